Context: an optimization exercise on an open-source flow, tuned for small area. The choices shown serve that exercise and are no tape-out recipe. Order is by start time. A run may have started before the one above it ended, and the first run may already hold edits. Some runs may be left out. An edit can pass the tests and still lose a function that they never use. No functional check of the RTL was part of any run shown here.

### constraint.sdc
create_clock -name core_clock -period 10.0 [get_ports {clk_50m}]
set_input_delay 2.0000 -clock core_clock [delete_from_list [all_inputs] [get_ports {clk_50m}]]
set_output_delay 2.0000 -clock core_clock [all_outputs]
set_load 0.01 [all_outputs]
### design.v
module sqrt
	#( 	     
			parameter  d_width = 32,
			parameter  q_width = d_width/2,
			parameter  r_width = q_width + 1	)
	(
	input	wire clk,
	input	wire rst_n,
	input	wire i_vaild,
	input	wire [d_width-1:0]	data_i,  
	output	reg	o_vaild,
	output	reg	[q_width-1:0]	data_o,  
	output	reg	[r_width-1:0]	data_r   
    );
	reg 	[d_width-1:0] D     [q_width:1];  
	reg 	[q_width-1:0] Q_z	[q_width:1];  
	reg	 	[q_width-1:0] Q_q	[q_width:1];  
	reg 	valid_flag		    [q_width:1];  
	always@(posedge	clk or negedge	rst_n)
		begin
			if(!rst_n)
				begin
					D[q_width] <= 0;
					Q_z[q_width] <= 0;
					Q_q[q_width] <= 0;
					valid_flag[q_width] <= 0;
				end
			else if(i_vaild)
				begin
					D[q_width] <= data_i;   
					Q_z[q_width] <= {1'b1,{(q_width-1){1'b0}}};  
					Q_q[q_width] <= 0;  
					valid_flag[q_width] <= 1;
				end
			else
				begin
					D[q_width] <= 0;
					Q_z[q_width] <= 0;
					Q_q[q_width] <= 0;
					valid_flag[q_width] <= 0;
				end
		end
		generate
			genvar i;
				for(i=q_width-1;i>=1;i=i-1)
					begin:U
						always@(posedge clk or negedge	rst_n)
							begin
								if(!rst_n)
									begin
										D[i] <= 0;
										Q_z[i] <= 0;
										Q_q[i] <= 0;
										valid_flag[i] <= 0;
									end
								else	if(valid_flag[i+1])
									begin
										if(Q_z[i+1]*Q_z[i+1] > D[i+1])
											begin
												Q_z[i] <= {Q_q[i+1][q_width-1:i],1'b1,{{i-1}{1'b0}}};
												Q_q[i] <= Q_q[i+1];
											end
										else
											begin
												Q_z[i] <= {Q_z[i+1][q_width-1:i],1'b1,{{i-1}{1'b0}}};
												Q_q[i] <= Q_z[i+1];
											end
										D[i] <= D[i+1];
										valid_flag[i] <= 1;
									end
								else
									begin
										valid_flag[i] <= 0;
										D[i] <= 0;
										Q_q[i] <= 0;
										Q_z[i] <= 0;
									end
							end
					end
		endgenerate
		always@(posedge	clk or negedge	rst_n) 
			begin
				if(!rst_n)
					begin
						data_o <= 0;
						data_r <= 0;
						o_vaild <= 0;
					end
				else	if(valid_flag[1])
					begin
						if(Q_z[1]*Q_z[1] > D[1])
							begin
								data_o <= Q_q[1];
								data_r <= D[1] - Q_q[1]*Q_q[1];
								o_vaild <= 1;
							end
						else
							begin
								data_o <= {Q_q[1][q_width-1:1],Q_z[1][0]};
								data_r <= D[1] - {Q_q[1][q_width-1:1],Q_z[1][0]}*{Q_q[1][q_width-1:1],Q_z[1][0]};
								o_vaild <= 1;
							end
					end
				else
					begin
						data_o <= 0;
						data_r <= 0;
						o_vaild <= 0;
					end
			end
endmodule
module data_modulus(
    input             clk_50m,
    input             rst_n,
    input   [15:0]    source_real,
    input   [15:0]    source_imag,
    input             source_sop,
    input             source_eop,
    input             source_valid,
    output  [15:0]    amp,  
    output            data_sop,
    output            data_eop,
    output            data_valid
);
reg  [31:0] amp_reg; 
reg  [15:0] data_real; 
reg  [15:0] data_imag;
always @ (posedge clk_50m or negedge rst_n) begin 
    if(!rst_n) begin 
        amp_reg <= 32'd0; 
        data_real   <= 16'd0; 
        data_imag   <= 16'd0; 
    end 
    else begin 
        if(source_real[15]==1'b0)                
            data_real <= source_real; 
        else 
            data_real <= ~source_real + 1'b1; 
        if(source_imag[15]==1'b0)                
           data_imag <= source_imag; 
        else 
            data_imag <= ~source_imag + 1'b1;             
        amp_reg <= (data_real*data_real) + (data_imag*data_imag); 
    end 
end
reg [18:0] source_valid_d;
reg [18:0] source_eop_d;
reg [18:0] source_sop_d;
assign data_eop = source_eop_d[18];
assign data_sop = source_sop_d[18];
assign data_valid = source_valid_d[18];
always @ (posedge clk_50m or negedge rst_n) begin
    if(!rst_n) begin
        source_eop_d <= 19'd0;
        source_valid_d <= 19'd0;
        source_sop_d <= 19'd0;
    end
    else begin
        source_valid_d <= {source_valid_d[17:0],source_valid};
        source_eop_d <= {source_eop_d[17:0],source_eop};
        source_sop_d <= {source_sop_d[17:0],source_sop};
    end
end
sqrt sqrt_inst 
(
    .clk(clk_50m),
    .rst_n(rst_n),
    .i_vaild(1'b1),
    .data_i(amp_reg),
    .data_o(amp)
 );
endmodule 
### config.mk
export PLATFORM = sky130hd
export DESIGN_NAME = data_modulus
export DESIGN_NICKNAME = data_modulus
export VERILOG_FILES = /design/flow/design.v
export SDC_FILE = /design/flow/constraint.sdc
export NUM_CORES = 4
export LEC_CHECK = 0
export CAP_MARGIN = 20
export CORE_MARGIN = 2
export CORE_UTILIZATION = 40
export SLEW_MARGIN = 20
### run.sh
#!/bin/bash
# synth_recipe.tcl (not shown) runs the flow's synth.tcl, then flattens the netlist and writes it again
# the make line also repeats each setting of config.mk as NAME=value (left out here)
make -C /OpenROAD-flow-scripts/flow DESIGN_CONFIG=/design/flow/config.mk WORK_HOME=/design/flow/orfs CLKGATE_MAP_FILE= SYNTH_SCRIPT=/design/flow/synth_recipe.tcl finish
==> results of run 1 <==
per-layer routing:
layer,up-vias,wire [µm]
met5,-,0
met4,0,4820
met3,245,6200
met2,831,95100
met1,28300,81700
li1,26700,-
cell type report:
| cell class | instances | share of cell area (%) |
|---|---|---|
| Multi-Input combinational cell | 5693 | 63.2 |
| Sequential cell | 785 | 20.9 |
| Inverter | 1966 | 7.86 |
| Tap cell | 2854 | 3.80 |
| Clock buffer | 118 | 2.69 |
| Timing Repair Buffer | 76 | 0.821 |
| Clock inverter | 50 | 0.708 |
| Antenna cell | 2 | 0.00533 |
metrics by stage:
stage | cells | instance area [µm²] | hold slack, ps
floorplan | 8656 | 87100 | 331
global placement | 11400 | 90700 | 333
detailed placement | 11400 | 90700 | 335
CTS | 11500 | 93800 | 341
global route | 11500 | 93900 | 342
finish | 11500 | 93900 | 342
worst max-delay path, delay by kind of cell (launching register included):
| family | cells | cell delay, ps |
|---|---|---|
| adders and majority gates | 8 | 3320 |
| and+or+nand+nor | 7 | 1560 |
| AOI/OAI and AO/OA | 7 | 1280 |
| DFF | 1 | 820 |
| buffers and inverters | 4 | 560 |
| xor gates and xnor gates | 2 | 330 |
path summary, 6_finish.rpt:
| path | slack (ps) | depth (start not counted) | endpoint | startpoint |
|---|---|---|---|---|
| worst max-delay path | 2010 | 28 | sqrt_inst.data_o[0] | sqrt_inst.Q_z[1][0] |
| worst min-delay path | 340 | 0 | source_valid_d[14] | source_valid_d[13] |
| worst max register to register | 2010 | 28 | sqrt_inst.data_o[0] | sqrt_inst.Q_z[1][0] |
| worst min register to register | 340 | 0 | source_valid_d[14] | source_valid_d[13] |
| max in group asynchronous | 6580 | 3 | source_eop_d[17] | rst_n |
| min in group asynchronous | 1270 | 1 | amp_reg[19] | rst_n |
logic make-up (layout without fill, tap and decap cells):
kind of cell | count (synthesis) | after routing | synth area share [%]
AOI/OAI and AO/OA | 722 | 722 | 5.39
xor gates and xnor gates | 323 | 323 | 3.25
adders and majority gates | 2478 | 2478 | 45.8
buffers and inverters | 2178 | 2210 | 9.39
DFF | 785 | 785 | 22.5
muxes | 14 | 14 | 0.181
other | 2 | 4 | 0.00862
and+or+nand+nor | 2154 | 2154 | 13.5
Yosys cell counts, types with 4 or more instances:
master	instances
ha_1	1293
a221o_1	4
and4_1	5
inv_1	1966
dfrtp_1	785
or4_1	11
and2_1	990
a211oi_1	17
nor2b_1	101
nor4_1	52
fa_1	1184
o221ai_1	4
a31o_2	7
nand3_1	60
o21a_1	29
nor3_1	56
xor2_1	70
o22ai_1	4
clkbuf_1	206
nand2_1	495
mux2_2	14
a21o_1	153
nor2_1	189
xnor2_1	253
o21bai_1	16
o31ai_1	12
o21ai_0	133
a221oi_1	9
a21oi_1	212
a31oi_1	20
or3_1	13
nor4b_1	14
or2_2	22
nand3b_1	5
o211ai_1	12
and3_1	26
o21ai_1	5
a211o_1	6
o2111ai_1	11
a21boi_0	18
o41ai_1	7
nand4_1	65
nand2b_1	31
==> reports/qor.txt, run 1 <==
layer with the highest usage - met2
HP Class - reg2reg
Synth top area share - 27.2%
post-route setup TNS - 0 ps
max_cap viols - 0
post-synth top area cell - fa_1
final net count - 11,100
setup slack at placement - 1940 ps
asr flop ratio synth - 100%
setup ws final - 2010 ps
met2 usage - 31.3%
CTS buffer count - 92
Final Util - 43.3%
Vias/cell - 4.86
max-slew violation count - 0
TritonCTS clock tree - yes
met3 usage - 2.05%
core area - 217,000 µm²
IO buf count - 55
max reg flops - 512
Post-Syn Area - 87,100 µm²
CTS Sinks - 785
Detail Placement HPWL - 156,000 µm
Max Fclk - 0.125 GHz
final worst path period share - 79.9%
Setup crit end kind - flip-flop
Synth area leaders - fa_1 27%, dfrtp_1 23%, ha_1 19%
max_slew headroom - 34.2%
critical-path maximum fanout - 17
initial antenna violation count - 2
H-Tree Depth - 3
CP peak stage delay - 820 ps
Longest Clk Path Bufs - 3
crit start category - flip-flop
DRC violations left - 0
Worst EP required - 10,580 ps
Mapped Avg Cell Area - 10.1 µm²
Die H - 471 µm
most common cell after layout, fill and taps aside - inv_1
setup violators final - 0
row count - 171
Wirelength per Cell - 16.3 µm
Mapped Cells - 8,656
final hold vios - 0
Clock Latency Late Sink - 730 ps
1st-iter DRT viols - 2,521
synthesis-stage register bit count - 785
outcome - finished clean
GR Overflow Total - 0
Worst Skew - 59.6 ps
Synthesized Nets - 11,200
vias in the first global route - 61,900
min Tclk post-route - 7990 ps
hold-fix buffers at CTS - 0
main flop type after synthesis - dfrtp_1
post-synthesis sequential area ratio - 22.5%
first-pass GRT wire length - 319,000 µm
Arr. time, crit path - 8570 ps
I/O pins - 56
Reg area - 19,600 µm²
antenna viol nets, final - 0
worst slew pin tran - 987 ps
Die Wd - 471 µm
Synth Warn # - 6
number of flops mapped to enable cells by yosys - 0
Critical Setup Path Class - reg2reg
Die ar. - 222,000 µm²
Root Buffer - clkbuf_16
largest net degree at the start of global routing - 168
Area growth, synth to finish - 7.73%
fillers - 20,700
met1 usage - 22.8%
initial core utilization - 40.2%
Post-CTS Setup Inserts - 0
layout cell share with drive strength beyond 1 - 2.74%
gp weighted congestion - 0.857
slowest CP cell - dfrtp_1
DRT Wirelength - 188,000 µm
Multi-input gate area - 59,300 µm²
most frequent cells in the layout - 1,966 x inv_1, 1,293 x ha_1, 1,184 x fa_1
DRT Pass-1 Iters - 5
vias post-DR - 56,100
Post-CTS Resized - 0
Worst-path clk slew - 60 ps
global-route usage over all layers - 17.6%
RSZ-0062 raised after global routing - false
Synth cell types - 88
Power of run 1 is not shown: the default activity estimate is doubtful for this run.
==> inputs of run 2 (changes only) <==
==> design.v (replaced) <==
module mag_core (
    input clk,
    input [15:0] re,
    input [15:0] im,
    output [15:0] amp
);
wire re_0 = re[0];
wire re_1 = re[1];
wire re_2 = re[2];
wire re_3 = re[3];
wire re_4 = re[4];
wire re_5 = re[5];
wire re_6 = re[6];
wire re_7 = re[7];
wire re_8 = re[8];
wire re_9 = re[9];
wire re_10 = re[10];
wire re_11 = re[11];
wire re_12 = re[12];
wire re_13 = re[13];
wire re_14 = re[14];
wire re_15 = re[15];
wire im_0 = im[0];
wire im_1 = im[1];
wire im_2 = im[2];
wire im_3 = im[3];
wire im_4 = im[4];
wire im_5 = im[5];
wire im_6 = im[6];
wire im_7 = im[7];
wire im_8 = im[8];
wire im_9 = im[9];
wire im_10 = im[10];
wire im_11 = im[11];
wire im_12 = im[12];
wire im_13 = im[13];
wire im_14 = im[14];
wire im_15 = im[15];
wire n1 = re_0 & re_1;
wire n2 = re_0 & re_2;
wire n3 = re_0 & re_3;
wire n4 = re_0 & re_4;
wire n5 = re_0 & re_5;
wire n6 = re_0 & re_6;
wire n7 = re_0 & re_7;
wire n8 = re_0 & re_8;
wire n9 = re_0 & re_9;
wire n10 = re_0 & re_10;
wire n11 = re_0 & re_11;
wire n12 = re_0 & re_12;
wire n13 = re_0 & re_13;
wire n14 = re_0 & re_14;
wire n15 = re_1 & re_2;
wire n16 = re_1 & re_3;
wire n17 = re_1 & re_4;
wire n18 = re_1 & re_5;
wire n19 = re_1 & re_6;
wire n20 = re_1 & re_7;
wire n21 = re_1 & re_8;
wire n22 = re_1 & re_9;
wire n23 = re_1 & re_10;
wire n24 = re_1 & re_11;
wire n25 = re_1 & re_12;
wire n26 = re_1 & re_13;
wire n27 = re_1 & re_14;
wire n28 = re_2 & re_3;
wire n29 = re_2 & re_4;
wire n30 = re_2 & re_5;
wire n31 = re_2 & re_6;
wire n32 = re_2 & re_7;
wire n33 = re_2 & re_8;
wire n34 = re_2 & re_9;
wire n35 = re_2 & re_10;
wire n36 = re_2 & re_11;
wire n37 = re_2 & re_12;
wire n38 = re_2 & re_13;
wire n39 = re_2 & re_14;
wire n40 = re_3 & re_4;
wire n41 = re_3 & re_5;
wire n42 = re_3 & re_6;
wire n43 = re_3 & re_7;
wire n44 = re_3 & re_8;
wire n45 = re_3 & re_9;
wire n46 = re_3 & re_10;
wire n47 = re_3 & re_11;
wire n48 = re_3 & re_12;
wire n49 = re_3 & re_13;
wire n50 = re_3 & re_14;
wire n51 = re_4 & re_5;
wire n52 = re_4 & re_6;
wire n53 = re_4 & re_7;
wire n54 = re_4 & re_8;
wire n55 = re_4 & re_9;
wire n56 = re_4 & re_10;
wire n57 = re_4 & re_11;
wire n58 = re_4 & re_12;
wire n59 = re_4 & re_13;
wire n60 = re_4 & re_14;
wire n61 = re_5 & re_6;
wire n62 = re_5 & re_7;
wire n63 = re_5 & re_8;
wire n64 = re_5 & re_9;
wire n65 = re_5 & re_10;
wire n66 = re_5 & re_11;
wire n67 = re_5 & re_12;
wire n68 = re_5 & re_13;
wire n69 = re_5 & re_14;
wire n70 = re_6 & re_7;
wire n71 = re_6 & re_8;
wire n72 = re_6 & re_9;
wire n73 = re_6 & re_10;
wire n74 = re_6 & re_11;
wire n75 = re_6 & re_12;
wire n76 = re_6 & re_13;
wire n77 = re_6 & re_14;
wire n78 = re_7 & re_8;
wire n79 = re_7 & re_9;
wire n80 = re_7 & re_10;
wire n81 = re_7 & re_11;
wire n82 = re_7 & re_12;
wire n83 = re_7 & re_13;
wire n84 = re_7 & re_14;
wire n85 = re_8 & re_9;
wire n86 = re_8 & re_10;
wire n87 = re_8 & re_11;
wire n88 = re_8 & re_12;
wire n89 = re_8 & re_13;
wire n90 = re_8 & re_14;
wire n91 = re_9 & re_10;
wire n92 = re_9 & re_11;
wire n93 = re_9 & re_12;
wire n94 = re_9 & re_13;
wire n95 = re_9 & re_14;
wire n96 = re_10 & re_11;
wire n97 = re_10 & re_12;
wire n98 = re_10 & re_13;
wire n99 = re_10 & re_14;
wire n100 = re_11 & re_12;
wire n101 = re_11 & re_13;
wire n102 = re_11 & re_14;
wire n103 = re_12 & re_13;
wire n104 = re_12 & re_14;
wire n105 = re_13 & re_14;
wire n106 = ~(re_15 & re_0);
wire n107 = ~(re_15 & re_1);
wire n108 = ~(re_15 & re_2);
wire n109 = ~(re_15 & re_3);
wire n110 = ~(re_15 & re_4);
wire n111 = ~(re_15 & re_5);
wire n112 = ~(re_15 & re_6);
wire n113 = ~(re_15 & re_7);
wire n114 = ~(re_15 & re_8);
wire n115 = ~(re_15 & re_9);
wire n116 = ~(re_15 & re_10);
wire n117 = ~(re_15 & re_11);
wire n118 = ~(re_15 & re_12);
wire n119 = ~(re_15 & re_13);
wire n120 = ~(re_15 & re_14);
wire n121 = im_0 & im_1;
wire n122 = im_0 & im_2;
wire n123 = im_0 & im_3;
wire n124 = im_0 & im_4;
wire n125 = im_0 & im_5;
wire n126 = im_0 & im_6;
wire n127 = im_0 & im_7;
wire n128 = im_0 & im_8;
wire n129 = im_0 & im_9;
wire n130 = im_0 & im_10;
wire n131 = im_0 & im_11;
wire n132 = im_0 & im_12;
wire n133 = im_0 & im_13;
wire n134 = im_0 & im_14;
wire n135 = im_1 & im_2;
wire n136 = im_1 & im_3;
wire n137 = im_1 & im_4;
wire n138 = im_1 & im_5;
wire n139 = im_1 & im_6;
wire n140 = im_1 & im_7;
wire n141 = im_1 & im_8;
wire n142 = im_1 & im_9;
wire n143 = im_1 & im_10;
wire n144 = im_1 & im_11;
wire n145 = im_1 & im_12;
wire n146 = im_1 & im_13;
wire n147 = im_1 & im_14;
wire n148 = im_2 & im_3;
wire n149 = im_2 & im_4;
wire n150 = im_2 & im_5;
wire n151 = im_2 & im_6;
wire n152 = im_2 & im_7;
wire n153 = im_2 & im_8;
wire n154 = im_2 & im_9;
wire n155 = im_2 & im_10;
wire n156 = im_2 & im_11;
wire n157 = im_2 & im_12;
wire n158 = im_2 & im_13;
wire n159 = im_2 & im_14;
wire n160 = im_3 & im_4;
wire n161 = im_3 & im_5;
wire n162 = im_3 & im_6;
wire n163 = im_3 & im_7;
wire n164 = im_3 & im_8;
wire n165 = im_3 & im_9;
wire n166 = im_3 & im_10;
wire n167 = im_3 & im_11;
wire n168 = im_3 & im_12;
wire n169 = im_3 & im_13;
wire n170 = im_3 & im_14;
wire n171 = im_4 & im_5;
wire n172 = im_4 & im_6;
wire n173 = im_4 & im_7;
wire n174 = im_4 & im_8;
wire n175 = im_4 & im_9;
wire n176 = im_4 & im_10;
wire n177 = im_4 & im_11;
wire n178 = im_4 & im_12;
wire n179 = im_4 & im_13;
wire n180 = im_4 & im_14;
wire n181 = im_5 & im_6;
wire n182 = im_5 & im_7;
wire n183 = im_5 & im_8;
wire n184 = im_5 & im_9;
wire n185 = im_5 & im_10;
wire n186 = im_5 & im_11;
wire n187 = im_5 & im_12;
wire n188 = im_5 & im_13;
wire n189 = im_5 & im_14;
wire n190 = im_6 & im_7;
wire n191 = im_6 & im_8;
wire n192 = im_6 & im_9;
wire n193 = im_6 & im_10;
wire n194 = im_6 & im_11;
wire n195 = im_6 & im_12;
wire n196 = im_6 & im_13;
wire n197 = im_6 & im_14;
wire n198 = im_7 & im_8;
wire n199 = im_7 & im_9;
wire n200 = im_7 & im_10;
wire n201 = im_7 & im_11;
wire n202 = im_7 & im_12;
wire n203 = im_7 & im_13;
wire n204 = im_7 & im_14;
wire n205 = im_8 & im_9;
wire n206 = im_8 & im_10;
wire n207 = im_8 & im_11;
wire n208 = im_8 & im_12;
wire n209 = im_8 & im_13;
wire n210 = im_8 & im_14;
wire n211 = im_9 & im_10;
wire n212 = im_9 & im_11;
wire n213 = im_9 & im_12;
wire n214 = im_9 & im_13;
wire n215 = im_9 & im_14;
wire n216 = im_10 & im_11;
wire n217 = im_10 & im_12;
wire n218 = im_10 & im_13;
wire n219 = im_10 & im_14;
wire n220 = im_11 & im_12;
wire n221 = im_11 & im_13;
wire n222 = im_11 & im_14;
wire n223 = im_12 & im_13;
wire n224 = im_12 & im_14;
wire n225 = im_13 & im_14;
wire n226 = ~(im_15 & im_0);
wire n227 = ~(im_15 & im_1);
wire n228 = ~(im_15 & im_2);
wire n229 = ~(im_15 & im_3);
wire n230 = ~(im_15 & im_4);
wire n231 = ~(im_15 & im_5);
wire n232 = ~(im_15 & im_6);
wire n233 = ~(im_15 & im_7);
wire n234 = ~(im_15 & im_8);
wire n235 = ~(im_15 & im_9);
wire n236 = ~(im_15 & im_10);
wire n237 = ~(im_15 & im_11);
wire n238 = ~(im_15 & im_12);
wire n239 = ~(im_15 & im_13);
wire n240 = ~(im_15 & im_14);
wire s241 = re_1 ^ im_1 ^ n1;
wire c242 = (re_1 & im_1) | (re_1 & n1) | (im_1 & n1);
wire s243 = n2 ^ n122 ^ c242;
wire c244 = (n2 & n122) | (n2 & c242) | (n122 & c242);
wire s245 = re_2 ^ im_2 ^ n3;
wire c246 = (re_2 & im_2) | (re_2 & n3) | (im_2 & n3);
wire s247 = n15 ^ n123 ^ n135;
wire c248 = (n15 & n123) | (n15 & n135) | (n123 & n135);
wire s249 = s245 ^ s247 ^ c244;
wire c250 = (s245 & s247) | (s245 & c244) | (s247 & c244);
wire s251 = n4 ^ n16 ^ n124;
wire c252 = (n4 & n16) | (n4 & n124) | (n16 & n124);
wire s253 = n136 ^ c246 ^ c248;
wire c254 = (n136 & c246) | (n136 & c248) | (c246 & c248);
wire s255 = s251 ^ s253 ^ c250;
wire c256 = (s251 & s253) | (s251 & c250) | (s253 & c250);
wire s257 = re_3 ^ im_3 ^ n5;
wire c258 = (re_3 & im_3) | (re_3 & n5) | (im_3 & n5);
wire s259 = n17 ^ n28 ^ n125;
wire c260 = (n17 & n28) | (n17 & n125) | (n28 & n125);
wire s261 = n137 ^ n148 ^ c252;
wire c262 = (n137 & n148) | (n137 & c252) | (n148 & c252);
wire s263 = s257 ^ s259 ^ c254;
wire c264 = (s257 & s259) | (s257 & c254) | (s259 & c254);
wire s265 = s261 ^ s263 ^ c256;
wire c266 = (s261 & s263) | (s261 & c256) | (s263 & c256);
wire s267 = n6 ^ n18 ^ n29;
wire c268 = (n6 & n18) | (n6 & n29) | (n18 & n29);
wire s269 = n126 ^ n138 ^ n149;
wire c270 = (n126 & n138) | (n126 & n149) | (n138 & n149);
wire s271 = c258 ^ c260 ^ s267;
wire c272 = (c258 & c260) | (c258 & s267) | (c260 & s267);
wire s273 = s269 ^ c262 ^ s271;
wire c274 = (s269 & c262) | (s269 & s271) | (c262 & s271);
wire s275 = c264 ^ s273 ^ c266;
wire c276 = (c264 & s273) | (c264 & c266) | (s273 & c266);
wire s277 = re_4 ^ im_4 ^ n7;
wire c278 = (re_4 & im_4) | (re_4 & n7) | (im_4 & n7);
wire s279 = n19 ^ n30 ^ n40;
wire c280 = (n19 & n30) | (n19 & n40) | (n30 & n40);
wire s281 = n127 ^ n139 ^ n150;
wire c282 = (n127 & n139) | (n127 & n150) | (n139 & n150);
wire s283 = n160 ^ c268 ^ c270;
wire c284 = (n160 & c268) | (n160 & c270) | (c268 & c270);
wire s285 = s277 ^ s279 ^ s281;
wire c286 = (s277 & s279) | (s277 & s281) | (s279 & s281);
wire s287 = c272 ^ s283 ^ s285;
wire c288 = (c272 & s283) | (c272 & s285) | (s283 & s285);
wire s289 = c274 ^ s287 ^ c276;
wire c290 = (c274 & s287) | (c274 & c276) | (s287 & c276);
wire s291 = n8 ^ n20 ^ n31;
wire c292 = (n8 & n20) | (n8 & n31) | (n20 & n31);
wire s293 = n41 ^ n128 ^ n140;
wire c294 = (n41 & n128) | (n41 & n140) | (n128 & n140);
wire s295 = n151 ^ n161 ^ c278;
wire c296 = (n151 & n161) | (n151 & c278) | (n161 & c278);
wire s297 = c280 ^ c282 ^ s291;
wire c298 = (c280 & c282) | (c280 & s291) | (c282 & s291);
wire s299 = s293 ^ c284 ^ c286;
wire c300 = (s293 & c284) | (s293 & c286) | (c284 & c286);
wire s301 = s295 ^ s297 ^ c288;
wire c302 = (s295 & s297) | (s295 & c288) | (s297 & c288);
wire s303 = s299 ^ s301 ^ c290;
wire c304 = (s299 & s301) | (s299 & c290) | (s301 & c290);
wire s305 = re_5 ^ im_5 ^ n9;
wire c306 = (re_5 & im_5) | (re_5 & n9) | (im_5 & n9);
wire s307 = n21 ^ n32 ^ n42;
wire c308 = (n21 & n32) | (n21 & n42) | (n32 & n42);
wire s309 = n51 ^ n129 ^ n141;
wire c310 = (n51 & n129) | (n51 & n141) | (n129 & n141);
wire s311 = n152 ^ n162 ^ n171;
wire c312 = (n152 & n162) | (n152 & n171) | (n162 & n171);
wire s313 = c292 ^ c294 ^ s305;
wire c314 = (c292 & c294) | (c292 & s305) | (c294 & s305);
wire s315 = s307 ^ s309 ^ s311;
wire c316 = (s307 & s309) | (s307 & s311) | (s309 & s311);
wire s317 = c296 ^ c298 ^ s313;
wire c318 = (c296 & c298) | (c296 & s313) | (c298 & s313);
wire s319 = s315 ^ c300 ^ s317;
wire c320 = (s315 & c300) | (s315 & s317) | (c300 & s317);
wire s321 = c302 ^ s319 ^ c304;
wire c322 = (c302 & s319) | (c302 & c304) | (s319 & c304);
wire s323 = n10 ^ n22 ^ n33;
wire c324 = (n10 & n22) | (n10 & n33) | (n22 & n33);
wire s325 = n43 ^ n52 ^ n130;
wire c326 = (n43 & n52) | (n43 & n130) | (n52 & n130);
wire s327 = n142 ^ n153 ^ n163;
wire c328 = (n142 & n153) | (n142 & n163) | (n153 & n163);
wire s329 = n172 ^ c306 ^ c308;
wire c330 = (n172 & c306) | (n172 & c308) | (c306 & c308);
wire s331 = c310 ^ c312 ^ s323;
wire c332 = (c310 & c312) | (c310 & s323) | (c312 & s323);
wire s333 = s325 ^ s327 ^ c314;
wire c334 = (s325 & s327) | (s325 & c314) | (s327 & c314);
wire s335 = c316 ^ s329 ^ s331;
wire c336 = (c316 & s329) | (c316 & s331) | (s329 & s331);
wire s337 = c318 ^ s333 ^ s335;
wire c338 = (c318 & s333) | (c318 & s335) | (s333 & s335);
wire s339 = c320 ^ s337 ^ c322;
wire c340 = (c320 & s337) | (c320 & c322) | (s337 & c322);
wire s341 = re_6 ^ im_6 ^ n11;
wire c342 = (re_6 & im_6) | (re_6 & n11) | (im_6 & n11);
wire s343 = n23 ^ n34 ^ n44;
wire c344 = (n23 & n34) | (n23 & n44) | (n34 & n44);
wire s345 = n53 ^ n61 ^ n131;
wire c346 = (n53 & n61) | (n53 & n131) | (n61 & n131);
wire s347 = n143 ^ n154 ^ n164;
wire c348 = (n143 & n154) | (n143 & n164) | (n154 & n164);
wire s349 = n173 ^ n181 ^ c324;
wire c350 = (n173 & n181) | (n173 & c324) | (n181 & c324);
wire s351 = c326 ^ c328 ^ s341;
wire c352 = (c326 & c328) | (c326 & s341) | (c328 & s341);
wire s353 = s343 ^ s345 ^ s347;
wire c354 = (s343 & s345) | (s343 & s347) | (s345 & s347);
wire s355 = c330 ^ c332 ^ s349;
wire c356 = (c330 & c332) | (c330 & s349) | (c332 & s349);
wire s357 = s351 ^ s353 ^ c334;
wire c358 = (s351 & s353) | (s351 & c334) | (s353 & c334);
wire s359 = c336 ^ s355 ^ s357;
wire c360 = (c336 & s355) | (c336 & s357) | (s355 & s357);
wire s361 = c338 ^ s359 ^ c340;
wire c362 = (c338 & s359) | (c338 & c340) | (s359 & c340);
wire s363 = n12 ^ n24 ^ n35;
wire c364 = (n12 & n24) | (n12 & n35) | (n24 & n35);
wire s365 = n45 ^ n54 ^ n62;
wire c366 = (n45 & n54) | (n45 & n62) | (n54 & n62);
wire s367 = n132 ^ n144 ^ n155;
wire c368 = (n132 & n144) | (n132 & n155) | (n144 & n155);
wire s369 = n165 ^ n174 ^ n182;
wire c370 = (n165 & n174) | (n165 & n182) | (n174 & n182);
wire s371 = c342 ^ c344 ^ c346;
wire c372 = (c342 & c344) | (c342 & c346) | (c344 & c346);
wire s373 = c348 ^ s363 ^ s365;
wire c374 = (c348 & s363) | (c348 & s365) | (s363 & s365);
wire s375 = s367 ^ s369 ^ c350;
wire c376 = (s367 & s369) | (s367 & c350) | (s369 & c350);
wire s377 = c352 ^ c354 ^ s371;
wire c378 = (c352 & c354) | (c352 & s371) | (c354 & s371);
wire s379 = s373 ^ c356 ^ s375;
wire c380 = (s373 & c356) | (s373 & s375) | (c356 & s375);
wire s381 = s377 ^ c358 ^ s379;
wire c382 = (s377 & c358) | (s377 & s379) | (c358 & s379);
wire s383 = c360 ^ s381 ^ c362;
wire c384 = (c360 & s381) | (c360 & c362) | (s381 & c362);
wire s385 = re_7 ^ im_7 ^ n13;
wire c386 = (re_7 & im_7) | (re_7 & n13) | (im_7 & n13);
wire s387 = n25 ^ n36 ^ n46;
wire c388 = (n25 & n36) | (n25 & n46) | (n36 & n46);
wire s389 = n55 ^ n63 ^ n70;
wire c390 = (n55 & n63) | (n55 & n70) | (n63 & n70);
wire s391 = n133 ^ n145 ^ n156;
wire c392 = (n133 & n145) | (n133 & n156) | (n145 & n156);
wire s393 = n166 ^ n175 ^ n183;
wire c394 = (n166 & n175) | (n166 & n183) | (n175 & n183);
wire s395 = n190 ^ c364 ^ c366;
wire c396 = (n190 & c364) | (n190 & c366) | (c364 & c366);
wire s397 = c368 ^ c370 ^ s385;
wire c398 = (c368 & c370) | (c368 & s385) | (c370 & s385);
wire s399 = s387 ^ s389 ^ s391;
wire c400 = (s387 & s389) | (s387 & s391) | (s389 & s391);
wire s401 = s393 ^ c372 ^ c374;
wire c402 = (s393 & c372) | (s393 & c374) | (c372 & c374);
wire s403 = s395 ^ s397 ^ s399;
wire c404 = (s395 & s397) | (s395 & s399) | (s397 & s399);
wire s405 = c376 ^ c378 ^ s401;
wire c406 = (c376 & c378) | (c376 & s401) | (c378 & s401);
wire s407 = s403 ^ c380 ^ s405;
wire c408 = (s403 & c380) | (s403 & s405) | (c380 & s405);
wire s409 = c382 ^ s407 ^ c384;
wire c410 = (c382 & s407) | (c382 & c384) | (s407 & c384);
wire s411 = n14 ^ n26 ^ n37;
wire c412 = (n14 & n26) | (n14 & n37) | (n26 & n37);
wire s413 = n47 ^ n56 ^ n64;
wire c414 = (n47 & n56) | (n47 & n64) | (n56 & n64);
wire s415 = n71 ^ n134 ^ n146;
wire c416 = (n71 & n134) | (n71 & n146) | (n134 & n146);
wire s417 = n157 ^ n167 ^ n176;
wire c418 = (n157 & n167) | (n157 & n176) | (n167 & n176);
wire s419 = n184 ^ n191 ^ c386;
wire c420 = (n184 & n191) | (n184 & c386) | (n191 & c386);
wire s421 = c388 ^ c390 ^ c392;
wire c422 = (c388 & c390) | (c388 & c392) | (c390 & c392);
wire s423 = c394 ^ s411 ^ s413;
wire c424 = (c394 & s411) | (c394 & s413) | (s411 & s413);
wire s425 = s415 ^ s417 ^ c396;
wire c426 = (s415 & s417) | (s415 & c396) | (s417 & c396);
wire s427 = c398 ^ c400 ^ s419;
wire c428 = (c398 & c400) | (c398 & s419) | (c400 & s419);
wire s429 = s421 ^ s423 ^ c402;
wire c430 = (s421 & s423) | (s421 & c402) | (s423 & c402);
wire s431 = s425 ^ c404 ^ s427;
wire c432 = (s425 & c404) | (s425 & s427) | (c404 & s427);
wire s433 = c406 ^ s429 ^ s431;
wire c434 = (c406 & s429) | (c406 & s431) | (s429 & s431);
wire s435 = c408 ^ s433 ^ c410;
wire c436 = (c408 & s433) | (c408 & c410) | (s433 & c410);
wire s437 = re_8 ^ im_8 ^ n106;
wire c438 = (re_8 & im_8) | (re_8 & n106) | (im_8 & n106);
wire s439 = n226 ^ n27 ^ n38;
wire c440 = (n226 & n27) | (n226 & n38) | (n27 & n38);
wire s441 = n48 ^ n57 ^ n65;
wire c442 = (n48 & n57) | (n48 & n65) | (n57 & n65);
wire s443 = n72 ^ n78 ^ n147;
wire c444 = (n72 & n78) | (n72 & n147) | (n78 & n147);
wire s445 = n158 ^ n168 ^ n177;
wire c446 = (n158 & n168) | (n158 & n177) | (n168 & n177);
wire s447 = n185 ^ n192 ^ n198;
wire c448 = (n185 & n192) | (n185 & n198) | (n192 & n198);
wire s449 = c412 ^ c414 ^ c416;
wire c450 = (c412 & c414) | (c412 & c416) | (c414 & c416);
wire s451 = c418 ^ s437 ^ s439;
wire c452 = (c418 & s437) | (c418 & s439) | (s437 & s439);
wire s453 = s441 ^ s443 ^ s445;
wire c454 = (s441 & s443) | (s441 & s445) | (s443 & s445);
wire s455 = s447 ^ c420 ^ c422;
wire c456 = (s447 & c420) | (s447 & c422) | (c420 & c422);
wire s457 = c424 ^ s449 ^ s451;
wire c458 = (c424 & s449) | (c424 & s451) | (s449 & s451);
wire s459 = s453 ^ c426 ^ c428;
wire c460 = (s453 & c426) | (s453 & c428) | (c426 & c428);
wire s461 = s455 ^ s457 ^ c430;
wire c462 = (s455 & s457) | (s455 & c430) | (s457 & c430);
wire s463 = c432 ^ s459 ^ s461;
wire c464 = (c432 & s459) | (c432 & s461) | (s459 & s461);
wire s465 = c434 ^ s463 ^ c436;
wire c466 = (c434 & s463) | (c434 & c436) | (s463 & c436);
wire n467 = ~(n107 ^ n227);
wire n468 = n107 | n227;
wire s469 = n39 ^ n49 ^ n58;
wire c470 = (n39 & n49) | (n39 & n58) | (n49 & n58);
wire s471 = n66 ^ n73 ^ n79;
wire c472 = (n66 & n73) | (n66 & n79) | (n73 & n79);
wire s473 = n159 ^ n169 ^ n178;
wire c474 = (n159 & n169) | (n159 & n178) | (n169 & n178);
wire s475 = n186 ^ n193 ^ n199;
wire c476 = (n186 & n193) | (n186 & n199) | (n193 & n199);
wire s477 = n467 ^ c438 ^ c440;
wire c478 = (n467 & c438) | (n467 & c440) | (c438 & c440);
wire s479 = c442 ^ c444 ^ c446;
wire c480 = (c442 & c444) | (c442 & c446) | (c444 & c446);
wire s481 = c448 ^ s469 ^ s471;
wire c482 = (c448 & s469) | (c448 & s471) | (s469 & s471);
wire s483 = s473 ^ s475 ^ c450;
wire c484 = (s473 & s475) | (s473 & c450) | (s475 & c450);
wire s485 = c452 ^ c454 ^ s477;
wire c486 = (c452 & c454) | (c452 & s477) | (c454 & s477);
wire s487 = s479 ^ s481 ^ c456;
wire c488 = (s479 & s481) | (s479 & c456) | (s481 & c456);
wire s489 = s483 ^ c458 ^ s485;
wire c490 = (s483 & c458) | (s483 & s485) | (c458 & s485);
wire s491 = c460 ^ s487 ^ s489;
wire c492 = (c460 & s487) | (c460 & s489) | (s487 & s489);
wire s493 = c462 ^ s491 ^ c464;
wire c494 = (c462 & s491) | (c462 & c464) | (s491 & c464);
wire s495 = re_9 ^ im_9 ^ n108;
wire c496 = (re_9 & im_9) | (re_9 & n108) | (im_9 & n108);
wire s497 = n228 ^ n50 ^ n59;
wire c498 = (n228 & n50) | (n228 & n59) | (n50 & n59);
wire s499 = n67 ^ n74 ^ n80;
wire c500 = (n67 & n74) | (n67 & n80) | (n74 & n80);
wire s501 = n85 ^ n170 ^ n179;
wire c502 = (n85 & n170) | (n85 & n179) | (n170 & n179);
wire s503 = n187 ^ n194 ^ n200;
wire c504 = (n187 & n194) | (n187 & n200) | (n194 & n200);
wire s505 = n205 ^ n468 ^ c470;
wire c506 = (n205 & n468) | (n205 & c470) | (n468 & c470);
wire s507 = c472 ^ c474 ^ c476;
wire c508 = (c472 & c474) | (c472 & c476) | (c474 & c476);
wire s509 = s495 ^ s497 ^ s499;
wire c510 = (s495 & s497) | (s495 & s499) | (s497 & s499);
wire s511 = s501 ^ s503 ^ c478;
wire c512 = (s501 & s503) | (s501 & c478) | (s503 & c478);
wire s513 = c480 ^ c482 ^ s505;
wire c514 = (c480 & c482) | (c480 & s505) | (c482 & s505);
wire s515 = s507 ^ s509 ^ c484;
wire c516 = (s507 & s509) | (s507 & c484) | (s509 & c484);
wire s517 = c486 ^ s511 ^ s513;
wire c518 = (c486 & s511) | (c486 & s513) | (s511 & s513);
wire s519 = c488 ^ s515 ^ c490;
wire c520 = (c488 & s515) | (c488 & c490) | (s515 & c490);
wire s521 = s517 ^ c492 ^ s519;
wire c522 = (s517 & c492) | (s517 & s519) | (c492 & s519);
wire s523 = n109 ^ n229 ^ n60;
wire c524 = (n109 & n229) | (n109 & n60) | (n229 & n60);
wire s525 = n68 ^ n75 ^ n81;
wire c526 = (n68 & n75) | (n68 & n81) | (n75 & n81);
wire s527 = n86 ^ n180 ^ n188;
wire c528 = (n86 & n180) | (n86 & n188) | (n180 & n188);
wire s529 = n195 ^ n201 ^ n206;
wire c530 = (n195 & n201) | (n195 & n206) | (n201 & n206);
wire s531 = c496 ^ c498 ^ c500;
wire c532 = (c496 & c498) | (c496 & c500) | (c498 & c500);
wire s533 = c502 ^ c504 ^ s523;
wire c534 = (c502 & c504) | (c502 & s523) | (c504 & s523);
wire s535 = s525 ^ s527 ^ s529;
wire c536 = (s525 & s527) | (s525 & s529) | (s527 & s529);
wire s537 = c506 ^ c508 ^ c510;
wire c538 = (c506 & c508) | (c506 & c510) | (c508 & c510);
wire s539 = s531 ^ s533 ^ s535;
wire c540 = (s531 & s533) | (s531 & s535) | (s533 & s535);
wire s541 = c512 ^ c514 ^ s537;
wire c542 = (c512 & c514) | (c512 & s537) | (c514 & s537);
wire s543 = s539 ^ c516 ^ c518;
wire c544 = (s539 & c516) | (s539 & c518) | (c516 & c518);
wire s545 = s541 ^ c520 ^ s543;
wire c546 = (s541 & c520) | (s541 & s543) | (c520 & s543);
wire s547 = re_10 ^ im_10 ^ n110;
wire c548 = (re_10 & im_10) | (re_10 & n110) | (im_10 & n110);
wire s549 = n230 ^ n69 ^ n76;
wire c550 = (n230 & n69) | (n230 & n76) | (n69 & n76);
wire s551 = n82 ^ n87 ^ n91;
wire c552 = (n82 & n87) | (n82 & n91) | (n87 & n91);
wire s553 = n189 ^ n196 ^ n202;
wire c554 = (n189 & n196) | (n189 & n202) | (n196 & n202);
wire s555 = n207 ^ n211 ^ c524;
wire c556 = (n207 & n211) | (n207 & c524) | (n211 & c524);
wire s557 = c526 ^ c528 ^ c530;
wire c558 = (c526 & c528) | (c526 & c530) | (c528 & c530);
wire s559 = s547 ^ s549 ^ s551;
wire c560 = (s547 & s549) | (s547 & s551) | (s549 & s551);
wire s561 = s553 ^ c532 ^ c534;
wire c562 = (s553 & c532) | (s553 & c534) | (c532 & c534);
wire s563 = c536 ^ s555 ^ s557;
wire c564 = (c536 & s555) | (c536 & s557) | (s555 & s557);
wire s565 = s559 ^ c538 ^ c540;
wire c566 = (s559 & c538) | (s559 & c540) | (c538 & c540);
wire s567 = s561 ^ s563 ^ c542;
wire c568 = (s561 & s563) | (s561 & c542) | (s563 & c542);
wire s569 = s565 ^ c544 ^ s567;
wire c570 = (s565 & c544) | (s565 & s567) | (c544 & s567);
wire s571 = n111 ^ n231 ^ n77;
wire c572 = (n111 & n231) | (n111 & n77) | (n231 & n77);
wire s573 = n83 ^ n88 ^ n92;
wire c574 = (n83 & n88) | (n83 & n92) | (n88 & n92);
wire s575 = n197 ^ n203 ^ n208;
wire c576 = (n197 & n203) | (n197 & n208) | (n203 & n208);
wire s577 = n212 ^ c548 ^ c550;
wire c578 = (n212 & c548) | (n212 & c550) | (c548 & c550);
wire s579 = c552 ^ c554 ^ s571;
wire c580 = (c552 & c554) | (c552 & s571) | (c554 & s571);
wire s581 = s573 ^ s575 ^ c556;
wire c582 = (s573 & s575) | (s573 & c556) | (s575 & c556);
wire s583 = c558 ^ c560 ^ s577;
wire c584 = (c558 & c560) | (c558 & s577) | (c560 & s577);
wire s585 = s579 ^ c562 ^ c564;
wire c586 = (s579 & c562) | (s579 & c564) | (c562 & c564);
wire s587 = s581 ^ s583 ^ c566;
wire c588 = (s581 & s583) | (s581 & c566) | (s583 & c566);
wire s589 = s585 ^ c568 ^ s587;
wire c590 = (s585 & c568) | (s585 & s587) | (c568 & s587);
wire s591 = re_11 ^ im_11 ^ n112;
wire c592 = (re_11 & im_11) | (re_11 & n112) | (im_11 & n112);
wire s593 = n232 ^ n84 ^ n89;
wire c594 = (n232 & n84) | (n232 & n89) | (n84 & n89);
wire s595 = n93 ^ n96 ^ n204;
wire c596 = (n93 & n96) | (n93 & n204) | (n96 & n204);
wire s597 = n209 ^ n213 ^ n216;
wire c598 = (n209 & n213) | (n209 & n216) | (n213 & n216);
wire s599 = c572 ^ c574 ^ c576;
wire c600 = (c572 & c574) | (c572 & c576) | (c574 & c576);
wire s601 = s591 ^ s593 ^ s595;
wire c602 = (s591 & s593) | (s591 & s595) | (s593 & s595);
wire s603 = s597 ^ c578 ^ c580;
wire c604 = (s597 & c578) | (s597 & c580) | (c578 & c580);
wire s605 = s599 ^ s601 ^ c582;
wire c606 = (s599 & s601) | (s599 & c582) | (s601 & c582);
wire s607 = c584 ^ s603 ^ c586;
wire c608 = (c584 & s603) | (c584 & c586) | (s603 & c586);
wire s609 = s605 ^ c588 ^ s607;
wire c610 = (s605 & c588) | (s605 & s607) | (c588 & s607);
wire s611 = n113 ^ n233 ^ n90;
wire c612 = (n113 & n233) | (n113 & n90) | (n233 & n90);
wire s613 = n94 ^ n97 ^ n210;
wire c614 = (n94 & n97) | (n94 & n210) | (n97 & n210);
wire s615 = n214 ^ n217 ^ c592;
wire c616 = (n214 & n217) | (n214 & c592) | (n217 & c592);
wire s617 = c594 ^ c596 ^ c598;
wire c618 = (c594 & c596) | (c594 & c598) | (c596 & c598);
wire s619 = s611 ^ s613 ^ c600;
wire c620 = (s611 & s613) | (s611 & c600) | (s613 & c600);
wire s621 = s615 ^ c602 ^ s617;
wire c622 = (s615 & c602) | (s615 & s617) | (c602 & s617);
wire s623 = c604 ^ s619 ^ s621;
wire c624 = (c604 & s619) | (c604 & s621) | (s619 & s621);
wire s625 = c606 ^ s623 ^ c608;
wire c626 = (c606 & s623) | (c606 & c608) | (s623 & c608);
wire s627 = re_12 ^ im_12 ^ n114;
wire c628 = (re_12 & im_12) | (re_12 & n114) | (im_12 & n114);
wire s629 = n234 ^ n95 ^ n98;
wire c630 = (n234 & n95) | (n234 & n98) | (n95 & n98);
wire s631 = n100 ^ n215 ^ n218;
wire c632 = (n100 & n215) | (n100 & n218) | (n215 & n218);
wire s633 = n220 ^ c612 ^ c614;
wire c634 = (n220 & c612) | (n220 & c614) | (c612 & c614);
wire s635 = s627 ^ s629 ^ s631;
wire c636 = (s627 & s629) | (s627 & s631) | (s629 & s631);
wire s637 = c616 ^ c618 ^ s633;
wire c638 = (c616 & c618) | (c616 & s633) | (c618 & s633);
wire s639 = s635 ^ c620 ^ c622;
wire c640 = (s635 & c620) | (s635 & c622) | (c620 & c622);
wire s641 = s637 ^ c624 ^ s639;
wire c642 = (s637 & c624) | (s637 & s639) | (c624 & s639);
wire s643 = n115 ^ n235 ^ n99;
wire c644 = (n115 & n235) | (n115 & n99) | (n235 & n99);
wire s645 = n101 ^ n219 ^ n221;
wire c646 = (n101 & n219) | (n101 & n221) | (n219 & n221);
wire s647 = c628 ^ c630 ^ c632;
wire c648 = (c628 & c630) | (c628 & c632) | (c630 & c632);
wire s649 = s643 ^ s645 ^ c634;
wire c650 = (s643 & s645) | (s643 & c634) | (s645 & c634);
wire s651 = c636 ^ s647 ^ c638;
wire c652 = (c636 & s647) | (c636 & c638) | (s647 & c638);
wire s653 = s649 ^ c640 ^ s651;
wire c654 = (s649 & c640) | (s649 & s651) | (c640 & s651);
wire s655 = re_13 ^ im_13 ^ n116;
wire c656 = (re_13 & im_13) | (re_13 & n116) | (im_13 & n116);
wire s657 = n236 ^ n102 ^ n103;
wire c658 = (n236 & n102) | (n236 & n103) | (n102 & n103);
wire s659 = n222 ^ n223 ^ c644;
wire c660 = (n222 & n223) | (n222 & c644) | (n223 & c644);
wire s661 = c646 ^ s655 ^ s657;
wire c662 = (c646 & s655) | (c646 & s657) | (s655 & s657);
wire s663 = c648 ^ s659 ^ s661;
wire c664 = (c648 & s659) | (c648 & s661) | (s659 & s661);
wire s665 = c650 ^ s663 ^ c652;
wire c666 = (c650 & s663) | (c650 & c652) | (s663 & c652);
wire s667 = n117 ^ n237 ^ n104;
wire c668 = (n117 & n237) | (n117 & n104) | (n237 & n104);
wire s669 = n224 ^ c656 ^ c658;
wire c670 = (n224 & c656) | (n224 & c658) | (c656 & c658);
wire s671 = s667 ^ c660 ^ c662;
wire c672 = (s667 & c660) | (s667 & c662) | (c660 & c662);
wire s673 = s669 ^ c664 ^ s671;
wire c674 = (s669 & c664) | (s669 & s671) | (c664 & s671);
wire s675 = re_14 ^ im_14 ^ n118;
wire c676 = (re_14 & im_14) | (re_14 & n118) | (im_14 & n118);
wire s677 = n238 ^ n105 ^ n225;
wire c678 = (n238 & n105) | (n238 & n225) | (n105 & n225);
wire s679 = c668 ^ s675 ^ s677;
wire c680 = (c668 & s675) | (c668 & s677) | (s675 & s677);
wire s681 = c670 ^ s679 ^ c672;
wire c682 = (c670 & s679) | (c670 & c672) | (s679 & c672);
wire s683 = n119 ^ n239 ^ c676;
wire c684 = (n119 & n239) | (n119 & c676) | (n239 & c676);
wire s685 = c678 ^ s683 ^ c680;
wire c686 = (c678 & s683) | (c678 & c680) | (s683 & c680);
wire s687 = re_15 ^ im_15 ^ n120;
wire c688 = (re_15 & im_15) | (re_15 & n120) | (im_15 & n120);
wire s689 = n240 ^ s687 ^ c684;
wire c690 = (n240 & s687) | (n240 & c684) | (s687 & c684);
wire s691 = re_0 ^ im_0;
wire c692 = re_0 & im_0;
wire s693 = n121 ^ s241;
wire c694 = n121 & s241;
wire s695 = s243 ^ c694;
wire c696 = s243 & c694;
wire s697 = s249 ^ c696;
wire c698 = s249 & c696;
wire s699 = s255 ^ c698;
wire c700 = s255 & c698;
wire s701 = s265 ^ c700;
wire c702 = s265 & c700;
wire s703 = s275 ^ c702;
wire c704 = s275 & c702;
wire s705 = s289 ^ c704;
wire c706 = s289 & c704;
wire s707 = s303 ^ c706;
wire c708 = s303 & c706;
wire s709 = s321 ^ c708;
wire c710 = s321 & c708;
wire s711 = s339 ^ c710;
wire c712 = s339 & c710;
wire s713 = s361 ^ c712;
wire c714 = s361 & c712;
wire s715 = s383 ^ c714;
wire c716 = s383 & c714;
wire s717 = s409 ^ c716;
wire c718 = s409 & c716;
wire s719 = s435 ^ c718;
wire c720 = s435 & c718;
wire s721 = s465 ^ c720;
wire c722 = s465 & c720;
wire s723 = c466 ^ s493 ^ c722;
wire c724 = (c466 & s493) | (c466 & c722) | (s493 & c722);
wire s725 = p0_c494 ^ p0_s521 ^ p0_c724;
wire c726 = (p0_c494 & p0_s521) | (p0_c494 & p0_c724) | (p0_s521 & p0_c724);
wire s727 = p0_c522 ^ p0_s545 ^ c726;
wire c728 = (p0_c522 & p0_s545) | (p0_c522 & c726) | (p0_s545 & c726);
wire s729 = p0_c546 ^ p0_s569 ^ c728;
wire c730 = (p0_c546 & p0_s569) | (p0_c546 & c728) | (p0_s569 & c728);
wire s731 = p0_c570 ^ p0_s589 ^ c730;
wire c732 = (p0_c570 & p0_s589) | (p0_c570 & c730) | (p0_s589 & c730);
wire s733 = p0_c590 ^ p0_s609 ^ c732;
wire c734 = (p0_c590 & p0_s609) | (p0_c590 & c732) | (p0_s609 & c732);
wire s735 = p0_c610 ^ p0_s625 ^ c734;
wire c736 = (p0_c610 & p0_s625) | (p0_c610 & c734) | (p0_s625 & c734);
wire s737 = p0_c626 ^ p0_s641 ^ c736;
wire c738 = (p0_c626 & p0_s641) | (p0_c626 & c736) | (p0_s641 & c736);
wire s739 = p0_c642 ^ p0_s653 ^ c738;
wire c740 = (p0_c642 & p0_s653) | (p0_c642 & c738) | (p0_s653 & c738);
wire s741 = p0_c654 ^ p0_s665 ^ c740;
wire c742 = (p0_c654 & p0_s665) | (p0_c654 & c740) | (p0_s665 & c740);
wire s743 = p0_c666 ^ p0_s673 ^ c742;
wire c744 = (p0_c666 & p0_s673) | (p0_c666 & c742) | (p0_s673 & c742);
wire s745 = p0_c674 ^ p0_s681 ^ c744;
wire c746 = (p0_c674 & p0_s681) | (p0_c674 & c744) | (p0_s681 & c744);
wire s747 = p0_c682 ^ p0_s685 ^ c746;
wire c748 = (p0_c682 & p0_s685) | (p0_c682 & c746) | (p0_s685 & c746);
wire s749 = p0_c686 ^ p0_s689 ^ c748;
wire c750 = (p0_c686 & p0_s689) | (p0_c686 & c748) | (p0_s689 & c748);
wire s751 = p0_c688 ^ p0_c690 ^ c750;
wire c752 = (p0_c688 & p0_c690) | (p0_c688 & c750) | (p0_c690 & c750);
wire n753 = ~s749;
wire n754 = ~(s751 ^ s749);
wire n755 = s751 | s749;
wire n756 = ~n755;
wire n757 = ~n756;
wire n758 = ~s745;
wire n759 = ~(s747 ^ s745);
wire n760 = s747 | s745;
wire n761 = n757 ^ n757;
wire s762 = n753 ^ n761 ^ n760;
wire c763 = (n753 & n761) | (n753 & n760) | (n761 & n760);
wire n764 = n754 ^ n757 ^ c763;
wire n765 = ~n764;
wire n766 = ~s741;
wire n767 = ~(s743 ^ s741);
wire n768 = s743 | s741;
wire n769 = n765 ^ n765;
wire s770 = n758 ^ n769 ^ n768;
wire c771 = (n758 & n769) | (n758 & n768) | (n769 & n768);
wire n772 = n757 ^ n765;
wire s773 = p1_n759 ^ p1_n772 ^ p1_c771;
wire c774 = (p1_n759 & p1_n772) | (p1_n759 & p1_c771) | (p1_n772 & p1_c771);
wire n775 = p1_s762 ^ p1_n765 ^ c774;
wire n776 = ~n775;
wire n777 = ~s737;
wire n778 = ~(s739 ^ s737);
wire n779 = s739 | s737;
wire n780 = n776 ^ n776;
wire s781 = p1_n766 ^ n780 ^ p1_n779;
wire c782 = (p1_n766 & n780) | (p1_n766 & p1_n779) | (n780 & p1_n779);
wire n783 = p1_n765 ^ n776;
wire s784 = p1_n767 ^ n783 ^ c782;
wire c785 = (p1_n767 & n783) | (p1_n767 & c782) | (n783 & c782);
wire n786 = p1_n757 ^ n776;
wire s787 = p1_s770 ^ n786 ^ c785;
wire c788 = (p1_s770 & n786) | (p1_s770 & c785) | (n786 & c785);
wire n789 = s773 ^ n776 ^ c788;
wire n790 = ~n789;
wire n791 = ~s733;
wire n792 = ~(s735 ^ s733);
wire n793 = s735 | s733;
wire n794 = n790 ^ n790;
wire s795 = p1_n777 ^ n794 ^ p1_n793;
wire c796 = (p1_n777 & n794) | (p1_n777 & p1_n793) | (n794 & p1_n793);
wire n797 = n776 ^ n790;
wire s798 = p1_n778 ^ n797 ^ c796;
wire c799 = (p1_n778 & n797) | (p1_n778 & c796) | (n797 & c796);
wire n800 = p1_n765 ^ n790;
wire s801 = s781 ^ n800 ^ c799;
wire c802 = (s781 & n800) | (s781 & c799) | (n800 & c799);
wire n803 = p1_n757 ^ n790;
wire s804 = s784 ^ n803 ^ c802;
wire c805 = (s784 & n803) | (s784 & c802) | (n803 & c802);
wire n806 = s787 ^ n790 ^ c805;
wire n807 = ~n806;
wire n808 = ~s729;
wire n809 = ~(s731 ^ s729);
wire n810 = s731 | s729;
wire n811 = n807 ^ n807;
wire s812 = p1_n791 ^ n811 ^ p1_n810;
wire c813 = (p1_n791 & n811) | (p1_n791 & p1_n810) | (n811 & p1_n810);
wire n814 = n790 ^ n807;
wire s815 = p1_n792 ^ n814 ^ c813;
wire c816 = (p1_n792 & n814) | (p1_n792 & c813) | (n814 & c813);
wire n817 = n776 ^ n807;
wire s818 = s795 ^ n817 ^ c816;
wire c819 = (s795 & n817) | (s795 & c816) | (n817 & c816);
wire n820 = p1_n765 ^ n807;
wire s821 = s798 ^ n820 ^ c819;
wire c822 = (s798 & n820) | (s798 & c819) | (n820 & c819);
wire n823 = p1_n757 ^ n807;
wire s824 = p2_s801 ^ p2_n823 ^ p2_c822;
wire c825 = (p2_s801 & p2_n823) | (p2_s801 & p2_c822) | (p2_n823 & p2_c822);
wire n826 = p2_s804 ^ p2_n807 ^ c825;
wire n827 = ~n826;
wire n828 = ~s725;
wire n829 = ~(s727 ^ s725);
wire n830 = s727 | s725;
wire n831 = n827 ^ n827;
wire s832 = p2_n808 ^ n831 ^ p2_n830;
wire c833 = (p2_n808 & n831) | (p2_n808 & p2_n830) | (n831 & p2_n830);
wire n834 = p2_n807 ^ n827;
wire s835 = p2_n809 ^ n834 ^ c833;
wire c836 = (p2_n809 & n834) | (p2_n809 & c833) | (n834 & c833);
wire n837 = p2_n790 ^ n827;
wire s838 = p2_s812 ^ n837 ^ c836;
wire c839 = (p2_s812 & n837) | (p2_s812 & c836) | (n837 & c836);
wire n840 = p2_n776 ^ n827;
wire s841 = p2_s815 ^ n840 ^ c839;
wire c842 = (p2_s815 & n840) | (p2_s815 & c839) | (n840 & c839);
wire n843 = p2_n765 ^ n827;
wire s844 = p2_s818 ^ n843 ^ c842;
wire c845 = (p2_s818 & n843) | (p2_s818 & c842) | (n843 & c842);
wire n846 = p2_n757 ^ n827;
wire s847 = p2_s821 ^ n846 ^ c845;
wire c848 = (p2_s821 & n846) | (p2_s821 & c845) | (n846 & c845);
wire n849 = s824 ^ n827 ^ c848;
wire n850 = ~n849;
wire n851 = ~s721;
wire n852 = ~(p0_s723 ^ p0_s721);
wire n853 = p0_s723 | p0_s721;
wire n854 = n850 ^ n850;
wire s855 = p2_n828 ^ n854 ^ p2_n853;
wire c856 = (p2_n828 & n854) | (p2_n828 & p2_n853) | (n854 & p2_n853);
wire n857 = n827 ^ n850;
wire s858 = p2_n829 ^ n857 ^ c856;
wire c859 = (p2_n829 & n857) | (p2_n829 & c856) | (n857 & c856);
wire n860 = p2_n807 ^ n850;
wire s861 = s832 ^ n860 ^ c859;
wire c862 = (s832 & n860) | (s832 & c859) | (n860 & c859);
wire n863 = p2_n790 ^ n850;
wire s864 = s835 ^ n863 ^ c862;
wire c865 = (s835 & n863) | (s835 & c862) | (n863 & c862);
wire n866 = p2_n776 ^ n850;
wire s867 = s838 ^ n866 ^ c865;
wire c868 = (s838 & n866) | (s838 & c865) | (n866 & c865);
wire n869 = p2_n765 ^ n850;
wire s870 = s841 ^ n869 ^ c868;
wire c871 = (s841 & n869) | (s841 & c868) | (n869 & c868);
wire n872 = p2_n757 ^ n850;
wire s873 = s844 ^ n872 ^ c871;
wire c874 = (s844 & n872) | (s844 & c871) | (n872 & c871);
wire n875 = s847 ^ n850 ^ c874;
wire n876 = ~p3_n875;
wire n877 = ~s717;
wire n878 = ~(s719 ^ s717);
wire n879 = s719 | s717;
wire n880 = n876 ^ n876;
wire s881 = p3_n851 ^ n880 ^ p3_n879;
wire c882 = (p3_n851 & n880) | (p3_n851 & p3_n879) | (n880 & p3_n879);
wire n883 = p3_n850 ^ n876;
wire s884 = p3_n852 ^ n883 ^ c882;
wire c885 = (p3_n852 & n883) | (p3_n852 & c882) | (n883 & c882);
wire n886 = p3_n827 ^ n876;
wire s887 = p3_s855 ^ n886 ^ c885;
wire c888 = (p3_s855 & n886) | (p3_s855 & c885) | (n886 & c885);
wire n889 = p3_n807 ^ n876;
wire s890 = p3_s858 ^ n889 ^ c888;
wire c891 = (p3_s858 & n889) | (p3_s858 & c888) | (n889 & c888);
wire n892 = p3_n790 ^ n876;
wire s893 = p3_s861 ^ n892 ^ c891;
wire c894 = (p3_s861 & n892) | (p3_s861 & c891) | (n892 & c891);
wire n895 = p3_n776 ^ n876;
wire s896 = p3_s864 ^ n895 ^ c894;
wire c897 = (p3_s864 & n895) | (p3_s864 & c894) | (n895 & c894);
wire n898 = p3_n765 ^ n876;
wire s899 = p3_s867 ^ n898 ^ c897;
wire c900 = (p3_s867 & n898) | (p3_s867 & c897) | (n898 & c897);
wire n901 = p3_n757 ^ n876;
wire s902 = p3_s870 ^ n901 ^ c900;
wire c903 = (p3_s870 & n901) | (p3_s870 & c900) | (n901 & c900);
wire n904 = p3_s873 ^ n876 ^ c903;
wire n905 = ~n904;
wire n906 = ~s713;
wire n907 = ~(s715 ^ s713);
wire n908 = s715 | s713;
wire n909 = n905 ^ n905;
wire s910 = p3_n877 ^ n909 ^ p3_n908;
wire c911 = (p3_n877 & n909) | (p3_n877 & p3_n908) | (n909 & p3_n908);
wire n912 = n876 ^ n905;
wire s913 = p3_n878 ^ n912 ^ c911;
wire c914 = (p3_n878 & n912) | (p3_n878 & c911) | (n912 & c911);
wire n915 = p3_n850 ^ n905;
wire s916 = s881 ^ n915 ^ c914;
wire c917 = (s881 & n915) | (s881 & c914) | (n915 & c914);
wire n918 = p3_n827 ^ n905;
wire s919 = s884 ^ n918 ^ c917;
wire c920 = (s884 & n918) | (s884 & c917) | (n918 & c917);
wire n921 = p3_n807 ^ n905;
wire s922 = s887 ^ n921 ^ c920;
wire c923 = (s887 & n921) | (s887 & c920) | (n921 & c920);
wire n924 = p3_n790 ^ n905;
wire s925 = s890 ^ n924 ^ c923;
wire c926 = (s890 & n924) | (s890 & c923) | (n924 & c923);
wire n927 = p3_n776 ^ n905;
wire s928 = s893 ^ n927 ^ c926;
wire c929 = (s893 & n927) | (s893 & c926) | (n927 & c926);
wire n930 = p3_n765 ^ n905;
wire s931 = s896 ^ n930 ^ c929;
wire c932 = (s896 & n930) | (s896 & c929) | (n930 & c929);
wire n933 = p3_n757 ^ n905;
wire s934 = p4_s899 ^ p4_n933 ^ p4_c932;
wire c935 = (p4_s899 & p4_n933) | (p4_s899 & p4_c932) | (p4_n933 & p4_c932);
wire n936 = p4_s902 ^ p4_n905 ^ c935;
wire n937 = ~n936;
wire n938 = ~s709;
wire n939 = ~(s711 ^ s709);
wire n940 = s711 | s709;
wire n941 = n937 ^ n937;
wire s942 = p4_n906 ^ n941 ^ p4_n940;
wire c943 = (p4_n906 & n941) | (p4_n906 & p4_n940) | (n941 & p4_n940);
wire n944 = p4_n905 ^ n937;
wire s945 = p4_n907 ^ n944 ^ c943;
wire c946 = (p4_n907 & n944) | (p4_n907 & c943) | (n944 & c943);
wire n947 = p4_n876 ^ n937;
wire s948 = p4_s910 ^ n947 ^ c946;
wire c949 = (p4_s910 & n947) | (p4_s910 & c946) | (n947 & c946);
wire n950 = p4_n850 ^ n937;
wire s951 = p4_s913 ^ n950 ^ c949;
wire c952 = (p4_s913 & n950) | (p4_s913 & c949) | (n950 & c949);
wire n953 = p4_n827 ^ n937;
wire s954 = p4_s916 ^ n953 ^ c952;
wire c955 = (p4_s916 & n953) | (p4_s916 & c952) | (n953 & c952);
wire n956 = p4_n807 ^ n937;
wire s957 = p4_s919 ^ n956 ^ c955;
wire c958 = (p4_s919 & n956) | (p4_s919 & c955) | (n956 & c955);
wire n959 = p4_n790 ^ n937;
wire s960 = p4_s922 ^ n959 ^ c958;
wire c961 = (p4_s922 & n959) | (p4_s922 & c958) | (n959 & c958);
wire n962 = p4_n776 ^ n937;
wire s963 = p4_s925 ^ n962 ^ c961;
wire c964 = (p4_s925 & n962) | (p4_s925 & c961) | (n962 & c961);
wire n965 = p4_n765 ^ n937;
wire s966 = p4_s928 ^ n965 ^ c964;
wire c967 = (p4_s928 & n965) | (p4_s928 & c964) | (n965 & c964);
wire n968 = p4_n757 ^ n937;
wire s969 = p4_s931 ^ n968 ^ c967;
wire c970 = (p4_s931 & n968) | (p4_s931 & c967) | (n968 & c967);
wire n971 = s934 ^ n937 ^ c970;
wire n972 = ~n971;
wire n973 = ~s705;
wire n974 = ~(s707 ^ s705);
wire n975 = s707 | s705;
wire n976 = p5_n972 ^ p5_n972;
wire s977 = p5_n938 ^ n976 ^ p5_n975;
wire c978 = (p5_n938 & n976) | (p5_n938 & p5_n975) | (n976 & p5_n975);
wire n979 = p5_n937 ^ p5_n972;
wire s980 = p5_n939 ^ n979 ^ c978;
wire c981 = (p5_n939 & n979) | (p5_n939 & c978) | (n979 & c978);
wire n982 = p5_n905 ^ p5_n972;
wire s983 = p5_s942 ^ n982 ^ c981;
wire c984 = (p5_s942 & n982) | (p5_s942 & c981) | (n982 & c981);
wire n985 = p5_n876 ^ p5_n972;
wire s986 = p5_s945 ^ n985 ^ c984;
wire c987 = (p5_s945 & n985) | (p5_s945 & c984) | (n985 & c984);
wire n988 = p5_n850 ^ p5_n972;
wire s989 = p5_s948 ^ n988 ^ c987;
wire c990 = (p5_s948 & n988) | (p5_s948 & c987) | (n988 & c987);
wire n991 = p5_n827 ^ p5_n972;
wire s992 = p5_s951 ^ n991 ^ c990;
wire c993 = (p5_s951 & n991) | (p5_s951 & c990) | (n991 & c990);
wire n994 = p5_n807 ^ p5_n972;
wire s995 = p5_s954 ^ n994 ^ c993;
wire c996 = (p5_s954 & n994) | (p5_s954 & c993) | (n994 & c993);
wire n997 = p5_n790 ^ p5_n972;
wire s998 = p5_s957 ^ n997 ^ c996;
wire c999 = (p5_s957 & n997) | (p5_s957 & c996) | (n997 & c996);
wire n1000 = p5_n776 ^ p5_n972;
wire s1001 = p5_s960 ^ n1000 ^ c999;
wire c1002 = (p5_s960 & n1000) | (p5_s960 & c999) | (n1000 & c999);
wire n1003 = p5_n765 ^ p5_n972;
wire s1004 = p5_s963 ^ n1003 ^ c1002;
wire c1005 = (p5_s963 & n1003) | (p5_s963 & c1002) | (n1003 & c1002);
wire n1006 = p5_n757 ^ p5_n972;
wire s1007 = p5_s966 ^ n1006 ^ c1005;
wire c1008 = (p5_s966 & n1006) | (p5_s966 & c1005) | (n1006 & c1005);
wire n1009 = p5_s969 ^ p5_n972 ^ c1008;
wire n1010 = ~n1009;
wire n1011 = ~s701;
wire n1012 = ~(s703 ^ s701);
wire n1013 = s703 | s701;
wire n1014 = n1010 ^ n1010;
wire s1015 = p5_n973 ^ n1014 ^ p5_n1013;
wire c1016 = (p5_n973 & n1014) | (p5_n973 & p5_n1013) | (n1014 & p5_n1013);
wire n1017 = p5_n972 ^ n1010;
wire s1018 = p5_n974 ^ n1017 ^ c1016;
wire c1019 = (p5_n974 & n1017) | (p5_n974 & c1016) | (n1017 & c1016);
wire n1020 = p5_n937 ^ n1010;
wire s1021 = s977 ^ n1020 ^ c1019;
wire c1022 = (s977 & n1020) | (s977 & c1019) | (n1020 & c1019);
wire n1023 = p5_n905 ^ n1010;
wire s1024 = s980 ^ n1023 ^ c1022;
wire c1025 = (s980 & n1023) | (s980 & c1022) | (n1023 & c1022);
wire n1026 = p5_n876 ^ n1010;
wire s1027 = s983 ^ n1026 ^ c1025;
wire c1028 = (s983 & n1026) | (s983 & c1025) | (n1026 & c1025);
wire n1029 = p5_n850 ^ n1010;
wire s1030 = s986 ^ n1029 ^ c1028;
wire c1031 = (s986 & n1029) | (s986 & c1028) | (n1029 & c1028);
wire n1032 = p5_n827 ^ n1010;
wire s1033 = s989 ^ n1032 ^ c1031;
wire c1034 = (s989 & n1032) | (s989 & c1031) | (n1032 & c1031);
wire n1035 = p5_n807 ^ n1010;
wire s1036 = p6_s992 ^ p6_n1035 ^ p6_c1034;
wire c1037 = (p6_s992 & p6_n1035) | (p6_s992 & p6_c1034) | (p6_n1035 & p6_c1034);
wire n1038 = p5_n790 ^ n1010;
wire s1039 = p6_s995 ^ p6_n1038 ^ c1037;
wire c1040 = (p6_s995 & p6_n1038) | (p6_s995 & c1037) | (p6_n1038 & c1037);
wire n1041 = p5_n776 ^ n1010;
wire s1042 = p6_s998 ^ p6_n1041 ^ c1040;
wire c1043 = (p6_s998 & p6_n1041) | (p6_s998 & c1040) | (p6_n1041 & c1040);
wire n1044 = p5_n765 ^ n1010;
wire s1045 = p6_s1001 ^ p6_n1044 ^ c1043;
wire c1046 = (p6_s1001 & p6_n1044) | (p6_s1001 & c1043) | (p6_n1044 & c1043);
wire n1047 = p5_n757 ^ n1010;
wire s1048 = p6_s1004 ^ p6_n1047 ^ c1046;
wire c1049 = (p6_s1004 & p6_n1047) | (p6_s1004 & c1046) | (p6_n1047 & c1046);
wire n1050 = p6_s1007 ^ p6_n1010 ^ c1049;
wire n1051 = ~n1050;
wire n1052 = ~s697;
wire n1053 = ~(s699 ^ s697);
wire n1054 = s699 | s697;
wire n1055 = n1051 ^ n1051;
wire s1056 = p6_n1011 ^ n1055 ^ p6_n1054;
wire c1057 = (p6_n1011 & n1055) | (p6_n1011 & p6_n1054) | (n1055 & p6_n1054);
wire n1058 = p6_n1010 ^ n1051;
wire s1059 = p6_n1012 ^ n1058 ^ c1057;
wire c1060 = (p6_n1012 & n1058) | (p6_n1012 & c1057) | (n1058 & c1057);
wire n1061 = p6_n972 ^ n1051;
wire s1062 = p6_s1015 ^ n1061 ^ c1060;
wire c1063 = (p6_s1015 & n1061) | (p6_s1015 & c1060) | (n1061 & c1060);
wire n1064 = p6_n937 ^ n1051;
wire s1065 = p6_s1018 ^ n1064 ^ c1063;
wire c1066 = (p6_s1018 & n1064) | (p6_s1018 & c1063) | (n1064 & c1063);
wire n1067 = p6_n905 ^ n1051;
wire s1068 = p6_s1021 ^ n1067 ^ c1066;
wire c1069 = (p6_s1021 & n1067) | (p6_s1021 & c1066) | (n1067 & c1066);
wire n1070 = p6_n876 ^ n1051;
wire s1071 = p6_s1024 ^ n1070 ^ c1069;
wire c1072 = (p6_s1024 & n1070) | (p6_s1024 & c1069) | (n1070 & c1069);
wire n1073 = p6_n850 ^ n1051;
wire s1074 = p6_s1027 ^ n1073 ^ c1072;
wire c1075 = (p6_s1027 & n1073) | (p6_s1027 & c1072) | (n1073 & c1072);
wire n1076 = p6_n827 ^ n1051;
wire s1077 = p6_s1030 ^ n1076 ^ c1075;
wire c1078 = (p6_s1030 & n1076) | (p6_s1030 & c1075) | (n1076 & c1075);
wire n1079 = p6_n807 ^ n1051;
wire s1080 = p6_s1033 ^ n1079 ^ c1078;
wire c1081 = (p6_s1033 & n1079) | (p6_s1033 & c1078) | (n1079 & c1078);
wire n1082 = p6_n790 ^ n1051;
wire s1083 = s1036 ^ n1082 ^ c1081;
wire c1084 = (s1036 & n1082) | (s1036 & c1081) | (n1082 & c1081);
wire n1085 = p6_n776 ^ n1051;
wire s1086 = s1039 ^ n1085 ^ c1084;
wire c1087 = (s1039 & n1085) | (s1039 & c1084) | (n1085 & c1084);
wire n1088 = p6_n765 ^ n1051;
wire s1089 = s1042 ^ n1088 ^ c1087;
wire c1090 = (s1042 & n1088) | (s1042 & c1087) | (n1088 & c1087);
wire n1091 = p6_n757 ^ n1051;
wire s1092 = s1045 ^ n1091 ^ c1090;
wire c1093 = (s1045 & n1091) | (s1045 & c1090) | (n1091 & c1090);
wire n1094 = p7_s1048 ^ p7_n1051 ^ p7_c1093;
wire n1095 = ~n1094;
wire n1096 = ~s693;
wire n1097 = ~(s695 ^ s693);
wire n1098 = s695 | s693;
wire n1099 = n1095 ^ n1095;
wire s1100 = p7_n1052 ^ n1099 ^ p7_n1098;
wire c1101 = (p7_n1052 & n1099) | (p7_n1052 & p7_n1098) | (n1099 & p7_n1098);
wire n1102 = p7_n1051 ^ n1095;
wire s1103 = p7_n1053 ^ n1102 ^ c1101;
wire c1104 = (p7_n1053 & n1102) | (p7_n1053 & c1101) | (n1102 & c1101);
wire n1105 = p7_n1010 ^ n1095;
wire s1106 = p7_s1056 ^ n1105 ^ c1104;
wire c1107 = (p7_s1056 & n1105) | (p7_s1056 & c1104) | (n1105 & c1104);
wire n1108 = p7_n972 ^ n1095;
wire s1109 = p7_s1059 ^ n1108 ^ c1107;
wire c1110 = (p7_s1059 & n1108) | (p7_s1059 & c1107) | (n1108 & c1107);
wire n1111 = p7_n937 ^ n1095;
wire s1112 = p7_s1062 ^ n1111 ^ c1110;
wire c1113 = (p7_s1062 & n1111) | (p7_s1062 & c1110) | (n1111 & c1110);
wire n1114 = p7_n905 ^ n1095;
wire s1115 = p7_s1065 ^ n1114 ^ c1113;
wire c1116 = (p7_s1065 & n1114) | (p7_s1065 & c1113) | (n1114 & c1113);
wire n1117 = p7_n876 ^ n1095;
wire s1118 = p7_s1068 ^ n1117 ^ c1116;
wire c1119 = (p7_s1068 & n1117) | (p7_s1068 & c1116) | (n1117 & c1116);
wire n1120 = p7_n850 ^ n1095;
wire s1121 = p7_s1071 ^ n1120 ^ c1119;
wire c1122 = (p7_s1071 & n1120) | (p7_s1071 & c1119) | (n1120 & c1119);
wire n1123 = p7_n827 ^ n1095;
wire s1124 = p7_s1074 ^ n1123 ^ c1122;
wire c1125 = (p7_s1074 & n1123) | (p7_s1074 & c1122) | (n1123 & c1122);
wire n1126 = p7_n807 ^ n1095;
wire s1127 = p7_s1077 ^ n1126 ^ c1125;
wire c1128 = (p7_s1077 & n1126) | (p7_s1077 & c1125) | (n1126 & c1125);
wire n1129 = p7_n790 ^ n1095;
wire s1130 = p7_s1080 ^ n1129 ^ c1128;
wire c1131 = (p7_s1080 & n1129) | (p7_s1080 & c1128) | (n1129 & c1128);
wire n1132 = p7_n776 ^ n1095;
wire s1133 = p7_s1083 ^ n1132 ^ c1131;
wire c1134 = (p7_s1083 & n1132) | (p7_s1083 & c1131) | (n1132 & c1131);
wire n1135 = p7_n765 ^ n1095;
wire s1136 = p7_s1086 ^ n1135 ^ c1134;
wire c1137 = (p7_s1086 & n1135) | (p7_s1086 & c1134) | (n1135 & c1134);
wire n1138 = p7_n757 ^ n1095;
wire s1139 = p7_s1089 ^ n1138 ^ c1137;
wire c1140 = (p7_s1089 & n1138) | (p7_s1089 & c1137) | (n1138 & c1137);
wire n1141 = p7_s1092 ^ n1095 ^ c1140;
wire n1142 = ~p8_n1141;
wire n1143 = ~s691;
wire n1144 = ~(c692 ^ s691);
wire n1145 = c692 | s691;
wire n1146 = n1142 ^ n1142;
wire n1147 = (p8_n1096 & n1146) | (p8_n1096 & p8_n1145) | (n1146 & p8_n1145);
wire n1148 = p8_n1095 ^ n1142;
wire n1149 = (p8_n1097 & n1148) | (p8_n1097 & n1147) | (n1148 & n1147);
wire n1150 = p8_n1051 ^ n1142;
wire n1151 = (p8_s1100 & n1150) | (p8_s1100 & n1149) | (n1150 & n1149);
wire n1152 = p8_n1010 ^ n1142;
wire n1153 = (p8_s1103 & n1152) | (p8_s1103 & n1151) | (n1152 & n1151);
wire n1154 = p8_n972 ^ n1142;
wire n1155 = (p8_s1106 & n1154) | (p8_s1106 & n1153) | (n1154 & n1153);
wire n1156 = p8_n937 ^ n1142;
wire n1157 = (p8_s1109 & n1156) | (p8_s1109 & n1155) | (n1156 & n1155);
wire n1158 = p8_n905 ^ n1142;
wire n1159 = (p8_s1112 & n1158) | (p8_s1112 & n1157) | (n1158 & n1157);
wire n1160 = p8_n876 ^ n1142;
wire n1161 = (p8_s1115 & n1160) | (p8_s1115 & n1159) | (n1160 & n1159);
wire n1162 = p8_n850 ^ n1142;
wire n1163 = (p8_s1118 & n1162) | (p8_s1118 & n1161) | (n1162 & n1161);
wire n1164 = p8_n827 ^ n1142;
wire n1165 = (p8_s1121 & n1164) | (p8_s1121 & n1163) | (n1164 & n1163);
wire n1166 = p8_n807 ^ n1142;
wire n1167 = (p8_s1124 & n1166) | (p8_s1124 & n1165) | (n1166 & n1165);
wire n1168 = p8_n790 ^ n1142;
wire n1169 = (p8_s1127 & n1168) | (p8_s1127 & n1167) | (n1168 & n1167);
wire n1170 = p8_n776 ^ n1142;
wire n1171 = (p8_s1130 & n1170) | (p8_s1130 & n1169) | (n1170 & n1169);
wire n1172 = p8_n765 ^ n1142;
wire n1173 = (p8_s1133 & n1172) | (p8_s1133 & n1171) | (n1172 & n1171);
wire n1174 = p8_n757 ^ n1142;
wire n1175 = (p8_s1136 & n1174) | (p8_s1136 & n1173) | (n1174 & n1173);
wire n1176 = p8_s1139 ^ n1142 ^ n1175;
wire n1177 = ~p18_n1176;
reg p0_c494;
reg p0_c522;
reg p0_c546;
reg p0_c570;
reg p0_c590;
reg p0_c610;
reg p0_c626;
reg p0_c642;
reg p0_c654;
reg p0_c666;
reg p0_c674;
reg p0_c682;
reg p0_c686;
reg p0_c688;
reg p0_c690;
reg p0_c724;
reg p0_n1011;
reg p0_n1012;
reg p0_n1013;
reg p0_n1052;
reg p0_n1053;
reg p0_n1054;
reg p0_n1096;
reg p0_n1097;
reg p0_n1098;
reg p0_n1145;
reg p0_n851;
reg p0_n877;
reg p0_n878;
reg p0_n879;
reg p0_n906;
reg p0_n907;
reg p0_n908;
reg p0_n938;
reg p0_n939;
reg p0_n940;
reg p0_n973;
reg p0_n974;
reg p0_n975;
reg p0_s521;
reg p0_s545;
reg p0_s569;
reg p0_s589;
reg p0_s609;
reg p0_s625;
reg p0_s641;
reg p0_s653;
reg p0_s665;
reg p0_s673;
reg p0_s681;
reg p0_s685;
reg p0_s689;
reg p0_s721;
reg p0_s723;
always @(posedge clk) begin
    p0_c494 <= c494;
    p0_c522 <= c522;
    p0_c546 <= c546;
    p0_c570 <= c570;
    p0_c590 <= c590;
    p0_c610 <= c610;
    p0_c626 <= c626;
    p0_c642 <= c642;
    p0_c654 <= c654;
    p0_c666 <= c666;
    p0_c674 <= c674;
    p0_c682 <= c682;
    p0_c686 <= c686;
    p0_c688 <= c688;
    p0_c690 <= c690;
    p0_c724 <= c724;
    p0_n1011 <= n1011;
    p0_n1012 <= n1012;
    p0_n1013 <= n1013;
    p0_n1052 <= n1052;
    p0_n1053 <= n1053;
    p0_n1054 <= n1054;
    p0_n1096 <= n1096;
    p0_n1097 <= n1097;
    p0_n1098 <= n1098;
    p0_n1145 <= n1145;
    p0_n851 <= n851;
    p0_n877 <= n877;
    p0_n878 <= n878;
    p0_n879 <= n879;
    p0_n906 <= n906;
    p0_n907 <= n907;
    p0_n908 <= n908;
    p0_n938 <= n938;
    p0_n939 <= n939;
    p0_n940 <= n940;
    p0_n973 <= n973;
    p0_n974 <= n974;
    p0_n975 <= n975;
    p0_s521 <= s521;
    p0_s545 <= s545;
    p0_s569 <= s569;
    p0_s589 <= s589;
    p0_s609 <= s609;
    p0_s625 <= s625;
    p0_s641 <= s641;
    p0_s653 <= s653;
    p0_s665 <= s665;
    p0_s673 <= s673;
    p0_s681 <= s681;
    p0_s685 <= s685;
    p0_s689 <= s689;
    p0_s721 <= s721;
    p0_s723 <= s723;
end
reg p1_n1011;
reg p1_n1012;
reg p1_n1013;
reg p1_n1052;
reg p1_n1053;
reg p1_n1054;
reg p1_n1096;
reg p1_n1097;
reg p1_n1098;
reg p1_n1145;
reg p1_n851;
reg p1_n877;
reg p1_n878;
reg p1_n879;
reg p1_n906;
reg p1_n907;
reg p1_n908;
reg p1_n938;
reg p1_n939;
reg p1_n940;
reg p1_n973;
reg p1_n974;
reg p1_n975;
reg p1_c771;
reg p1_n757;
reg p1_n759;
reg p1_n765;
reg p1_n766;
reg p1_n767;
reg p1_n772;
reg p1_n777;
reg p1_n778;
reg p1_n779;
reg p1_n791;
reg p1_n792;
reg p1_n793;
reg p1_n808;
reg p1_n809;
reg p1_n810;
reg p1_n828;
reg p1_n829;
reg p1_n830;
reg p1_n852;
reg p1_n853;
reg p1_s762;
reg p1_s770;
always @(posedge clk) begin
    p1_n1011 <= p0_n1011;
    p1_n1012 <= p0_n1012;
    p1_n1013 <= p0_n1013;
    p1_n1052 <= p0_n1052;
    p1_n1053 <= p0_n1053;
    p1_n1054 <= p0_n1054;
    p1_n1096 <= p0_n1096;
    p1_n1097 <= p0_n1097;
    p1_n1098 <= p0_n1098;
    p1_n1145 <= p0_n1145;
    p1_n851 <= p0_n851;
    p1_n877 <= p0_n877;
    p1_n878 <= p0_n878;
    p1_n879 <= p0_n879;
    p1_n906 <= p0_n906;
    p1_n907 <= p0_n907;
    p1_n908 <= p0_n908;
    p1_n938 <= p0_n938;
    p1_n939 <= p0_n939;
    p1_n940 <= p0_n940;
    p1_n973 <= p0_n973;
    p1_n974 <= p0_n974;
    p1_n975 <= p0_n975;
    p1_c771 <= c771;
    p1_n757 <= n757;
    p1_n759 <= n759;
    p1_n765 <= n765;
    p1_n766 <= n766;
    p1_n767 <= n767;
    p1_n772 <= n772;
    p1_n777 <= n777;
    p1_n778 <= n778;
    p1_n779 <= n779;
    p1_n791 <= n791;
    p1_n792 <= n792;
    p1_n793 <= n793;
    p1_n808 <= n808;
    p1_n809 <= n809;
    p1_n810 <= n810;
    p1_n828 <= n828;
    p1_n829 <= n829;
    p1_n830 <= n830;
    p1_n852 <= n852;
    p1_n853 <= n853;
    p1_s762 <= s762;
    p1_s770 <= s770;
end
reg p2_n1011;
reg p2_n1012;
reg p2_n1013;
reg p2_n1052;
reg p2_n1053;
reg p2_n1054;
reg p2_n1096;
reg p2_n1097;
reg p2_n1098;
reg p2_n1145;
reg p2_n851;
reg p2_n877;
reg p2_n878;
reg p2_n879;
reg p2_n906;
reg p2_n907;
reg p2_n908;
reg p2_n938;
reg p2_n939;
reg p2_n940;
reg p2_n973;
reg p2_n974;
reg p2_n975;
reg p2_n757;
reg p2_n765;
reg p2_n808;
reg p2_n809;
reg p2_n828;
reg p2_n829;
reg p2_n830;
reg p2_n852;
reg p2_n853;
reg p2_c822;
reg p2_n776;
reg p2_n790;
reg p2_n807;
reg p2_n823;
reg p2_s801;
reg p2_s804;
reg p2_s812;
reg p2_s815;
reg p2_s818;
reg p2_s821;
always @(posedge clk) begin
    p2_n1011 <= p1_n1011;
    p2_n1012 <= p1_n1012;
    p2_n1013 <= p1_n1013;
    p2_n1052 <= p1_n1052;
    p2_n1053 <= p1_n1053;
    p2_n1054 <= p1_n1054;
    p2_n1096 <= p1_n1096;
    p2_n1097 <= p1_n1097;
    p2_n1098 <= p1_n1098;
    p2_n1145 <= p1_n1145;
    p2_n851 <= p1_n851;
    p2_n877 <= p1_n877;
    p2_n878 <= p1_n878;
    p2_n879 <= p1_n879;
    p2_n906 <= p1_n906;
    p2_n907 <= p1_n907;
    p2_n908 <= p1_n908;
    p2_n938 <= p1_n938;
    p2_n939 <= p1_n939;
    p2_n940 <= p1_n940;
    p2_n973 <= p1_n973;
    p2_n974 <= p1_n974;
    p2_n975 <= p1_n975;
    p2_n757 <= p1_n757;
    p2_n765 <= p1_n765;
    p2_n808 <= p1_n808;
    p2_n809 <= p1_n809;
    p2_n828 <= p1_n828;
    p2_n829 <= p1_n829;
    p2_n830 <= p1_n830;
    p2_n852 <= p1_n852;
    p2_n853 <= p1_n853;
    p2_c822 <= c822;
    p2_n776 <= n776;
    p2_n790 <= n790;
    p2_n807 <= n807;
    p2_n823 <= n823;
    p2_s801 <= s801;
    p2_s804 <= s804;
    p2_s812 <= s812;
    p2_s815 <= s815;
    p2_s818 <= s818;
    p2_s821 <= s821;
end
reg p3_n1011;
reg p3_n1012;
reg p3_n1013;
reg p3_n1052;
reg p3_n1053;
reg p3_n1054;
reg p3_n1096;
reg p3_n1097;
reg p3_n1098;
reg p3_n1145;
reg p3_n851;
reg p3_n877;
reg p3_n878;
reg p3_n879;
reg p3_n906;
reg p3_n907;
reg p3_n908;
reg p3_n938;
reg p3_n939;
reg p3_n940;
reg p3_n973;
reg p3_n974;
reg p3_n975;
reg p3_n757;
reg p3_n765;
reg p3_n852;
reg p3_n776;
reg p3_n790;
reg p3_n807;
reg p3_n827;
reg p3_n850;
reg p3_n875;
reg p3_s855;
reg p3_s858;
reg p3_s861;
reg p3_s864;
reg p3_s867;
reg p3_s870;
reg p3_s873;
always @(posedge clk) begin
    p3_n1011 <= p2_n1011;
    p3_n1012 <= p2_n1012;
    p3_n1013 <= p2_n1013;
    p3_n1052 <= p2_n1052;
    p3_n1053 <= p2_n1053;
    p3_n1054 <= p2_n1054;
    p3_n1096 <= p2_n1096;
    p3_n1097 <= p2_n1097;
    p3_n1098 <= p2_n1098;
    p3_n1145 <= p2_n1145;
    p3_n851 <= p2_n851;
    p3_n877 <= p2_n877;
    p3_n878 <= p2_n878;
    p3_n879 <= p2_n879;
    p3_n906 <= p2_n906;
    p3_n907 <= p2_n907;
    p3_n908 <= p2_n908;
    p3_n938 <= p2_n938;
    p3_n939 <= p2_n939;
    p3_n940 <= p2_n940;
    p3_n973 <= p2_n973;
    p3_n974 <= p2_n974;
    p3_n975 <= p2_n975;
    p3_n757 <= p2_n757;
    p3_n765 <= p2_n765;
    p3_n852 <= p2_n852;
    p3_n776 <= p2_n776;
    p3_n790 <= p2_n790;
    p3_n807 <= p2_n807;
    p3_n827 <= n827;
    p3_n850 <= n850;
    p3_n875 <= n875;
    p3_s855 <= s855;
    p3_s858 <= s858;
    p3_s861 <= s861;
    p3_s864 <= s864;
    p3_s867 <= s867;
    p3_s870 <= s870;
    p3_s873 <= s873;
end
reg p4_n1011;
reg p4_n1012;
reg p4_n1013;
reg p4_n1052;
reg p4_n1053;
reg p4_n1054;
reg p4_n1096;
reg p4_n1097;
reg p4_n1098;
reg p4_n1145;
reg p4_n906;
reg p4_n907;
reg p4_n938;
reg p4_n939;
reg p4_n940;
reg p4_n973;
reg p4_n974;
reg p4_n975;
reg p4_n757;
reg p4_n765;
reg p4_n776;
reg p4_n790;
reg p4_n807;
reg p4_n827;
reg p4_n850;
reg p4_c932;
reg p4_n876;
reg p4_n905;
reg p4_n933;
reg p4_s899;
reg p4_s902;
reg p4_s910;
reg p4_s913;
reg p4_s916;
reg p4_s919;
reg p4_s922;
reg p4_s925;
reg p4_s928;
reg p4_s931;
always @(posedge clk) begin
    p4_n1011 <= p3_n1011;
    p4_n1012 <= p3_n1012;
    p4_n1013 <= p3_n1013;
    p4_n1052 <= p3_n1052;
    p4_n1053 <= p3_n1053;
    p4_n1054 <= p3_n1054;
    p4_n1096 <= p3_n1096;
    p4_n1097 <= p3_n1097;
    p4_n1098 <= p3_n1098;
    p4_n1145 <= p3_n1145;
    p4_n906 <= p3_n906;
    p4_n907 <= p3_n907;
    p4_n938 <= p3_n938;
    p4_n939 <= p3_n939;
    p4_n940 <= p3_n940;
    p4_n973 <= p3_n973;
    p4_n974 <= p3_n974;
    p4_n975 <= p3_n975;
    p4_n757 <= p3_n757;
    p4_n765 <= p3_n765;
    p4_n776 <= p3_n776;
    p4_n790 <= p3_n790;
    p4_n807 <= p3_n807;
    p4_n827 <= p3_n827;
    p4_n850 <= p3_n850;
    p4_c932 <= c932;
    p4_n876 <= n876;
    p4_n905 <= n905;
    p4_n933 <= n933;
    p4_s899 <= s899;
    p4_s902 <= s902;
    p4_s910 <= s910;
    p4_s913 <= s913;
    p4_s916 <= s916;
    p4_s919 <= s919;
    p4_s922 <= s922;
    p4_s925 <= s925;
    p4_s928 <= s928;
    p4_s931 <= s931;
end
reg p5_n1011;
reg p5_n1012;
reg p5_n1013;
reg p5_n1052;
reg p5_n1053;
reg p5_n1054;
reg p5_n1096;
reg p5_n1097;
reg p5_n1098;
reg p5_n1145;
reg p5_n938;
reg p5_n939;
reg p5_n973;
reg p5_n974;
reg p5_n975;
reg p5_n757;
reg p5_n765;
reg p5_n776;
reg p5_n790;
reg p5_n807;
reg p5_n827;
reg p5_n850;
reg p5_n876;
reg p5_n905;
reg p5_n937;
reg p5_n972;
reg p5_s942;
reg p5_s945;
reg p5_s948;
reg p5_s951;
reg p5_s954;
reg p5_s957;
reg p5_s960;
reg p5_s963;
reg p5_s966;
reg p5_s969;
always @(posedge clk) begin
    p5_n1011 <= p4_n1011;
    p5_n1012 <= p4_n1012;
    p5_n1013 <= p4_n1013;
    p5_n1052 <= p4_n1052;
    p5_n1053 <= p4_n1053;
    p5_n1054 <= p4_n1054;
    p5_n1096 <= p4_n1096;
    p5_n1097 <= p4_n1097;
    p5_n1098 <= p4_n1098;
    p5_n1145 <= p4_n1145;
    p5_n938 <= p4_n938;
    p5_n939 <= p4_n939;
    p5_n973 <= p4_n973;
    p5_n974 <= p4_n974;
    p5_n975 <= p4_n975;
    p5_n757 <= p4_n757;
    p5_n765 <= p4_n765;
    p5_n776 <= p4_n776;
    p5_n790 <= p4_n790;
    p5_n807 <= p4_n807;
    p5_n827 <= p4_n827;
    p5_n850 <= p4_n850;
    p5_n876 <= p4_n876;
    p5_n905 <= p4_n905;
    p5_n937 <= n937;
    p5_n972 <= n972;
    p5_s942 <= s942;
    p5_s945 <= s945;
    p5_s948 <= s948;
    p5_s951 <= s951;
    p5_s954 <= s954;
    p5_s957 <= s957;
    p5_s960 <= s960;
    p5_s963 <= s963;
    p5_s966 <= s966;
    p5_s969 <= s969;
end
reg p6_n1011;
reg p6_n1012;
reg p6_n1052;
reg p6_n1053;
reg p6_n1054;
reg p6_n1096;
reg p6_n1097;
reg p6_n1098;
reg p6_n1145;
reg p6_n757;
reg p6_n765;
reg p6_n776;
reg p6_n790;
reg p6_n807;
reg p6_n827;
reg p6_n850;
reg p6_n876;
reg p6_n905;
reg p6_n937;
reg p6_n972;
reg p6_c1034;
reg p6_n1010;
reg p6_n1035;
reg p6_n1038;
reg p6_n1041;
reg p6_n1044;
reg p6_n1047;
reg p6_s1001;
reg p6_s1004;
reg p6_s1007;
reg p6_s1015;
reg p6_s1018;
reg p6_s1021;
reg p6_s1024;
reg p6_s1027;
reg p6_s1030;
reg p6_s1033;
reg p6_s992;
reg p6_s995;
reg p6_s998;
always @(posedge clk) begin
    p6_n1011 <= p5_n1011;
    p6_n1012 <= p5_n1012;
    p6_n1052 <= p5_n1052;
    p6_n1053 <= p5_n1053;
    p6_n1054 <= p5_n1054;
    p6_n1096 <= p5_n1096;
    p6_n1097 <= p5_n1097;
    p6_n1098 <= p5_n1098;
    p6_n1145 <= p5_n1145;
    p6_n757 <= p5_n757;
    p6_n765 <= p5_n765;
    p6_n776 <= p5_n776;
    p6_n790 <= p5_n790;
    p6_n807 <= p5_n807;
    p6_n827 <= p5_n827;
    p6_n850 <= p5_n850;
    p6_n876 <= p5_n876;
    p6_n905 <= p5_n905;
    p6_n937 <= p5_n937;
    p6_n972 <= p5_n972;
    p6_c1034 <= c1034;
    p6_n1010 <= n1010;
    p6_n1035 <= n1035;
    p6_n1038 <= n1038;
    p6_n1041 <= n1041;
    p6_n1044 <= n1044;
    p6_n1047 <= n1047;
    p6_s1001 <= s1001;
    p6_s1004 <= s1004;
    p6_s1007 <= s1007;
    p6_s1015 <= s1015;
    p6_s1018 <= s1018;
    p6_s1021 <= s1021;
    p6_s1024 <= s1024;
    p6_s1027 <= s1027;
    p6_s1030 <= s1030;
    p6_s1033 <= s1033;
    p6_s992 <= s992;
    p6_s995 <= s995;
    p6_s998 <= s998;
end
reg p7_n1052;
reg p7_n1053;
reg p7_n1096;
reg p7_n1097;
reg p7_n1098;
reg p7_n1145;
reg p7_n757;
reg p7_n765;
reg p7_n776;
reg p7_n790;
reg p7_n807;
reg p7_n827;
reg p7_n850;
reg p7_n876;
reg p7_n905;
reg p7_n937;
reg p7_n972;
reg p7_n1010;
reg p7_c1093;
reg p7_n1051;
reg p7_s1048;
reg p7_s1056;
reg p7_s1059;
reg p7_s1062;
reg p7_s1065;
reg p7_s1068;
reg p7_s1071;
reg p7_s1074;
reg p7_s1077;
reg p7_s1080;
reg p7_s1083;
reg p7_s1086;
reg p7_s1089;
reg p7_s1092;
always @(posedge clk) begin
    p7_n1052 <= p6_n1052;
    p7_n1053 <= p6_n1053;
    p7_n1096 <= p6_n1096;
    p7_n1097 <= p6_n1097;
    p7_n1098 <= p6_n1098;
    p7_n1145 <= p6_n1145;
    p7_n757 <= p6_n757;
    p7_n765 <= p6_n765;
    p7_n776 <= p6_n776;
    p7_n790 <= p6_n790;
    p7_n807 <= p6_n807;
    p7_n827 <= p6_n827;
    p7_n850 <= p6_n850;
    p7_n876 <= p6_n876;
    p7_n905 <= p6_n905;
    p7_n937 <= p6_n937;
    p7_n972 <= p6_n972;
    p7_n1010 <= p6_n1010;
    p7_c1093 <= c1093;
    p7_n1051 <= n1051;
    p7_s1048 <= s1048;
    p7_s1056 <= s1056;
    p7_s1059 <= s1059;
    p7_s1062 <= s1062;
    p7_s1065 <= s1065;
    p7_s1068 <= s1068;
    p7_s1071 <= s1071;
    p7_s1074 <= s1074;
    p7_s1077 <= s1077;
    p7_s1080 <= s1080;
    p7_s1083 <= s1083;
    p7_s1086 <= s1086;
    p7_s1089 <= s1089;
    p7_s1092 <= s1092;
end
reg p8_n1096;
reg p8_n1097;
reg p8_n1145;
reg p8_n757;
reg p8_n765;
reg p8_n776;
reg p8_n790;
reg p8_n807;
reg p8_n827;
reg p8_n850;
reg p8_n876;
reg p8_n905;
reg p8_n937;
reg p8_n972;
reg p8_n1010;
reg p8_n1051;
reg p8_n1095;
reg p8_n1141;
reg p8_s1100;
reg p8_s1103;
reg p8_s1106;
reg p8_s1109;
reg p8_s1112;
reg p8_s1115;
reg p8_s1118;
reg p8_s1121;
reg p8_s1124;
reg p8_s1127;
reg p8_s1130;
reg p8_s1133;
reg p8_s1136;
reg p8_s1139;
always @(posedge clk) begin
    p8_n1096 <= p7_n1096;
    p8_n1097 <= p7_n1097;
    p8_n1145 <= p7_n1145;
    p8_n757 <= p7_n757;
    p8_n765 <= p7_n765;
    p8_n776 <= p7_n776;
    p8_n790 <= p7_n790;
    p8_n807 <= p7_n807;
    p8_n827 <= p7_n827;
    p8_n850 <= p7_n850;
    p8_n876 <= p7_n876;
    p8_n905 <= p7_n905;
    p8_n937 <= p7_n937;
    p8_n972 <= p7_n972;
    p8_n1010 <= p7_n1010;
    p8_n1051 <= p7_n1051;
    p8_n1095 <= n1095;
    p8_n1141 <= n1141;
    p8_s1100 <= s1100;
    p8_s1103 <= s1103;
    p8_s1106 <= s1106;
    p8_s1109 <= s1109;
    p8_s1112 <= s1112;
    p8_s1115 <= s1115;
    p8_s1118 <= s1118;
    p8_s1121 <= s1121;
    p8_s1124 <= s1124;
    p8_s1127 <= s1127;
    p8_s1130 <= s1130;
    p8_s1133 <= s1133;
    p8_s1136 <= s1136;
    p8_s1139 <= s1139;
end
reg p9_n757;
reg p9_n765;
reg p9_n776;
reg p9_n790;
reg p9_n807;
reg p9_n827;
reg p9_n850;
reg p9_n876;
reg p9_n905;
reg p9_n937;
reg p9_n972;
reg p9_n1010;
reg p9_n1051;
reg p9_n1095;
reg p9_n1142;
reg p9_n1176;
always @(posedge clk) begin
    p9_n757 <= p8_n757;
    p9_n765 <= p8_n765;
    p9_n776 <= p8_n776;
    p9_n790 <= p8_n790;
    p9_n807 <= p8_n807;
    p9_n827 <= p8_n827;
    p9_n850 <= p8_n850;
    p9_n876 <= p8_n876;
    p9_n905 <= p8_n905;
    p9_n937 <= p8_n937;
    p9_n972 <= p8_n972;
    p9_n1010 <= p8_n1010;
    p9_n1051 <= p8_n1051;
    p9_n1095 <= p8_n1095;
    p9_n1142 <= n1142;
    p9_n1176 <= n1176;
end
reg p10_n757;
reg p10_n765;
reg p10_n776;
reg p10_n790;
reg p10_n807;
reg p10_n827;
reg p10_n850;
reg p10_n876;
reg p10_n905;
reg p10_n937;
reg p10_n972;
reg p10_n1010;
reg p10_n1051;
reg p10_n1095;
reg p10_n1142;
reg p10_n1176;
always @(posedge clk) begin
    p10_n757 <= p9_n757;
    p10_n765 <= p9_n765;
    p10_n776 <= p9_n776;
    p10_n790 <= p9_n790;
    p10_n807 <= p9_n807;
    p10_n827 <= p9_n827;
    p10_n850 <= p9_n850;
    p10_n876 <= p9_n876;
    p10_n905 <= p9_n905;
    p10_n937 <= p9_n937;
    p10_n972 <= p9_n972;
    p10_n1010 <= p9_n1010;
    p10_n1051 <= p9_n1051;
    p10_n1095 <= p9_n1095;
    p10_n1142 <= p9_n1142;
    p10_n1176 <= p9_n1176;
end
reg p11_n757;
reg p11_n765;
reg p11_n776;
reg p11_n790;
reg p11_n807;
reg p11_n827;
reg p11_n850;
reg p11_n876;
reg p11_n905;
reg p11_n937;
reg p11_n972;
reg p11_n1010;
reg p11_n1051;
reg p11_n1095;
reg p11_n1142;
reg p11_n1176;
always @(posedge clk) begin
    p11_n757 <= p10_n757;
    p11_n765 <= p10_n765;
    p11_n776 <= p10_n776;
    p11_n790 <= p10_n790;
    p11_n807 <= p10_n807;
    p11_n827 <= p10_n827;
    p11_n850 <= p10_n850;
    p11_n876 <= p10_n876;
    p11_n905 <= p10_n905;
    p11_n937 <= p10_n937;
    p11_n972 <= p10_n972;
    p11_n1010 <= p10_n1010;
    p11_n1051 <= p10_n1051;
    p11_n1095 <= p10_n1095;
    p11_n1142 <= p10_n1142;
    p11_n1176 <= p10_n1176;
end
reg p12_n757;
reg p12_n765;
reg p12_n776;
reg p12_n790;
reg p12_n807;
reg p12_n827;
reg p12_n850;
reg p12_n876;
reg p12_n905;
reg p12_n937;
reg p12_n972;
reg p12_n1010;
reg p12_n1051;
reg p12_n1095;
reg p12_n1142;
reg p12_n1176;
always @(posedge clk) begin
    p12_n757 <= p11_n757;
    p12_n765 <= p11_n765;
    p12_n776 <= p11_n776;
    p12_n790 <= p11_n790;
    p12_n807 <= p11_n807;
    p12_n827 <= p11_n827;
    p12_n850 <= p11_n850;
    p12_n876 <= p11_n876;
    p12_n905 <= p11_n905;
    p12_n937 <= p11_n937;
    p12_n972 <= p11_n972;
    p12_n1010 <= p11_n1010;
    p12_n1051 <= p11_n1051;
    p12_n1095 <= p11_n1095;
    p12_n1142 <= p11_n1142;
    p12_n1176 <= p11_n1176;
end
reg p13_n757;
reg p13_n765;
reg p13_n776;
reg p13_n790;
reg p13_n807;
reg p13_n827;
reg p13_n850;
reg p13_n876;
reg p13_n905;
reg p13_n937;
reg p13_n972;
reg p13_n1010;
reg p13_n1051;
reg p13_n1095;
reg p13_n1142;
reg p13_n1176;
always @(posedge clk) begin
    p13_n757 <= p12_n757;
    p13_n765 <= p12_n765;
    p13_n776 <= p12_n776;
    p13_n790 <= p12_n790;
    p13_n807 <= p12_n807;
    p13_n827 <= p12_n827;
    p13_n850 <= p12_n850;
    p13_n876 <= p12_n876;
    p13_n905 <= p12_n905;
    p13_n937 <= p12_n937;
    p13_n972 <= p12_n972;
    p13_n1010 <= p12_n1010;
    p13_n1051 <= p12_n1051;
    p13_n1095 <= p12_n1095;
    p13_n1142 <= p12_n1142;
    p13_n1176 <= p12_n1176;
end
reg p14_n757;
reg p14_n765;
reg p14_n776;
reg p14_n790;
reg p14_n807;
reg p14_n827;
reg p14_n850;
reg p14_n876;
reg p14_n905;
reg p14_n937;
reg p14_n972;
reg p14_n1010;
reg p14_n1051;
reg p14_n1095;
reg p14_n1142;
reg p14_n1176;
always @(posedge clk) begin
    p14_n757 <= p13_n757;
    p14_n765 <= p13_n765;
    p14_n776 <= p13_n776;
    p14_n790 <= p13_n790;
    p14_n807 <= p13_n807;
    p14_n827 <= p13_n827;
    p14_n850 <= p13_n850;
    p14_n876 <= p13_n876;
    p14_n905 <= p13_n905;
    p14_n937 <= p13_n937;
    p14_n972 <= p13_n972;
    p14_n1010 <= p13_n1010;
    p14_n1051 <= p13_n1051;
    p14_n1095 <= p13_n1095;
    p14_n1142 <= p13_n1142;
    p14_n1176 <= p13_n1176;
end
reg p15_n757;
reg p15_n765;
reg p15_n776;
reg p15_n790;
reg p15_n807;
reg p15_n827;
reg p15_n850;
reg p15_n876;
reg p15_n905;
reg p15_n937;
reg p15_n972;
reg p15_n1010;
reg p15_n1051;
reg p15_n1095;
reg p15_n1142;
reg p15_n1176;
always @(posedge clk) begin
    p15_n757 <= p14_n757;
    p15_n765 <= p14_n765;
    p15_n776 <= p14_n776;
    p15_n790 <= p14_n790;
    p15_n807 <= p14_n807;
    p15_n827 <= p14_n827;
    p15_n850 <= p14_n850;
    p15_n876 <= p14_n876;
    p15_n905 <= p14_n905;
    p15_n937 <= p14_n937;
    p15_n972 <= p14_n972;
    p15_n1010 <= p14_n1010;
    p15_n1051 <= p14_n1051;
    p15_n1095 <= p14_n1095;
    p15_n1142 <= p14_n1142;
    p15_n1176 <= p14_n1176;
end
reg p16_n757;
reg p16_n765;
reg p16_n776;
reg p16_n790;
reg p16_n807;
reg p16_n827;
reg p16_n850;
reg p16_n876;
reg p16_n905;
reg p16_n937;
reg p16_n972;
reg p16_n1010;
reg p16_n1051;
reg p16_n1095;
reg p16_n1142;
reg p16_n1176;
always @(posedge clk) begin
    p16_n757 <= p15_n757;
    p16_n765 <= p15_n765;
    p16_n776 <= p15_n776;
    p16_n790 <= p15_n790;
    p16_n807 <= p15_n807;
    p16_n827 <= p15_n827;
    p16_n850 <= p15_n850;
    p16_n876 <= p15_n876;
    p16_n905 <= p15_n905;
    p16_n937 <= p15_n937;
    p16_n972 <= p15_n972;
    p16_n1010 <= p15_n1010;
    p16_n1051 <= p15_n1051;
    p16_n1095 <= p15_n1095;
    p16_n1142 <= p15_n1142;
    p16_n1176 <= p15_n1176;
end
reg p17_n757;
reg p17_n765;
reg p17_n776;
reg p17_n790;
reg p17_n807;
reg p17_n827;
reg p17_n850;
reg p17_n876;
reg p17_n905;
reg p17_n937;
reg p17_n972;
reg p17_n1010;
reg p17_n1051;
reg p17_n1095;
reg p17_n1142;
reg p17_n1176;
always @(posedge clk) begin
    p17_n757 <= p16_n757;
    p17_n765 <= p16_n765;
    p17_n776 <= p16_n776;
    p17_n790 <= p16_n790;
    p17_n807 <= p16_n807;
    p17_n827 <= p16_n827;
    p17_n850 <= p16_n850;
    p17_n876 <= p16_n876;
    p17_n905 <= p16_n905;
    p17_n937 <= p16_n937;
    p17_n972 <= p16_n972;
    p17_n1010 <= p16_n1010;
    p17_n1051 <= p16_n1051;
    p17_n1095 <= p16_n1095;
    p17_n1142 <= p16_n1142;
    p17_n1176 <= p16_n1176;
end
reg p18_n757;
reg p18_n765;
reg p18_n776;
reg p18_n790;
reg p18_n807;
reg p18_n827;
reg p18_n850;
reg p18_n876;
reg p18_n905;
reg p18_n937;
reg p18_n972;
reg p18_n1010;
reg p18_n1051;
reg p18_n1095;
reg p18_n1142;
reg p18_n1176;
always @(posedge clk) begin
    p18_n757 <= p17_n757;
    p18_n765 <= p17_n765;
    p18_n776 <= p17_n776;
    p18_n790 <= p17_n790;
    p18_n807 <= p17_n807;
    p18_n827 <= p17_n827;
    p18_n850 <= p17_n850;
    p18_n876 <= p17_n876;
    p18_n905 <= p17_n905;
    p18_n937 <= p17_n937;
    p18_n972 <= p17_n972;
    p18_n1010 <= p17_n1010;
    p18_n1051 <= p17_n1051;
    p18_n1095 <= p17_n1095;
    p18_n1142 <= p17_n1142;
    p18_n1176 <= p17_n1176;
end
assign amp = {p18_n757, p18_n765, p18_n776, p18_n790, p18_n807, p18_n827, p18_n850, p18_n876, p18_n905, p18_n937, p18_n972, p18_n1010, p18_n1051, p18_n1095, p18_n1142, n1177};
endmodule
module data_modulus(
    input             clk_50m,
    input             rst_n,
    input   [15:0]    source_real,
    input   [15:0]    source_imag,
    input             source_sop,
    input             source_eop,
    input             source_valid,
    output  [15:0]    amp,
    output            data_sop,
    output            data_eop,
    output            data_valid
);
mag_core core (
    .clk(clk_50m),
    .re(source_real),
    .im(source_imag),
    .amp(amp)
);
reg [18:0] valid_d;
reg [18:0] sop_d;
reg [18:0] eop_d;
always @(posedge clk_50m) begin
    valid_d <= {valid_d[17:0], source_valid};
    sop_d   <= {sop_d[17:0], source_sop};
    eop_d   <= {eop_d[17:0], source_eop};
end
reg [4:0] fill;
wire      live = (fill == 5'd19);
always @(posedge clk_50m or negedge rst_n) begin
    if (!rst_n)
        fill <= 5'd0;
    else if (!live)
        fill <= fill + 5'd1;
end
assign data_valid = valid_d[18] & live;
assign data_sop   = sop_d[18] & live;
assign data_eop   = eop_d[18] & live;
endmodule
==> run 2 against run 1 <==
Setup slack got worse by 220 ps. Fmax is 2.7% lower. Design area is 71% lower. Via count shrank 79%. Clock-buffer cell count fell by 45. Flip-flop and latch count shrank 200. Cell count down 76%. Register-to-register slack gained 420 ps. Critical path depth decreased by 5. Global-route usage decreased by 4.6 points. Synthesized cell count shrank 78%. Sequential share of layout area increased by 22 points. Critical endpoint is now core.p0_s723.
==> reports/qor.txt, run 2 <==
outcome - finished clean
crit start category - primary input
Post-CTS Setup Inserts - 0 (unchanged)
layout cell share with drive strength beyond 1 - 6.67% (+3.9 points)
number of flops mapped to enable cells by yosys - 0 (unchanged)
GR Overflow Total - 0 (unchanged)
antenna viol nets, final - 0 (unchanged)
worst slew pin tran - 877 ps (-110 ps)
CTS buffer count - 57 (-38%)
Final Util - 46.3% (+3.0 points)
Synth top area share - 48.9% (+22 points)
Adder-Cell Fraction of Synth Area - 30.0% (-16 points)
Post-CTS Resized - 0 (unchanged)
vias in the first global route - 12,400 (-80%)
initial antenna violation count - 1 (-1)
most frequent cell after synthesis - dfxtp_1
Compound-Gate Fraction of Synth Area - 1.50% (-3.9 points)
gp weighted congestion - 0.891 (+4.0%)
antenna fix cells - 0 (-2)
Synthesized Nets - 2,311 (-79%)
HP Class - reg2reg
slowest CP cell - clkdlybuf4s50_1
DRT Pass-1 Iters - 4 (-1)
post-synthesis simple-gate area fraction - 6.06% (-7.4 points)
TritonCTS clock tree - yes
Worst Skew - 35.2 ps (-24.4 ps)
IO buf count - 55 (unchanged)
Detail Placement HPWL - 28,900 µm (-81%)
CP Buf/Inv Count - 6 (+2)
max_slew headroom - 41.4% (+7.2 points)
final net count - 2,386 (-79%)
post-synthesis sequential area ratio - 49.5% (+27 points)
Die Wd - 248 µm (-47%)
most common cell after layout, fill and taps aside - dfxtp_1
Worst-path clk slew - 60 ps (about the same)
most frequent CP cell - fa_1
final hold vios - 0 (unchanged)
synthesis-stage register bit count - 585 (-25%)
Top Family by Delay on Critical Path - adder cells
fillers - 5,319 (-74%)
max_cap viols - 0 (unchanged)
min Tclk post-route - 8210 ps (+223 ps)
Area growth, synth to finish - 14.7%
Die H - 248 µm (-47%)
I/O pins - 56 (unchanged)
post-route setup TNS - 0 ps (unchanged)
Die ar. - 61,300 µm² (-72%)
Post-Synth XOR/XNOR Area - 4.58% (+1.3 points)
Synth Warn # - 2 (-4)
hold-fix buffers at CTS - 0 (unchanged)
max-slew violation count - 0 (unchanged)
Worst EP required - 10,470 ps (-110 ps)
DRC violations left - 0 (unchanged)
Synth cell types - 44 (-50%)
first-pass GRT wire length - 62,500 µm (-80%)
post-synth top area cell - dfxtp_1
Clock Latency Late Sink - 610 ps (-120 ps)
Max Fclk - 0.122 GHz (-2.7%)
most frequent cells in the layout - 580 x dfxtp_1, 445 x inv_1, 327 x fa_1
row count - 89 (-48%)
H-Tree Depth - 2 (-1)
hold_ws - 310 ps (-32.0 ps)
setup violators final - 0 (unchanged)
DRT Wirelength - 37,700 µm (-80%)
initial core utilization - 40.3% (+0.18 points)
CP peak stage delay - 670 ps (-150 ps)
largest family of logic cells by synthesized area - adder cells
most frequent cells after synthesis - 580 x dfxtp_1, 445 x inv_1, 327 x fa_1
asr flop ratio synth - 0.855% (-99 points)
vias post-DR - 11,600 (-79%)
1st-iter DRT viols - 417 (-83%)
Setup crit end kind - flip-flop
Longest Clk Path Bufs - 3 (unchanged)
RSZ-0062 raised after global routing - false
Mapped Cells - 1,901 (-78%)
Mapped Avg Cell Area - 12.5 µm² (+24%)
Synth area leaders - dfxtp_1 49%, fa_1 28%, inv_1 7.0%
Critical Setup Path Class - in2reg
final worst path period share - 82.1% (+2.2 points)
worst-path cell chain - clkdlybuf4s50_1 -> buf_4 -> and2_1 -> fa_1 -> fa_1 -> inv_1 -> fa_1 -> fa_1 -> fa_1 -> fa_1 -> fa_1 -> inv_1 -> fa_1 -> fa_1 -> fa_1 -> fa_1 -> fa_1 -> inv_1 -> fa_1 -> fa_1 -> inv_1 -> ha_1 -> fa_1
Arr. time, crit path - 8680 ps (+110 ps)
largest net degree at the start of global routing - 21 (-88%)
global-route usage over all layers - 13.0% (-4.6 points)
main flop type after synthesis - dfxtp_1
core area - 58,800 µm² (-73%)
Post-Syn Area - 23,700 µm² (-73%)
CTS Sinks - 585 (-25%)
Root Buffer - clkbuf_16
Wirelength per Cell - 13.5 µm (-17%)
critical-path maximum fanout - 10 (-7)
multiplexer area fraction after synthesis - 0.0897% (-0.091 points)
Vias/cell - 4.13 (-15%)
run 2: cell count changes in the layout (fill, tap and decap cells not counted), sizes merged, moves of 94 or more:
cell,delta
nand2,-413
ha,-1247
and2,-857
a21o,-152
nor2,-155
nor2b,-94
fa,-857
dfxtp,+580
o21ai,-133
dfrtp,-780
a21oi,-210
inv,-1531
xnor2,-180
run 2: logic make-up after synthesis:
| family | after synthesis |
|---|---|
| flip-flops | 585 |
| AND/OR/NAND/NOR | 277 |
| adder cells (fa/ha/maj) | 373 |
| XOR/XNOR | 119 |
| AO/OA/AOI/OAI | 44 |
| multiplexers | 2 |
| buffers and inverters | 501 |
run 2: metrics by stage:
stage / cells / worst slack (ps) / cell area, µm²
finish: 2798 / 1790 / 27200
global route: 2798 / 1480 / 27200
CTS: 2798 / 1740 / 27200
detailed placement: 2690 / 1110 / 25100
global placement: 2690 / 1180 / 25100
floorplan: 1901 / 2170 / 23700
run 2: cell type report:
cell class	instances	area [µm²]	area share [%]
clock inverter	35	494	1.82
tap	773	967	3.56
clock buffer	73	1630	5.99
multi-input combinational	815	10000	36.9
inverter	445	1670	6.14
timing repair buffer	72	678	2.49
sequential	585	11700	43.2
run 2: layer usage:
layer	share of wire [%]	vias up	GRT usage (%)
met5	0	-	0
met4	1.9	0	3.87
met3	4.3	49	2.28
met2	50	166	22.9
met1	43	5775	16.3
li1	-	5576	-
run 2: final timing paths:
| kind | to | from | slack (ps) | depth (start not counted) |
|---|---|---|---|---|
| min in group asynchronous | fill[0] | rst_n | 1630 | 1 |
| max in group asynchronous | fill[3] | rst_n | 8180 | 1 |
| min reg2reg | core.p12_n937 | core.p11_n937 | 310 | 0 |
| max | core.p0_s723 | source_imag[1] | 1790 | 23 |
| max reg2reg | core.p6_s1033 | core.p5_n972 | 2430 | 21 |
| min | core.p12_n937 | core.p11_n937 | 310 | 0 |
run 2: worst register-to-register path, cell delays in order, from the launching register on:
cell	delay, ps
dfxtp_1	310
buf_4	220
xnor2_1	180
fa_1	440
inv_1	90
fa_1	200
fa_1	170
inv_1	50
fa_1	430
fa_1	430
fa_1	440
fa_1	430
fa_1	430
fa_1	450
fa_1	420
xor2_1	240
fa_1	490
fa_1	410
fa_1	400
fa_1	400
fa_1	400
fa_1	430
Power of run 2 is not shown: default switching activity piles up to over one toggle a cycle in this logic, so the estimate is an artifact.
==> inputs of run 3 (changes only) <==
==> flow/run.sh (new file) <==
#!/bin/bash
# Standard layout, run whole; its output goes to its own log.
bash standard.sh > standard.log 2>&1
==> standard.sh (new file) <==
#!/bin/bash
# synth_recipe.tcl (not shown) runs the flow's synth.tcl, then flattens the netlist and writes it again
# the make line also repeats each setting of config.mk as NAME=value (left out here)
make -C /OpenROAD-flow-scripts/flow DESIGN_CONFIG=/design/flow/config.mk WORK_HOME=/design/flow/orfs CLKGATE_MAP_FILE= SYNTH_SCRIPT=/design/flow/synth_recipe.tcl "${@:-finish}"
removed: run.sh
==> run 3 against run 2 <==
Still clean on timing, DRC and antenna. Routed wire length unchanged. Clock-buffer cell count unchanged. Sequential share of layout area unchanged. Cell count unchanged. Largest cell class unchanged.
==> reports/qor.txt, run 3 <==
I/O pins - 56 (unchanged)
CTS Sinks - 585 (unchanged)
Die ar. - 61,300 µm² (unchanged)
1st-iter DRT viols - 417 (unchanged)
Synth Warn # - 2 (unchanged)
Worst EP required - 10,470 ps (about the same)
setup violators final - 0 (unchanged)
DRT Wirelength - 37,700 µm (unchanged)
synthesis-stage register bit count - 585 (unchanged)
Synthesized Nets - 2,311 (unchanged)
Vias/cell - 4.13 (unchanged)
worst-path cell chain - clkdlybuf4s50_1 -> buf_4 -> and2_1 -> fa_1 -> fa_1 -> inv_1 -> fa_1 -> fa_1 -> fa_1 -> fa_1 -> fa_1 -> inv_1 -> fa_1 -> fa_1 -> fa_1 -> fa_1 -> fa_1 -> inv_1 -> fa_1 -> fa_1 -> inv_1 -> ha_1 -> fa_1
Post-CTS Setup Inserts - 0 (unchanged)
hold-fix buffers at CTS - 0 (unchanged)
global-route usage over all layers - 13.0% (unchanged)
layout cell share with drive strength beyond 1 - 6.67% (unchanged)
Die H - 248 µm (unchanged)
CTS buffer count - 57 (unchanged)
vias in the first global route - 12,400 (unchanged)
H-Tree Depth - 2 (unchanged)
most frequent CP cell - fa_1
most frequent cells in the layout - 580 x dfxtp_1, 445 x inv_1, 327 x fa_1
CP peak stage delay - 670 ps (about the same)
Max Fclk - 0.122 GHz (unchanged)
Area growth, synth to finish - 14.7% (unchanged)
min Tclk post-route - 8210 ps (unchanged)
GR Overflow Total - 0 (unchanged)
slowest CP cell - clkdlybuf4s50_1
row count - 89 (unchanged)
Worst-path clk slew - 60 ps (about the same)
Mapped Avg Cell Area - 12.5 µm² (unchanged)
Worst Skew - 35.2 ps (unchanged)
max_slew headroom - 41.4% (unchanged)
initial antenna violation count - 1 (unchanged)
most frequent cells after synthesis - 580 x dfxtp_1, 445 x inv_1, 327 x fa_1
Hold Path Stages - 0 (unchanged)
largest net degree at the start of global routing - 21 (unchanged)
main flop type after synthesis - dfxtp_1
post-synth top area cell - dfxtp_1
final hold vios - 0 (unchanged)
post-route setup TNS - 0 ps (unchanged)
crit path launch - source_imag[1]
initial core utilization - 40.3% (unchanged)
outcome - finished clean
Critical Setup Path Class - in2reg
HP Class - reg2reg
Wirelength per Cell - 13.5 µm (unchanged)
CP Buf/Inv Count - 6 (unchanged)
Crit path depth - 23 (unchanged)
Synth area leaders - dfxtp_1 49%, fa_1 28%, inv_1 7.0%
Post-Syn Area - 23,700 µm² (unchanged)
first-pass GRT wire length - 62,500 µm (unchanged)
Clock Latency Late Sink - 610 ps (about the same)
core area - 58,800 µm² (unchanged)
Critical Path Sink - core.p0_s723
Die Wd - 248 µm (unchanged)
final worst path period share - 82.1% (unchanged)
Longest Clk Path Bufs - 3 (unchanged)
TritonCTS clock tree - yes
IO buf count - 55 (unchanged)
r2r setup slk - 2430 ps (about the same)
Setup crit end kind - flip-flop
critical-path maximum fanout - 10 (unchanged)
DRC violations left - 0 (unchanged)
RSZ-0062 raised after global routing - false
Synth top area share - 48.9% (unchanged)
worst slew pin tran - 877 ps (unchanged)
antenna viol nets, final - 0 (unchanged)
max-slew violation count - 0 (unchanged)
Mapped Cells - 1,901 (unchanged)
worst r2r path cells - 21 (unchanged)
number of flops mapped to enable cells by yosys - 0 (unchanged)
gp weighted congestion - 0.891 (unchanged)
Crit Reg-Reg Endpoint - core.p6_s1033
Top Family by Delay on Critical Path - adder cells
Root Buffer - clkbuf_16
max_cap viols - 0 (unchanged)
post-synthesis sequential area ratio - 49.5% (unchanged)
Detail Placement HPWL - 28,900 µm (unchanged)
antenna fix cells - 0 (unchanged)
Synth cell types - 44 (unchanged)
Arr. time, crit path - 8680 ps (about the same)
vias post-DR - 11,600 (unchanged)
DRT Pass-1 Iters - 4 (unchanged)
RR Startpoint - core.p5_n972
final net count - 2,386 (unchanged)
Post-CTS Resized - 0 (unchanged)
most common cell after layout, fill and taps aside - dfxtp_1
most frequent cell after synthesis - dfxtp_1
crit start category - primary input
asr flop ratio synth - 0.855% (unchanged)
## run 3: worst min path at each step
stage / slack [ps] / from / end
6_report: 310 / core.p11_n937 / core.p12_n937
5_1_grt: 310 / core.p11_n937 / core.p12_n937
4_1_cts: 310 / core.p11_n937 / core.p12_n937
3_5_place_dp: 310 / core.p9_n1095 / core.p10_n1095
3_3_place_gp: 310 / core.p1_n828 / core.p2_n828
2_1_floorplan: 310 / core.p9_n1010 / core.p10_n1010
## run 3: final cells by class
class | instances | area, µm²
inverter | 445 | 1670
fill | 5319 | 31600
timing repair buffer | 72 | 678
tap | 773 | 967
multi-input combinational | 815 | 10000
clock inverter | 35 | 494
clock buffer | 73 | 1630
sequential | 585 | 11700
## run 3: routing by layer
layer  global-route usage, %  part of all wire, %  vias to the layer above
met1                    16.3                   43                     5775
met4                    3.87                  1.9                        0
met2                    22.9                   50                      166
li1                        -                    -                     5576
met3                    2.28                  4.3                       49
met5                       0                    0                        -
## run 3: kinds of logic (layout without fill, tap and decap cells)
kind of cell / after synthesis / in the layout / synth area share (%)
multiplexers: 2 / 2 / 0.0897
AO/OA/AOI/OAI: 44 / 44 / 1.50
adder cells (fa/ha/maj): 373 / 373 / 30.0
AND/OR/NAND/NOR: 277 / 277 / 6.06
XOR/XNOR: 119 / 119 / 4.58
buffers and inverters: 501 / 625 / 8.27
flip-flops: 585 / 585 / 49.5
## run 3: through the flow
| step | std cells | utilization [%] | worst slack (ps) | area (µm²) | hold slack (ps) |
|---|---|---|---|---|---|
| after floorplan | 1901 | - | 2170 | 23700 | 310 |
| after global placement | 2690 | 42.6 | 1180 | 25100 | 310 |
| after detailed placement | 2690 | 42.6 | 1110 | 25100 | 312 |
| after CTS | 2798 | 46.3 | 1740 | 27200 | 307 |
| after global routing | 2798 | 46.3 | 1480 | 27200 | 313 |
| final | 2798 | 46.3 | 1790 | 27200 | 310 |
Power of run 3 is left out for the same reason.

static timing again, ports no longer ideal:
Ports are ideal in the flow. The routed layouts listed here were re-timed in OpenROAD. Step 1 (the two cells are an assumption about what drives the block):
set clk [get_ports {clk_50m}]
set_driving_cell -lib_cell sky130_fd_sc_hd__clkbuf_16 $clk
set_driving_cell -lib_cell sky130_fd_sc_hd__buf_2 [delete_from_list [all_inputs] $clk]
Step 2 adds t to the input delays and takes it off the output delays; t is the mean of the earliest and latest rising clock arrival at the registers after step 1. Input paths then give back, and output paths get back, about the clock's delay inside the block. Slacks: ideal ports / drivers / drivers and shift; pairs: ideal ports / drivers.
run | t (ns) | setup slack, ns | hold slack, ns
run 1 | 0.797 | 2.012 / 2.012 / 2.012 | 0.342 / 0.342 / 0.342
run 2 | 0.653 | 1.790 / 1.824 / 1.170 | 0.310 / 0.310 / 0.310
run 3 | 0.653 | 1.790 / 1.824 / 1.170 | 0.310 / 0.310 / 0.310
After both steps every run listed still meets setup and hold.
